Source: an optimization exercise on an open RTL-to-GDS flow (aim: small area). Production flows keep margins and buffers that such runs may drop.
RTL that was checked went through simulation tests only; none was proved equivalent to the original.
Order is by start time. A run may have started before the one above it ended, and the first run may already hold edits.
The series may have gaps, and a smaller design here may also do less where the tests do not look.
Function not checked in runs 2 and 3: the RTL went through the layout flow alone.
No activity file was given, so power comes from the tool's default toggle rates. No driver is modelled on the clock port, so clocking that relies on it looks cheaper here than on a real chip.

--- flow/design.v ---
module CNx8 # (
	parameter DATA_W = 32,
	parameter PIPE_DEPTH = 2
)(
	input wire          			clk,
	input wire          			rst,
	input wire  [7:0]         		InputValid,
	input wire  [DATA_W*8-1:0]   	InDestVid,
	input wire  [DATA_W*8-1:0]   	InUpdate,
	output wire [DATA_W*8-1:0]   	OutUpdate,
	output wire [DATA_W*8-1:0]  	OutDestVid,
	output wire [7:0]  				OutValid
);
wire [7:0]   v [0:6];
wire [255:0] d [0:6];
wire [255:0] u [0:6];
assign v[0] = InputValid;
assign d[0] = InDestVid;
assign u[0] = InUpdate;
cnx_stage #(.DIST(1)) s0 (.clk(clk), .iv(v[0]), .id(d[0]), .iu(u[0]), .ov(v[1]), .od(d[1]), .ou(u[1]));
cnx_stage #(.DIST(2)) s1 (.clk(clk), .iv(v[1]), .id(d[1]), .iu(u[1]), .ov(v[2]), .od(d[2]), .ou(u[2]));
cnx_stage #(.DIST(1)) s2 (.clk(clk), .iv(v[2]), .id(d[2]), .iu(u[2]), .ov(v[3]), .od(d[3]), .ou(u[3]));
cnx_stage #(.DIST(4)) s3 (.clk(clk), .iv(v[3]), .id(d[3]), .iu(u[3]), .ov(v[4]), .od(d[4]), .ou(u[4]));
cnx_stage #(.DIST(2)) s4 (.clk(clk), .iv(v[4]), .id(d[4]), .iu(u[4]), .ov(v[5]), .od(d[5]), .ou(u[5]));
cnx_stage #(.DIST(1)) s5 (.clk(clk), .iv(v[5]), .id(d[5]), .iu(u[5]), .ov(v[6]), .od(d[6]), .ou(u[6]));
reg [3:0] rcnt;
always @(posedge clk) begin
	if (rst)
		rcnt <= 4'd12;
	else if (rcnt != 4'd0)
		rcnt <= rcnt - 4'd1;
end
assign OutValid   = (rcnt == 4'd0) ? v[6] : 8'h00;
assign OutDestVid = d[6];
assign OutUpdate  = u[6];
endmodule
module cnx_stage #(
	parameter DIST = 1
)(
	input  wire         clk,
	input  wire [7:0]   iv,
	input  wire [255:0] id,
	input  wire [255:0] iu,
	output reg  [7:0]   ov,
	output reg  [255:0] od,
	output reg  [255:0] ou
);
reg [7:0]   cv;
reg [255:0] cd;
reg [255:0] cu;
reg [3:0]   cm;
genvar p, k;
generate
for (p = 0; p < 4; p = p + 1) begin : pr
	localparam integer A = (DIST == 1) ? 2*p :
	                       (DIST == 2) ? ((p >> 1) * 4 + (p & 1)) :
	                       p;
	localparam integer B = A + DIST;
	wire [31:0] da = id[32*A +: 32];
	wire [31:0] db = id[32*B +: 32];
	wire [31:0] ua = iu[32*A +: 32];
	wire [31:0] ub = iu[32*B +: 32];
	wire both = iv[A] & iv[B];
	wire sw = both & (db < da);
	wire mg = both & (da == db);
	always @(posedge clk) begin
		cv[A] <= iv[A];
		cv[B] <= iv[B];
		cd[32*A +: 32] <= sw ? db : da;
		cd[32*B +: 32] <= sw ? da : db;
		cu[32*A +: 32] <= sw ? ub : ua;
		cu[32*B +: 32] <= sw ? ua : ub;
		cm[p] <= mg;
	end
	wire [31:0] xa = cu[32*A +: 32];
	wire [31:0] yb = cu[32*B +: 32] & {32{cm[p]}};
	wire [32:0] c;
	wire [31:0] s;
	assign c[0] = 1'b0;
	for (k = 0; k < 32; k = k + 1) begin : rc
		assign s[k]   = xa[k] ^ yb[k] ^ c[k];
		assign c[k+1] = (xa[k] & yb[k]) | (c[k] & (xa[k] ^ yb[k]));
	end
	always @(posedge clk) begin
		ov[A] <= cv[A];
		ov[B] <= cv[B] & ~cm[p];
		od[32*A +: 32] <= cd[32*A +: 32];
		od[32*B +: 32] <= cd[32*B +: 32];
		ou[32*A +: 32] <= s;
		ou[32*B +: 32] <= cu[32*B +: 32];
	end
end
endgenerate
endmodule
--- flow/config.mk ---
export PLATFORM = sky130hd
export DESIGN_NAME = CNx8
export DESIGN_NICKNAME = CNx8
export VERILOG_FILES = /design/flow/design.v
export SDC_FILE = /design/flow/constraint.sdc
export NUM_CORES = 4
export LEC_CHECK = 0
export CAP_MARGIN = 20
export CORE_MARGIN = 2
export CORE_UTILIZATION = 40
export SLEW_MARGIN = 20
--- flow/constraint.sdc ---
create_clock -name core_clock -period 10.0 [get_ports {clk}]
set_input_delay 2.0000 -clock core_clock [delete_from_list [all_inputs] [get_ports {clk}]]
set_output_delay 2.0000 -clock core_clock [all_outputs]
set_load 0.01 [all_outputs]
--- flow/run.sh ---
#!/bin/bash
# synth_recipe.tcl (not shown) runs the flow's synth.tcl, then flattens the netlist and writes it again
# the make line also repeats each setting of config.mk as NAME=value (left out here)
make -C /OpenROAD-flow-scripts/flow DESIGN_CONFIG=/design/flow/config.mk WORK_HOME=/design/flow/orfs CLKGATE_MAP_FILE= SYNTH_SCRIPT=/design/flow/synth_recipe.tcl finish
==> reports/results.txt, run 1 <==
status = complete, but fails checks
violated checks = negative setup slack
# DRC = 0
worst slack, placed = -1.68 ns
Tot Pwr = 71,400 µW
Finished Layout Cells = 23,200
final WL = 563,000 µm
clock tree buffer depth = 4
ranking of synthesized cells by area = dfxtp_1 (61%), mux2_2 (12%), fa_1 (7.0%)
CP top delay family = adder cells
worst vdd ir = 0.000185 V
Ports = 1,042
clock-pin slew on the worst setup and hold paths = 0.06 ns
Yosys cell types = 42
Tot GR Track Use = 21.0%
Main synth FF type = dfxtp_1
storage element area = 126,000 µm²
Synth Warn # = 4
switching power = 19,400 µW
Layout area overhead = 20.2%
Tmin final = 11.62 ns
CP Class = flop to flop
Clk pwr share = 34.5%
delay of the slowest cell on the worst path = 0.47 ns
initial drt markers = 6,707
# Max-Cap Violations = 0
WP buf/inv = 2
vias per cell = 4.54
CTS tree = yes
critical-path maximum fanout = 5
Clock Skew = 0.0533 ns
Synth Instances = 14,200
period utilization = 116%
Antenna Nets Post-Route = 0
vias in the first global route = 106,000
NumNets Final = 17,700
FILL cells = 44,300
post-synth top area share = 60.8%
Comb pwr share = 15.8%
Max Freq = 86.0 MHz
Initial Utilization = 40.2%
P_leak = 0.105 µW
1st-pass router iterations = 7
# port buffers = 1,041
RSZ-0062 raised after global routing = true
Hold Fails Final Rpt = 0
initial antenna violation count = 234
final slew viol count = 0
sequential share of power = 49.6%
Worst setup EP type = flop
multi-input logic area = 76,600 µm²
clock root buffer = clkbuf_16
pin count of the biggest net entering global routing = 127
Startpoint Class = flop
total gr overflow = 0
Max-slew headroom = 26.5%
Placed Cells = 21,900
mapped cell area = 206,000 µm²
layout cells sized above 1 = 31.2%
CP max-delay cell = fa_2
Sw Ratio = 27.1%
post-synthesis net count = 16,300
Synth async-reset ratio = 0%
Worst-Skew Late Latency = 1.09 ns
Tightest Pin Transition = 1.10 ns
global-route wire length before repair = 779,000 µm
design area = 248,000 µm²
total core area = 514,000 µm²
placed standard-cell area = 226,000 µm²
H-tree depth = 6
Critical Path RT = 10.95 ns
synthesis-stage register bit count = 6,268
min-delay worst type = flop to flop
EDFF count, synth = 0
die footprint = 522,000 µm²
syn_area_per_cell = 14.5 µm²
DR vias = 105,000
Power Dens Cells = 288 nW/µm²
Pint = 52,000 µW
Most Frequent Cell on Critical Path = fa_2
# clock sinks = 6,268
crit path DAT = 12.58 ns
DIE HEIGHT = 722 µm
cell taking the most area after synthesis = dfxtp_1
HPWL after detailed placement = 459,000 µm
cts bufs inserted = 628
final setup vio count = 122
DR WL/cell = 24.3 µm
post-synthesis sequential area ratio = 60.8%
final worst slack = -1.62 ns
die width = 722 µm
row cnt = 263
Placer Congestion = 0.905
-- through the flow --
step	TNS [ns]	utilization, %	hold WS [ns]
2_1_floorplan	-77.74	-	0.310
3_3_place_gp	-108.63	44.0	0.310
3_5_place_dp	-115.79	44.0	0.312
4_1_cts	-116.71	48.3	0.309
5_1_grt	-140.97	48.3	0.316
6_report	-114.40	48.3	0.312
-- layout by cell type (no fill, tap or decap), types with 140 or more instances in the layout --
| cell type | count |
|---|---|
| dfxtp_1 | 6227 |
| mux2_2 | 2132 |
| clkdlybuf4s50_1 | 1041 |
| inv_1 | 842 |
| mux2_4 | 800 |
| ha_1 | 770 |
| fa_2 | 720 |
| and2_1 | 704 |
| clkbuf_16 | 640 |
| a21oi_1 | 259 |
| nand2_1 | 233 |
| buf_4 | 178 |
| nand4_1 | 156 |
| mux2_1 | 140 |
-- synth_stat cells (57+ instances only) --
cell type	n
a21o_1	68
o21ai_0	77
nand4_1	156
dfxtp_1	6268
mux2_4	800
nand2_1	233
ha_1	794
inv_1	890
clkbuf_1	88
mux2_1	140
nand3_1	119
buf_2	197
a21oi_1	273
and2_1	728
nor2_1	57
mux2_2	2132
buf_12	88
fa_1	720
-- cells by family (layout without fill, tap and decap cells) --
logic type               count (synthesis)  in the layout  synth area share, %
flip-flops                            6268           6268                 60.8
multiplexers                          3072           3072                 18.2
XOR/XNOR                                50             50                0.212
AND/OR/NAND/NOR                       1459           1459                 3.99
other                                    0             92                    0
buffers and inverters                 1299           3261                 3.28
adder cells (fa/ha/maj)               1514           1514                 11.8
AO/OA/AOI/OAI                          553            553                 1.73
-- power groups by stage --
| stage | logic, µW | registers [µW] | clock network, µW |
|---|---|---|---|
| detailed placement | 11300 | 35900 | 0 |
| CTS | 11400 | 35400 | 25100 |
| global placement | 11200 | 35800 | 0 |
| finish | 11300 | 35400 | 24600 |
| floorplan | 5980 | 34000 | 0 |
| global route | 12200 | 35900 | 26100 |
-- per-layer routing --
metal  GRT usage (%)  vias to the layer above  routed length (µm)  share of wire [%]
met5               0                        -                 535              0.095
met4            6.15                       86               17200                3.1
met3            4.49                      828               36300                6.5
met2            28.9                     2696              220000                 39
met1            32.5                    50900              289000                 51
li1                -                    50500                   -                  -
-- final timing paths --
path / startpoint / to / slack (ns) / depth (start not counted)
setup / recovery: s5.cm[3] / s5.ou[223] / -1.62 / 36
hold reg to reg: s2.cu[100] / s2.ou[100] / 0.31 / 0
setup reg to reg: s5.cm[3] / s5.ou[223] / -1.62 / 36
hold / removal: s2.cu[100] / s2.ou[100] / 0.31 / 0
-- layout make-up --
type                       count  share of cell area [%]
sequential                  6268                    50.6
multi-input combinational   6648                    30.8
clock buffer                 870                    7.31
timing repair buffer        1227                    4.79
tap                         6890                    3.47
clock inverter               274                    1.57
inverter                     890                    1.35
antenna                       92                  0.0927
-- timing repair --
item / in CTS / in global routing
cloned: 0 / 0
setup buffers: 9 / 1
resized for setup: 40 / 16
pin swaps: 1 / 3
setup endpoints to repair: 128 / 144
hold buffers: 0 / 0
==> run 2: changes to the inputs <==
--- a/flow/design.v
+++ b/flow/design.v
@@ -18,5 +18,5 @@
 assign d[0] = InDestVid;
 assign u[0] = InUpdate;
-cnx_stage #(.DIST(1)) s0 (.clk(clk), .iv(v[0]), .id(d[0]), .iu(u[0]), .ov(v[1]), .od(d[1]), .ou(u[1]));
+cnx_stage #(.DIST(1), .LO(14), .UNSW(1)) s0 (.clk(clk), .iv(v[0]), .id(d[0]), .iu(u[0]), .ov(v[1]), .od(d[1]), .ou(u[1]));
 cnx_stage #(.DIST(2)) s1 (.clk(clk), .iv(v[1]), .id(d[1]), .iu(u[1]), .ov(v[2]), .od(d[2]), .ou(u[2]));
 cnx_stage #(.DIST(1)) s2 (.clk(clk), .iv(v[2]), .id(d[2]), .iu(u[2]), .ov(v[3]), .od(d[3]), .ou(u[3]));
@@ -36,5 +36,7 @@
 endmodule
 module cnx_stage #(
-	parameter DIST = 1
+	parameter DIST = 1,
+	parameter LO = 15,
+	parameter UNSW = 0
 )(
 	input  wire         clk,
@@ -64,4 +66,16 @@
 	wire sw = both & (db < da);
 	wire mg = both & (da == db);
+	wire [LO-1:0] xs = sw ? ub[LO-1:0] : ua[LO-1:0];
+	wire [LO-1:0] xl = UNSW ? ua[LO-1:0] : xs;
+	wire [LO-1:0] yl = UNSW ? ub[LO-1:0] : ub[LO-1:0] & {LO{mg}};
+	wire [LO:0]   cl;
+	wire [LO-1:0] al;
+	assign cl[0] = 1'b0;
+	for (k = 0; k < LO; k = k + 1) begin : rl
+		assign al[k]   = xl[k] ^ yl[k] ^ cl[k];
+		assign cl[k+1] = (xl[k] & yl[k]) | (cl[k] & (xl[k] ^ yl[k]));
+	end
+	wire [LO-1:0] sl = (UNSW && !mg) ? xs : al;
+	wire          co = UNSW ? (mg & cl[LO]) : cl[LO];
 	always @(posedge clk) begin
 		cv[A] <= iv[A];
@@ -69,14 +83,16 @@
 		cd[32*A +: 32] <= sw ? db : da;
 		cd[32*B +: 32] <= sw ? da : db;
-		cu[32*A +: 32] <= sw ? ub : ua;
+		cu[32*A +: 32] <= {sw ? ub[31:LO] : ua[31:LO], sl};
 		cu[32*B +: 32] <= sw ? ua : ub;
 		cm[p] <= mg;
 	end
-	wire [31:0] xa = cu[32*A +: 32];
-	wire [31:0] yb = cu[32*B +: 32] & {32{cm[p]}};
-	wire [32:0] c;
-	wire [31:0] s;
-	assign c[0] = 1'b0;
-	for (k = 0; k < 32; k = k + 1) begin : rc
+	reg cc;
+	always @(posedge clk) cc <= co;
+	wire [31-LO:0] xa = cu[32*A+LO +: 32-LO];
+	wire [31-LO:0] yb = cu[32*B+LO +: 32-LO] & {(32-LO){cm[p]}};
+	wire [32-LO:0] c;
+	wire [31-LO:0] s;
+	assign c[0] = cc;
+	for (k = 0; k < 32-LO; k = k + 1) begin : rc
 		assign s[k]   = xa[k] ^ yb[k] ^ c[k];
 		assign c[k+1] = (xa[k] & yb[k]) | (c[k] & (xa[k] ^ yb[k]));
@@ -87,5 +103,5 @@
 		od[32*A +: 32] <= cd[32*A +: 32];
 		od[32*B +: 32] <= cd[32*B +: 32];
-		ou[32*A +: 32] <= s;
+		ou[32*A +: 32] <= {s, cu[32*A +: LO]};
 		ou[32*B +: 32] <= cu[32*B +: 32];
 	end
--- a/flow/config.mk
+++ b/flow/config.mk
@@ -8,4 +8,6 @@
 export CAP_MARGIN = 20
 export CORE_MARGIN = 2
-export CORE_UTILIZATION = 40
+export CORE_UTILIZATION = 60
+export CTS_BUF_LIST = sky130_fd_sc_hd__clkbuf_4 sky130_fd_sc_hd__clkbuf_8
+export PLACE_DENSITY = 0.72
 export SLEW_MARGIN = 20
==> reports/results.txt, run 2 <==
FILL cells = 24,300 (-45%)
RR Endpoint = s2.cu[14]
status = no timing/DRC/antenna violations
most common cell in the netlist = dfxtp_1
H-tree depth = 6 (unchanged)
1st-pass router iterations = 6 (-1)
Max Freq = 113 MHz (+31%)
die width = 594 µm (-18%)
Critical Path RT = 11.18 ns (+0.23 ns)
clock-pin slew on the worst setup and hold paths = 0.06 ns (about the same)
switching power = 19,200 µW (-0.66%)
initial drt markers = 9,952 (+48%)
global-route wire length before repair = 762,000 µm (-2.2%)
multi-input logic area = 76,400 µm² (-0.18%)
Worst-Skew Late Latency = 1.29 ns (+0.20 ns)
synthesis-stage register bit count = 6,292 (+0.38%)
FF-to-FF Start = s1.od[7]
RSZ-0062 raised after global routing = false
final setup vio count = 0 (-100%)
critical-path maximum fanout = 63 (+58)
Comb pwr share = 17.2% (+1.4 points)
Clk pwr share = 31.5% (-3.0 points)
total core area = 346,000 µm² (-33%)
Synth Warn # = 5 (+1)
DR vias = 120,000 (+14%)
reg2reg path depth = 27 (-25%)
clock root buffer = clkbuf_8
delay of the slowest cell on the worst path = 0.66 ns (+0.19 ns)
CP Class = flop to flop
# clock sinks = 6,292 (+0.38%)
Max-slew headroom = 27.8% (+1.3 points)
design area = 243,000 µm² (-2.0%)
Tightest Pin Transition = 1.08 ns (-0.0173 ns)
CTS tree = yes
Placer Congestion = 0.930 (+2.8%)
Initial Utilization = 60.3% (+20 points)
cell taking the most area after synthesis = dfxtp_1
postcts setup bufs = 0 (-9)
most frequent cells in the layout = dfxtp_1 (6,292), mux2_1 (2,504), clkbuf_8 (1,158)
Power Dens Cells = 279 nW/µm² (-2.9%)
period utilization = 88.4% (-28 points)
final slew viol count = 0 (unchanged)
HPWL after detailed placement = 419,000 µm (-8.7%)
# DRC = 0 (unchanged)
# Max-Cap Violations = 0 (unchanged)
DIE HEIGHT = 594 µm (-18%)
Tot GR Track Use = 29.4% (+8.4 points)
clock tree buffer depth = 4 (unchanged)
Placed Cells = 21,000 (-4.3%)
# port buffers = 1,041 (unchanged)
storage element area = 126,000 µm² (+0.33%)
NumNets Final = 19,300 (+9.3%)
Tmin final = 8.84 ns (-2.78 ns)
CP max-delay cell = buf_4
DR WL/cell = 23.3 µm (-4.2%)
Antenna Nets Post-Route = 0 (unchanged)
vias in the first global route = 116,000 (+9.4%)
cts bufs inserted = 910 (+45%)
final WL = 528,000 µm (-6.2%)
Most Frequent Cell on Critical Path = fa_1
Main synth FF type = dfxtp_1
Clock Skew = 0.0718 ns (+0.0185 ns)
Worst setup startpoint = s1.od[7]
Synth Area in Simple Gates = 5.22% (+1.2 points)
main combinational cell family by area after synthesis = multiplexers
vias per cell = 5.29 (+17%)
most common cell after layout, fill and taps aside = dfxtp_1
Setup crit end = s2.cu[14]
Startpoint Class = flop
Yosys cell types = 53 (+26%)
post-synth top area share = 60.4% (-0.40 points)
Worst setup EP type = flop
pin count of the biggest net entering global routing = 130 (+2.4%)
row cnt = 216 (-18%)
Pint = 48,700 µW (-6.4%)
total gr overflow = 0 (unchanged)
mux share of post-synthesis cell area = 14.3% (-3.9 points)
placed standard-cell area = 223,000 µm² (-1.1%)
Layout area overhead = 16.6%
worst reg2reg setup slack = 1.16 ns (+2.78 ns)
Synth Instances = 15,800 (+11%)
initial antenna violation count = 203 (-13%)
layout cells sized above 1 = 10.5% (-21 points)
commonest cells in the netlist = dfxtp_1 (6,292), mux2_1 (2,504), nand2_1 (1,042)
post-synthesis net count = 17,900 (+10%)
total negative slack = 0 ns (+114.40 ns)
post-cts resize count = 0 (-100%)
Sw Ratio = 28.3% (+1.2 points)
post-synthesis sequential area ratio = 60.4% (-0.40 points)
sequential share of power = 51.3% (+1.7 points)
mapped cell area = 209,000 µm² (+1.0%)
Synth Area in XOR/XNOR = 0.210% (-0.0022 points)
ranking of synthesized cells by area = dfxtp_1 (60%), mux2_1 (14%), fa_1 (6.9%)
crit path DAT = 10.02 ns (-2.56 ns)
EDFF count, synth = 0 (unchanged)
Synth async-reset ratio = 0% (unchanged)
Finished Layout Cells = 22,700 (-2.1%)
Ports = 1,042 (unchanged)
Hold Fails Final Rpt = 0 (unchanged)
die footprint = 352,000 µm² (-32%)
Compound-Gate Fraction of Synth Area = 5.01% (+3.3 points)
syn_area_per_cell = 13.2 µm² (-9.4%)
WP depth = 27 (-25%)
P_leak = 0.105 µW (+0.14%)
CP top delay family = adder cells
worst vdd ir = 0.000172 V (-6.8%)
Synth Area in Adders = 11.7% (-0.12 points)
WP buf/inv = 6 (+4)
min-delay worst type = flop to flop
Hold-fix buffers, CTS = 0 (unchanged)
==> run 2: cell count changes after synthesis, moves of 138 or more <==
| cell | delta |
|---|---|
| mux2_2 | -2132 |
| mux2_4 | -710 |
| o211ai_1 | +781 |
| nand2_1 | +809 |
| inv_1 | +138 |
| mux2_1 | +2364 |
| clkbuf_1 | +205 |
==> run 2: final cells by class <==
cell class / count / share of cell area, %
Antenna cell: 78 / 0.0802
Multi-Input combinational cell: 7915 / 31.4
Timing Repair Buffer: 1156 / 4.64
Sequential cell: 6292 / 51.8
Clock buffer: 1441 / 7.42
Clock inverter: 194 / 0.737
Inverter: 1028 / 1.59
Tap cell: 4578 / 2.35
==> run 2: per-layer routing <==
metal	track usage (%)	wire [µm]	up-vias
met5	0	209	-
met4	8.03	12600	34
met3	5.72	45900	701
met2	37.9	196000	4826
met1	48.9	274000	57800
li1	-	-	56500
==> run 2: cell families after synthesis <==
| family | Yosys count |
|---|---|
| simple gates | 2214 |
| fa+ha+maj | 1514 |
| buf+inv | 1642 |
| compound gates | 1509 |
| xor+xnor | 50 |
| mux | 2628 |
| flops | 6292 |
==> run 2: worst min path at each step <==
stage	from	end	slack (ns)	cells past startpoint
after global routing	s4.cu[103]	s4.ou[103]	0.30	0
after floorplan	s0.cd[0]	s0.od[0]	0.31	0
after global placement	s1.cu[196]	s1.ou[196]	0.31	0
after detailed placement	s0.cd[107]	s0.od[107]	0.31	0
final	s1.cd[209]	s1.od[209]	0.30	0
after CTS	s2.cd[212]	s2.od[212]	0.29	0
==> run 2: stage by stage <==
step | util, % | total power [µW] | hold WS [ns] | worst slack, ns
after detailed placement | 64.5 | 46700 | 0.312 | 1.04
after global routing | 70.2 | 70700 | 0.303 | 0.736
after global placement | 64.5 | 46300 | 0.310 | 1.09
after floorplan | - | 39700 | 0.310 | 1.88
after CTS | 70.2 | 68000 | 0.288 | 1.03
final | 70.3 | 67900 | 0.296 | 1.16
==> run 2: power by group through the flow <==
stage	Sequential [µW]	Clock (µW)	Combinational, µW
floorplan	34000	0	5680
global placement	35000	0	11300
detailed placement	35200	0	11400
CTS	34700	21700	11600
global route	35300	22800	12500
finish	34800	21400	11700
==> run 3: changes to the inputs <==
--- a/flow/config.mk
+++ b/flow/config.mk
@@ -9,5 +9,4 @@
 export CORE_MARGIN = 2
 export CORE_UTILIZATION = 60
-export CTS_BUF_LIST = sky130_fd_sc_hd__clkbuf_4 sky130_fd_sc_hd__clkbuf_8
 export PLACE_DENSITY = 0.72
 export SLEW_MARGIN = 20
==> reports/results.txt, run 3 <==
status = complete, but fails checks
violated checks = antenna violations
Startpoint Class = flop
commonest cells in the netlist = dfxtp_1 (6,292), mux2_1 (2,504), nand2_1 (1,042)
Most Frequent Cell on Critical Path = fa_1
hold path endpoint = s2.ou[160]
post-synthesis sequential area ratio = 60.4% (unchanged)
clock root buffer = clkbuf_16
NumNets Final = 19,000 (-1.6%)
WP buf/inv = 6 (unchanged)
total negative slack = 0 ns (unchanged)
H-tree depth = 6 (unchanged)
Tot GR Track Use = 29.5% (+0.068 points)
vias per cell = 5.38 (+1.7%)
Layout area overhead = 16.9%
reg2reg path depth = 27 (unchanged)
Clock Skew = 0.0372 ns (-0.0345 ns)
hold slack = 0.302 ns (+0.00540 ns)
initial drt markers = 10,600 (+6.4%)
DR vias = 119,000 (-0.85%)
layout cells sized above 1 = 6.99% (-3.5 points)
Pint = 50,300 µW (+3.3%)
DR WL/cell = 24.0 µm (+3.0%)
# DRC = 0 (unchanged)
Placed Cells = 21,000 (unchanged)
CP top delay family = adder cells
most common cell in the netlist = dfxtp_1
Max Freq = 112 MHz (-0.98%)
RR Endpoint = s2.cu[14]
most frequent cells in the layout = dfxtp_1 (6,292), mux2_1 (2,504), nand2_1 (1,042)
total gr overflow = 0 (unchanged)
Synth async-reset ratio = 0% (unchanged)
Worst-Skew Late Latency = 1.04 ns (-0.25 ns)
P_leak = 0.104 µW (-0.55%)
Worst setup EP type = flop
Synth Warn # = 5 (unchanged)
clock tree buffer depth = 4 (unchanged)
RSZ-0062 raised after global routing = false
cts bufs inserted = 597 (-34%)
worst slack, placed = 1.04 ns (unchanged)
Sw Ratio = 27.8% (-0.54 points)
Placer Congestion = 0.930 (unchanged)
DIE HEIGHT = 594 µm (unchanged)
CP Class = flop to flop
hold path cells = 0 (unchanged)
Yosys cell types = 53 (unchanged)
vias in the first global route = 114,000 (-1.6%)
cell taking the most area after synthesis = dfxtp_1
worst reg2reg setup slack = 1.07 ns (-0.09 ns)
final WL = 530,000 µm (+0.39%)
critical-path maximum fanout = 63 (unchanged)
Power Dens Cells = 286 nW/µm² (+2.3%)
final worst slack = 1.07 ns (-0.0872 ns)
syn_area_per_cell = 13.2 µm² (unchanged)
# clock sinks = 6,292 (unchanged)
Hold Fails Final Rpt = 0 (unchanged)
CTS tree = yes
sequential share of power = 50.0% (-1.3 points)
total core area = 346,000 µm² (unchanged)
post-cts resize count = 0 (unchanged)
placed standard-cell area = 223,000 µm² (unchanged)
Comb pwr share = 16.8% (-0.4 points)
die width = 594 µm (unchanged)
FILL cells = 23,900 (-1.7%)
global-route wire length before repair = 763,000 µm (+0.11%)
row cnt = 216 (unchanged)
initial antenna violation count = 204 (+0.49%)
ranking of synthesized cells by area = dfxtp_1 (60%), mux2_1 (14%), fa_1 (6.9%)
delay of the slowest cell on the worst path = 0.68 ns (+0.02 ns)
clock-pin slew on the worst setup and hold paths = 0.06 ns (about the same)
post-synthesis net count = 17,900 (unchanged)
Synth Instances = 15,800 (unchanged)
most common cell after layout, fill and taps aside = dfxtp_1
FF-to-FF Start = s1.od[7]
final setup vio count = 0 (unchanged)
period utilization = 89.3% (+0.87 points)
Hold Startpoint = s2.cu[160]
Initial Utilization = 60.3% (unchanged)
die footprint = 352,000 µm² (unchanged)
EDFF count, synth = 0 (unchanged)
# port buffers = 1,041 (unchanged)
Ports = 1,042 (unchanged)
design area = 244,000 µm² (+0.23%)
Max-slew headroom = 25.5% (-2.3 points)
CP max-delay cell = buf_4
worst vdd ir = 0.000180 V (+4.4%)
Tightest Pin Transition = 1.11 ns (+0.0268 ns)
min-delay worst type = flop to flop
Hold-fix buffers, CTS = 0 (unchanged)
Finished Layout Cells = 22,100 (-2.6%)
Worst setup startpoint = s1.od[7]
1st-pass router iterations = 8 (+2)
Tmin final = 8.93 ns (+0.0872 ns)
crit path DAT = 9.90 ns (-0.12 ns)
final slew viol count = 0 (unchanged)
Main synth FF type = dfxtp_1
mapped cell area = 209,000 µm² (unchanged)
# Max-Cap Violations = 0 (unchanged)
Antenna Nets Post-Route = 1 (+1)
Critical Path RT = 10.97 ns (-0.21 ns)
synthesis-stage register bit count = 6,292 (unchanged)
postcts setup bufs = 0 (unchanged)
HPWL after detailed placement = 419,000 µm (unchanged)
post-synth top area share = 60.4% (unchanged)
pin count of the biggest net entering global routing = 130 (unchanged)
switching power = 19,400 µW (+0.62%)
Clk pwr share = 33.2% (+1.7 points)
## run 3: cell types whose count changed in the layout (fill, tap and decap cells not counted), moves of 7 or more
| cell | before | now |
|---|---|---|
| clkbuf_4 | 283 | 0 |
| clkbuf_8 | 1158 | 119 |
| clkbuf_1 | 0 | 103 |
| clkbuf_16 | 0 | 618 |
| diode_2 | 78 | 65 |
| bufinv_16 | 25 | 57 |
| clkinv_4 | 1 | 11 |
| clkinv_8 | 2 | 9 |
| clkinv_2 | 118 | 87 |
| inv_6 | 19 | 29 |
| clkinvlp_4 | 23 | 33 |
## run 3: area by class of cell
type	instances	area, µm²	area share, %
Sequential cell	6292	126000	51.6
Multi-Input combinational cell	7915	76400	31.3
Clock buffer	840	17500	7.17
Timing Repair Buffer	1156	11300	4.63
Tap cell	4578	5730	2.35
Inverter	1028	3860	1.58
Clock inverter	229	2950	1.21
Antenna cell	65	163	0.0667
## run 3: logic make-up after synthesis
group                      synth area share [%]
muxes                                      14.3
AOI/OAI and AO/OA                          5.01
buffers and inverters                      3.19
xor gates and xnor gates                  0.210
adders and majority gates                  11.7
and+or+nand+nor                            5.22
DFF                                        60.4
## run 3: power by group through the flow
stage          Combinational (µW)  Clock, µW  Sequential [µW]
3_5_place_dp                11400          0            35200
5_1_grt                     12600      24400            35300
2_1_floorplan                5680          0            34000
6_report                    11700      23100            34800
3_3_place_gp                11300          0            35000
4_1_cts                     11600      23400            34700
## run 3: how the worst max path moves through the flow
stage	cells past startpoint	slack [ns]	end
after global placement	27	1.09	s1.cu[174]
after detailed placement	27	1.04	s1.cu[174]
after CTS	27	1.00	s1.cu[174]
after global routing	27	0.72	s1.cu[174]
final	27	1.07	s2.cu[14]
after floorplan	18	1.88	s0.cu[13]
## run 3: stage by stage
step                      total power, µW  util [%]
after floorplan                     39700         -
after global placement              46300      64.5
after detailed placement            46700      64.5
after CTS                           69700      70.4
after global routing                72300      70.4
final                               69700      70.4
## run 3: layer usage
metal	up-vias	track usage, %	routed length (µm)
met5	-	0	133
met2	4781	38.3	198000
met3	696	5.17	43700
li1	55700	-	-
met1	57600	49.2	276000
met4	24	7.66	12700
## run 3: worst register-to-register path: stages (launching register included)
cell and delay, ns:
dfxtp_1 0.34, inv_1 0.05, ha_1 0.32, a21oi_1 0.12
o21ai_0 0.14, a21oi_1 0.30, o221ai_1 0.38, a211oi_4 0.48
buf_4 0.68, mux2_1 0.42, fa_1 0.45, fa_1 0.40
fa_1 0.39, fa_1 0.41, fa_1 0.40, fa_1 0.40
fa_1 0.41, fa_1 0.39, fa_1 0.40, fa_1 0.42
fa_1 0.38, inv_1 0.08, fa_1 0.16, inv_1 0.05
fa_1 0.36, inv_1 0.08, fa_1 0.40, inv_1 0.06
==> run 4: changes to the inputs <==
--- a/flow/design.v
+++ b/flow/design.v
@@ -64,6 +64,12 @@
 	wire [31:0] ub = iu[32*B +: 32];
 	wire both = iv[A] & iv[B];
-	wire sw = both & (db < da);
-	wire mg = both & (da == db);
+	wire [31:0] dt = da ^ db;
+	wire [32:0] lc;
+	assign lc[0] = 1'b0;
+	for (k = 0; k < 32; k = k + 1) begin : cmp
+		assign lc[k+1] = dt[k] ? da[k] : lc[k];
+	end
+	wire sw = both & lc[32];
+	wire mg = both & ~|dt;
 	wire [LO-1:0] xs = sw ? ub[LO-1:0] : ua[LO-1:0];
 	wire [LO-1:0] xl = UNSW ? ua[LO-1:0] : xs;
==> flow/flow/run.sh (new file) <==
#!/bin/bash
set -euo pipefail
bash standard.sh \
  "BUFFER_PORTS_ARGS=-buffer_cell sky130_fd_sc_hd__buf_1" \
  "CTS_ARGS=-sink_clustering_enable -repair_clock_nets -dont_use_dummy_load -buf_list sky130_fd_sc_hd__clkbuf_16 -sink_clustering_size 32 -sink_clustering_max_diameter 80" \
  finish > flow_make.log 2>&1
==> flow/standard.sh (new file) <==
#!/bin/bash
# synth_recipe.tcl (not shown) runs the flow's synth.tcl, then flattens the netlist and writes it again
# the make line also repeats each setting of config.mk as NAME=value (left out here)
make -C /OpenROAD-flow-scripts/flow DESIGN_CONFIG=/design/flow/config.mk WORK_HOME=/design/flow/orfs CLKGATE_MAP_FILE= SYNTH_SCRIPT=/design/flow/synth_recipe.tcl "${@:-finish}"
--- a/flow/config.mk
+++ b/flow/config.mk
@@ -8,5 +8,5 @@
 export CAP_MARGIN = 20
 export CORE_MARGIN = 2
-export CORE_UTILIZATION = 60
-export PLACE_DENSITY = 0.72
+export CORE_UTILIZATION = 55
+export PLACE_DENSITY = 0.65
 export SLEW_MARGIN = 20
removed: flow/run.sh
==> reports/results.txt, run 4 <==
status = no timing/DRC/antenna violations
clock root buffer = clkbuf_16
placed standard-cell area = 211,000 µm² (-5.6%)
crit path DAT = 10.42 ns (+0.52 ns)
Tot GR Track Use = 30.1% (+0.67 points)
Layout area overhead = 7.57%
final WL = 575,000 µm (+8.4%)
clock-pin slew on the worst setup and hold paths = 0.11 ns (+0.05 ns)
FILL cells = 29,500 (+23%)
Max Freq = 105 MHz (-6.6%)
CTS tree = yes
FF-to-FF Start = s1.od[59]
Finished Layout Cells = 21,100 (-4.6%)
most common cell after layout, fill and taps aside = dfxtp_1
Main synth FF type = dfxtp_1
P_leak = 0.0903 µW (-13%)
Antenna Nets Post-Route = 0 (-1)
DIE HEIGHT = 610 µm (+2.7%)
die width = 610 µm (+2.7%)
RSZ-0062 raised after global routing = false
hold path cells = 0 (unchanged)
initial drt markers = 11,300 (+6.6%)
worst reg2reg setup slack = 0.43 ns (-0.63 ns)
row cnt = 222 (+2.8%)
min-delay worst type = flop to flop
Placer Congestion = 1.04 (+12%)
period utilization = 95.7% (+6.3 points)
most common cell in the netlist = dfxtp_1
Synth async-reset ratio = 0% (unchanged)
Initial Utilization = 55.2% (-5.1 points)
Tightest Pin Transition = 1.11 ns (+0.00296 ns)
Worst-Skew Late Latency = 0.99 ns (-0.05 ns)
total negative slack = 0 ns (unchanged)
hold path endpoint = s3.od[43]
Startpoint Class = flop
# port buffers = 1,041 (unchanged)
post-cts resize count = 0 (unchanged)
# DRC = 0 (unchanged)
total gr overflow = 0 (unchanged)
synthesis-stage register bit count = 6,292 (unchanged)
final setup vio count = 0 (unchanged)
Hold-fix buffers, CTS = 0 (unchanged)
global-route wire length before repair = 797,000 µm (+4.4%)
Clock Skew = 0.119 ns (+0.0819 ns)
Synth Warn # = 5 (unchanged)
NumNets Final = 17,500 (-8.1%)
Worst setup EP type = flop
CP Class = flop to flop
worst vdd ir = 0.000181 V (+0.89%)
RR Endpoint = s2.cu[14]
total core area = 365,000 µm² (+5.5%)
pin count of the biggest net entering global routing = 101 (-22%)
commonest cells in the netlist = dfxtp_1 (6,292), mux2_2 (2,240), inv_1 (1,183)
Ports = 1,042 (unchanged)
EDFF count, synth = 0 (unchanged)
Max-slew headroom = 25.2% (-0.30 points)
Placed Cells = 20,800 (-0.97%)
post-synth top area share = 62.5% (+2.1 points)
die footprint = 371,000 µm² (+5.4%)
syn_area_per_cell = 13.2 µm² (+0.24%)
Tot Pwr = 56,400 µW (-19%)
Hold Startpoint = s3.cd[43]
DR vias = 113,000 (-4.8%)
vias in the first global route = 108,000 (-5.4%)
mapped cell area = 202,000 µm² (-3.3%)
Critical Path RT = 10.85 ns (-0.12 ns)
1st-pass router iterations = 6 (-2)
hold slack = 0.256 ns (-0.0452 ns)
HPWL after detailed placement = 471,000 µm (+13%)
ranking of synthesized cells by area = dfxtp_1 (62%), mux2_2 (13%), fa_1 (7.1%)
DR WL/cell = 27.3 µm (+14%)
cell taking the most area after synthesis = dfxtp_1
post-synthesis sequential area ratio = 62.5% (+2.1 points)
H-tree depth = 4 (-2)
cts bufs inserted = 233 (-61%)
critical-path maximum fanout = 5 (-92%)
layout cells sized above 1 = 16.9% (+9.9 points)
clock tree buffer depth = 4 (unchanged)
# clock sinks = 6,292 (unchanged)
reg2reg path depth = 27 (unchanged)
post-synthesis net count = 16,600 (-7.3%)
Synth Instances = 15,300 (-3.6%)
Hold Fails Final Rpt = 0 (unchanged)
# Max-Cap Violations = 0 (unchanged)
design area = 217,000 µm² (-11%)
postcts setup bufs = 0 (unchanged)
vias per cell = 5.37 (-0.18%)
Tmin final = 9.57 ns (+0.634 ns)
Yosys cell types = 79 (+49%)
initial antenna violation count = 235 (+15%)
most frequent cells in the layout = dfxtp_1 (6,292), mux2_2 (2,240), inv_1 (1,183)
Power Dens Cells = 260 nW/µm² (-9.0%)
final slew viol count = 0 (unchanged)
-- run 4: changes by cell type in the layout (fill, tap and decap cells not counted), moves of 167 or more --
cell and change:
buf_1 +1041, clkbuf_16 -385, clkdlybuf4s50_1 -1041, ha_1 -744, mux2_1 -2491, mux2_2 +2240
mux2i_1 +507, nand2_1 -678, nand2b_1 +183, nand3_1 +178, nor2b_1 +167, o211ai_1 -727
o22ai_1 +332
-- run 4: how the worst max path moves through the flow --
stage | endpoint | depth (start not counted) | start
floorplan | s1.cu[142] | 29 | s0.od[206]
global placement | s2.cu[14] | 27 | s1.od[59]
detailed placement | s2.cu[14] | 27 | s1.od[59]
CTS | s2.cu[14] | 27 | s1.od[59]
global route | s2.cu[14] | 27 | s1.od[59]
finish | s2.cu[14] | 27 | s1.od[59]
-- run 4: area by class of cell --
type                    instances  area, µm²  share of cell area, %
flip-flops and latches       6292     126000                   58.1
multi-input cells            7308      69600                   32.1
well taps                    4816       6030                   2.78
clock buffers                 233       5830                   2.69
repair buffers               1166       4860                   2.24
inverters                    1183       4440                   2.05
diodes                         86        215                 0.0992
-- run 4: layer usage --
metal	track usage (%)	share of wire, %	vias up
li1	-	-	52900
met1	48.9	51	55200
met2	40.6	38	4203
met3	4.26	7.1	758
met4	9.75	3.7	40
met5	0	0.048	-
-- run 4: power by group --
group	switching [µW]	total, µW	leakage (µW)	internal (µW)
registers	3930	35200	0.0531	31300
logic	5620	9800	0.0344	4180
clock network	7180	11400	0.00287	4190
total	16700	56400	0.0903	39700
-- run 4: stage by stage --
stage	utilization, %	setup WS [ns]
2_1_floorplan	-	1.10
3_3_place_gp	57.7	0.603
3_5_place_dp	57.7	0.551
4_1_cts	59.3	0.464
5_1_grt	59.4	0.123
6_report	59.4	0.435
-- run 4: cell families after synthesis --
logic type,count (synthesis),synth area share (%)
AO/OA/AOI/OAI,1314,4.46
AND/OR/NAND/NOR,2280,6.35
XOR/XNOR,90,0.391
buffers and inverters,1683,3.26
adder cells (fa/ha/maj),810,7.66
flip-flops,6292,62.5
multiplexers,2814,15.4
-- run 4: worst max-delay path, stage by stage, from the launching register on --
cell,delay (ns)
dfxtp_1,0.34
inv_1,0.10
o22ai_1,0.09
a211oi_1,0.78
nand3_1,0.20
a31oi_1,0.41
o21ai_0,0.24
a21oi_4,0.35
mux2_2,0.38
ha_1,0.21
fa_1,0.45
fa_1,0.47
fa_1,0.47
fa_1,0.46
fa_1,0.47
fa_1,0.47
fa_1,0.46
fa_1,0.48
fa_1,0.46
fa_1,0.47
fa_1,0.42
inv_1,0.08
fa_1,0.16
inv_1,0.05
fa_1,0.41
inv_1,0.08
fa_1,0.39
inv_1,0.06
==> run 5: changes to the inputs <==
==> flow/run.sh (new file) <==
#!/bin/bash
# synth_recipe.tcl (not shown) runs the flow's synth.tcl, then flattens the netlist and writes it again
# the make line also repeats each setting of config.mk as NAME=value (left out here)
make -C /OpenROAD-flow-scripts/flow DESIGN_CONFIG=/design/flow/config.mk WORK_HOME=/design/flow/orfs CLKGATE_MAP_FILE= SYNTH_SCRIPT=/design/flow/synth_recipe.tcl finish
--- a/flow/config.mk
+++ b/flow/config.mk
@@ -9,4 +9,7 @@
 export CORE_MARGIN = 2
 export CORE_UTILIZATION = 55
+export CTS_BUF_LIST = sky130_fd_sc_hd__clkbuf_16
+export CTS_CLUSTER_DIAMETER = 80
+export CTS_CLUSTER_SIZE = 32
 export PLACE_DENSITY = 0.65
 export SLEW_MARGIN = 20
removed: flow/flow/run.sh
removed: flow/standard.sh
==> reports/results.txt, run 5 <==
status = no timing/DRC/antenna violations
Clk pwr share = 20.9% (+0.7 points)
RSZ-0062 raised after global routing = false
most common cell in the netlist = dfxtp_1
total core area = 365,000 µm² (unchanged)
sequential share of power = 60.2% (-2.2 points)
final WL = 573,000 µm (-0.46%)
Max Freq = 106 MHz (+1.4%)
Initial Utilization = 55.2% (unchanged)
Max-slew headroom = 25.6% (+0.37 points)
Placer Congestion = 1.03 (-0.68%)
post-synthesis sequential area ratio = 62.5% (unchanged)
Synth Warn # = 5 (unchanged)
DR vias = 113,000 (-0.17%)
Hold Fails Final Rpt = 0 (unchanged)
Sw Ratio = 29.2% (-0.41 points)
clock-pin slew on the worst setup and hold paths = 0.11 ns (about the same)
NumNets Final = 17,500 (+0.011%)
initial antenna violation count = 203 (-14%)
commonest cells in the netlist = dfxtp_1 (6,292), mux2_2 (2,240), inv_1 (1,183)
# Max-Cap Violations = 0 (unchanged)
final slew viol count = 0 (unchanged)
Final Core Density = 61.5% (+2.1 points)
CTS tree = yes
Antenna Nets Post-Route = 0 (unchanged)
met2 wire len = 222,000 µm (+0.27%)
min-delay worst type = flop to flop
Hold-fix buffers, CTS = 0 (unchanged)
# port buffers = 1,041 (unchanged)
Worst-Skew Late Latency = 1.01 ns (+0.02 ns)
synthesis-stage register bit count = 6,292 (unchanged)
CP top delay family = adder cells
most frequent cells in the layout = dfxtp_1 (6,292), mux2_2 (2,240), inv_1 (1,192)
Power Dens Cells = 260 nW/µm² (+0.14%)
switching power = 17,100 µW (+2.2%)
initial drt markers = 11,700 (+3.7%)
mapped cell area = 202,000 µm² (unchanged)
postcts setup bufs = 0 (unchanged)
Worst setup EP type = flop
Comb pwr share = 18.9% (+1.5 points)
Ports = 1,042 (unchanged)
M1 wire length = 292,000 µm (+0.19%)
crit path DAT = 10.37 ns (-0.05 ns)
Startpoint Class = flop
uppermost layer routed = met5
# DRC = 0 (unchanged)
Yosys cell types = 79 (unchanged)
vias per cell = 5.34 (-0.54%)
critical-path maximum fanout = 72 (+67)
ranking of synthesized cells by area = dfxtp_1 (62%), mux2_2 (13%), fa_1 (7.1%)
Critical Path RT = 10.93 ns (+0.08 ns)
Clock Skew = 0.0517 ns (-0.0675 ns)
Main synth FF type = dfxtp_1
CP max-delay cell = buf_4
final setup vio count = 0 (unchanged)
1st-pass router iterations = 7 (+1)
Pint = 41,300 µW (+4.3%)
WL met3 = 38,300 µm (-5.9%)
period utilization = 94.4% (-1.3 points)
Tmin final = 9.44 ns (-0.130 ns)
Most Frequent Cell on Critical Path = fa_1
cell taking the most area after synthesis = dfxtp_1
delay of the slowest cell on the worst path = 0.81 ns (+0.03 ns)
row cnt = 222 (unchanged)
post-synthesis net count = 16,600 (unchanged)
total gr overflow = 0 (unchanged)
Tightest Pin Transition = 1.09 ns (-0.0249 ns)
P_leak = 0.0937 µW (+3.7%)
clock root buffer = clkbuf_16
post-cts resize count = 0 (unchanged)
die footprint = 371,000 µm² (unchanged)
vias in the first global route = 107,000 (-0.25%)
post-synth top area share = 62.5% (unchanged)
Layout area overhead = 11.3%
EDFF count, synth = 0 (unchanged)
die width = 610 µm (unchanged)
DIE HEIGHT = 610 µm (unchanged)
layout cells sized above 1 = 17.2% (+0.33 points)
DR WL/cell = 27.1 µm (-0.83%)
H-tree depth = 4 (unchanged)
syn_area_per_cell = 13.2 µm² (unchanged)
cts bufs inserted = 234 (+0.43%)
# clock sinks = 6,292 (unchanged)
WP buf/inv = 7 (+2)
global-route wire length before repair = 795,000 µm (-0.17%)
worst vdd ir = 0.000177 V (-2.2%)
CP Class = flop to flop
total negative slack = 0 ns (unchanged)
Tot GR Track Use = 30.0% (-0.11 points)
Synth Instances = 15,300 (unchanged)
Synth async-reset ratio = 0% (unchanged)
clock tree buffer depth = 4 (unchanged)
HPWL after detailed placement = 469,000 µm (-0.50%)
most common cell after layout, fill and taps aside = dfxtp_1
pin count of the biggest net entering global routing = 134 (+33%)
## run 5: metrics by stage
| stage | hold WS [ns] | setup WS (ns) | area (µm²) | power (µW) | cells |
|---|---|---|---|---|---|
| finish | 0.308 | 0.564 | 225000 | 58400 | 21200 |
| global route | 0.315 | 0.0715 | 224000 | 60600 | 21100 |
| CTS | 0.309 | 0.563 | 224000 | 58400 | 21100 |
| detailed placement | 0.312 | 0.589 | 217000 | 46500 | 20800 |
| global placement | 0.310 | 0.614 | 217000 | 46400 | 20800 |
| floorplan | 0.310 | 1.10 | 202000 | 39500 | 15300 |
## run 5: path summary, 6_finish.rpt
kind | end | start | depth (start not counted) | slack, ns
setup reg to reg | s2.cu[142] | s1.od[178] | 25 | 0.56
setup / recovery | s2.cu[142] | s1.od[178] | 25 | 0.56
hold reg to reg | s0.od[1] | s0.cd[1] | 0 | 0.31
hold / removal | s0.od[1] | s0.cd[1] | 0 | 0.31
## run 5: layout make-up
type / instances / area [µm²]
fillers: 28500 / 141000
flip-flops and latches: 6292 / 126000
multi-input cells: 7308 / 69600
repair buffers: 1167 / 11400
well taps: 4816 / 6030
clock buffers: 239 / 5980
inverters: 1183 / 4440
clock inverters: 77 / 951
diodes: 80 / 200
## run 5: per-layer routing
metal  track usage [%]  vias to the layer above
li1                  -                    53000
met1              49.0                    55000
met2              40.8                     4234
met3              3.60                      748
met4              9.32                       22
met5                 0                        -
## run 5: kinds of logic (layout without fill, tap and decap cells)
| family | count (synthesis) | count (layout) | share of synthesized area (%) |
|---|---|---|---|
| buf+inv | 1683 | 2666 | 3.26 |
| xor+xnor | 90 | 90 | 0.391 |
| simple gates | 2280 | 2280 | 6.35 |
| other cells | 0 | 80 | 0 |
| fa+ha+maj | 810 | 810 | 7.66 |
| compound gates | 1314 | 1314 | 4.46 |
| flops | 6292 | 6292 | 62.5 |
| mux | 2814 | 2814 | 15.4 |
## run 5: power groups by stage
stage	clock (µW)	combinational [µW]	sequential, µW
after floorplan	0	5500	34000
after global placement	0	10900	35500
after detailed placement	0	10800	35700
after CTS	12400	10900	35100
after global routing	13200	11700	35700
final	12200	11000	35200
==> run 6: changes to the inputs <==
--- a/flow/design.v
+++ b/flow/design.v
@@ -37,5 +37,5 @@
 module cnx_stage #(
 	parameter DIST = 1,
-	parameter LO = 15,
+	parameter LO = 13,
 	parameter UNSW = 0
 )(
==> flow/flow/run.sh (new file) <==
#!/bin/bash
set -euo pipefail
bash standard.sh \
  "BUFFER_PORTS_ARGS=-buffer_cell sky130_fd_sc_hd__buf_1" \
  "CTS_ARGS=-sink_clustering_enable -repair_clock_nets -dont_use_dummy_load -buf_list sky130_fd_sc_hd__clkbuf_16 -sink_clustering_size 32 -sink_clustering_max_diameter 80" \
  finish > flow_make.log 2>&1
==> flow/standard.sh (new file) <==
#!/bin/bash
# synth_recipe.tcl (not shown) runs the flow's synth.tcl, then flattens the netlist and writes it again
# the make line also repeats each setting of config.mk as NAME=value (left out here)
make -C /OpenROAD-flow-scripts/flow DESIGN_CONFIG=/design/flow/config.mk WORK_HOME=/design/flow/orfs CLKGATE_MAP_FILE= SYNTH_SCRIPT=/design/flow/synth_recipe.tcl "${@:-finish}"
--- a/flow/config.mk
+++ b/flow/config.mk
@@ -9,7 +9,4 @@
 export CORE_MARGIN = 2
 export CORE_UTILIZATION = 55
-export CTS_BUF_LIST = sky130_fd_sc_hd__clkbuf_16
-export CTS_CLUSTER_DIAMETER = 80
-export CTS_CLUSTER_SIZE = 32
 export PLACE_DENSITY = 0.65
 export SLEW_MARGIN = 20
removed: flow/run.sh
==> reports/results.txt, run 6 <==
worst vdd ir = 0.000156 V (-12%)
HPWL after detailed placement = 458,000 µm (-2.4%)
post-synthesis net count = 16,100 (-3.1%)
met1 Usage GRT = 47.8% (-1.2 points)
die width = 606 µm (-0.65%)
die footprint = 367,000 µm² (-1.3%)
# port buffers = 1,041 (unchanged)
Final Core Density = 59.5% (-2.0 points)
final setup vio count = 0 (unchanged)
total gr overflow = 0 (unchanged)
Hold Fails Final Rpt = 0 (unchanged)
post-synthesis sequential area ratio = 63.3% (+0.83 points)
mapped cell area = 199,000 µm² (-1.3%)
Synth Area in Simple Gates = 5.29% (-1.1 points)
Power Dens Cells = 256 nW/µm² (-1.6%)
commonest cells in the netlist = dfxtp_1 (6,292), mux2_2 (2,297), inv_1 (1,193)
CP Class = flop to flop
Synth Instances = 14,800 (-3.3%)
worst slack, placed = 1.17 ns (+0.581 ns)
synthesis-stage register bit count = 6,292 (unchanged)
# Max-Cap Violations = 0 (unchanged)
Tightest Pin Transition = 1.13 ns (+0.0399 ns)
main combinational cell family by area after synthesis = multiplexers
final worst slack = 1.24 ns (+0.677 ns)
Initial Utilization = 55.3% (+0.11 points)
DR WL/cell = 27.0 µm (-0.28%)
reg2reg path depth = 23 (-8.0%)
critical-path maximum fanout = 12 (-83%)
Worst-Skew Late Latency = 1.01 ns (about the same)
Tot GR Track Use = 29.5% (-0.51 points)
total negative slack = 0 ns (unchanged)
Layout area overhead = 7.54%
Compound-Gate Fraction of Synth Area = 3.92% (-0.54 points)
period utilization = 87.6% (-6.8 points)
vias in the first global route = 102,000 (-5.4%)
Startpoint Class = flop
Hold-fix buffers, CTS = 0 (unchanged)
cts bufs inserted = 233 (-0.43%)
Tot Pwr = 54,800 µW (-6.2%)
pin count of the biggest net entering global routing = 150 (+12%)
Max Freq = 114 MHz (+7.7%)
Yosys cell types = 91 (+15%)
Critical Path RT = 10.91 ns (-0.02 ns)
final slew viol count = 0 (unchanged)
most common cell in the netlist = dfxtp_1
clock root buffer = clkbuf_16
mux share of post-synthesis cell area = 16.0% (+0.55 points)
most frequent cells in the layout = dfxtp_1 (6,292), mux2_2 (2,297), inv_1 (1,193)
post-cts resize count = 0 (unchanged)
initial antenna violation count = 194 (-4.4%)
Max-slew headroom = 22.8% (-2.7 points)
DR vias = 108,000 (-4.7%)
status = no timing/DRC/antenna violations
P_leak = 0.0882 µW (-5.8%)
RSZ-0062 raised after global routing = false
crit path DAT = 9.66 ns (-0.71 ns)
vias per cell = 5.23 (-2.0%)
NumNets Final = 17,000 (-2.6%)
Ports = 1,042 (unchanged)
layout cells sized above 1 = 17.3% (+0.098 points)
total core area = 360,000 µm² (-1.5%)
Synth Warn # = 5 (unchanged)
cell taking the most area after synthesis = dfxtp_1
most common cell after layout, fill and taps aside = dfxtp_1
row cnt = 220 (-0.90%)
clock-pin slew on the worst setup and hold paths = 0.11 ns (about the same)
Tmin final = 8.76 ns (-0.677 ns)
Worst setup EP type = flop
Synth async-reset ratio = 0% (unchanged)
GRT met3 Usage = 3.66% (+0.057 points)
# clock sinks = 6,292 (unchanged)
post-synth top area share = 63.3% (+0.83 points)
hold path cells = 0 (unchanged)
gr busiest metal = met1
met2 usage in global routing = 40.8% (about the same)
CTS tree = yes
clock tree buffer depth = 4 (unchanged)
# DRC = 0 (unchanged)
Clock Skew = 0.101 ns (+0.0496 ns)
Main synth FF type = dfxtp_1
Finished Layout Cells = 20,600 (-2.8%)
Antenna Nets Post-Route = 0 (unchanged)
Synth Area in XOR/XNOR = 0.409% (+0.018 points)
Synth Area in Adders = 7.85% (+0.20 points)
DIE HEIGHT = 606 µm (-0.65%)
EDFF count, synth = 0 (unchanged)
min-delay worst type = flop to flop
syn_area_per_cell = 13.5 µm² (+2.1%)
1st-pass router iterations = 9 (+2)
Placer Congestion = 1.01 (-2.4%)
H-tree depth = 4 (unchanged)
ranking of synthesized cells by area = dfxtp_1 (63%), mux2_2 (13%), fa_1 (7.2%)
global-route wire length before repair = 761,000 µm (-4.3%)
initial drt markers = 10,500 (-10%)
postcts setup bufs = 0 (unchanged)
final WL = 555,000 µm (-3.0%)
Placed Cells = 20,300 (-2.4%)
## run 6: cell count changes after synthesis, moves of 64 or more
cell,delta
nand4_1,-85
nand2_1,+64
and3_1,-81
nand3_1,-227
a221oi_1,-113
clkbuf_1,-119
## run 6: critical path, cell delays in order (launching register included)
cell,delay [ns]
dfxtp_1,0.41
buf_4,0.21
nand2_1,0.10
fa_1,0.19
inv_1,0.06
fa_1,0.42
fa_1,0.47
fa_1,0.44
fa_1,0.42
fa_1,0.43
fa_1,0.43
fa_1,0.43
fa_1,0.43
fa_1,0.43
fa_1,0.43
fa_1,0.50
fa_1,0.46
fa_1,0.43
fa_1,0.43
fa_1,0.44
fa_1,0.43
fa_1,0.41
xor2_1,0.16
xnor2_1,0.12
## run 6: final timing paths
path | start | end | slack, ns
setup / recovery | s4.cm[3] | s4.ou[191] | 1.24
hold / removal | s2.cd[29] | s2.od[29] | 0.26
setup reg to reg | s4.cm[3] | s4.ou[191] | 1.24
hold reg to reg | s2.cd[29] | s2.od[29] | 0.26
## run 6: cell type report
class	count	area, µm²
antenna	78	195
clock buffer	233	5830
fill	28800	146000
inverter	1193	4480
multi-input combinational	6874	66900
sequential	6292	126000
tap	4773	5970
timing repair buffer	1137	4650
## run 6: metrics by stage
stage	hold slack [ns]	cell area (µm²)
detailed placement	0.312	208000
global route	0.259	214000
global placement	0.310	208000
CTS	0.240	214000
finish	0.262	214000
floorplan	0.310	199000
## run 6: cell families after synthesis
logic type / count (synthesis)
flip-flops: 6292
adder cells (fa/ha/maj): 829
AO/OA/AOI/OAI: 1183
XOR/XNOR: 93
multiplexers: 2879
AND/OR/NAND/NOR: 1890
buffers and inverters: 1606
## run 6: power by group
part / internal (µW) / switching, µW
Sequential: 30800 / 3780
Combinational: 3830 / 5090
Clock: 4190 / 7150
## run 6: routing by layer
layer | routed length [µm] | vias to the layer above
li1 | - | 50700
met1 | 284000 | 52700
met2 | 219000 | 3576
met3 | 34800 | 638
met4 | 17300 | 32
met5 | 199 | -
==> run 7: changes to the inputs <==
==> flow/flow/run.sh (replaced) <==
#!/bin/bash
set -euo pipefail
bash standard.sh \
  "BUFFER_PORTS_ARGS=-buffer_cell sky130_fd_sc_hd__buf_1" \
  "CTS_ARGS=-sink_clustering_enable -repair_clock_nets -dont_use_dummy_load -buf_list sky130_fd_sc_hd__clkbuf_16 -sink_clustering_size 30 -sink_clustering_max_diameter 70" \
  finish > flow_make.log 2>&1
--- a/flow/config.mk
+++ b/flow/config.mk
@@ -8,5 +8,5 @@
 export CAP_MARGIN = 20
 export CORE_MARGIN = 2
-export CORE_UTILIZATION = 55
-export PLACE_DENSITY = 0.65
+export CORE_UTILIZATION = 65
+export PLACE_DENSITY = 0.75
 export SLEW_MARGIN = 20
==> reports/results.txt, run 7 <==
Worst setup EP type = flop
cell taking the most area after synthesis = dfxtp_1
HPWL after detailed placement = 452,000 µm (-1.3%)
status = no timing/DRC/antenna violations
Tightest Pin Transition = 1.23 ns (+0.105 ns)
die width = 557 µm (-8.0%)
postcts setup bufs = 0 (unchanged)
hold path cells = 0 (unchanged)
Initial Utilization = 65.2% (+9.9 points)
DR WL/cell = 27.8 µm (+2.9%)
critical-path maximum fanout = 12 (unchanged)
total negative slack = 0 ns (unchanged)
# port buffers = 1,041 (unchanged)
final WL = 553,000 µm (-0.33%)
pin count of the biggest net entering global routing = 117 (-22%)
most common cell in the netlist = dfxtp_1
most frequent cells in the layout = dfxtp_1 (6,292), mux2_2 (2,297), inv_1 (1,193)
clock root buffer = clkbuf_16
worst vdd ir = 0.000148 V (-4.7%)
DR vias = 111,000 (+2.7%)
# clock sinks = 6,292 (unchanged)
total gr overflow = 0 (unchanged)
post-cts resize count = 0 (unchanged)
Ports = 1,042 (unchanged)
Antenna Nets Post-Route = 0 (unchanged)
global-route wire length before repair = 764,000 µm (+0.43%)
initial drt markers = 12,000 (+14%)
Hold Fails Final Rpt = 0 (unchanged)
Final Core Density = 70.1% (+11 points)
period utilization = 87.6% (about the same)
EDFF count, synth = 0 (unchanged)
Tot GR Track Use = 34.8% (+5.3 points)
RSZ-0062 raised after global routing = false
vias in the first global route = 105,000 (+3.6%)
ranking of synthesized cells by area = dfxtp_1 (63%), mux2_2 (13%), fa_1 (7.2%)
hold slack = 0.286 ns (+0.0243 ns)
Layout area overhead = 7.49% (about the same)
clock-pin slew on the worst setup and hold paths = 0.11 ns (about the same)
Synth async-reset ratio = 0% (unchanged)
Yosys cell types = 91 (unchanged)
layout cells sized above 1 = 17.5% (+0.17 points)
H-tree depth = 5 (+1)
post-synthesis net count = 16,100 (unchanged)
CTS tree = yes
Main synth FF type = dfxtp_1
# Max-Cap Violations = 0 (unchanged)
final setup vio count = 0 (unchanged)
P_leak = 0.0886 µW (+0.44%)
CP Class = flop to flop
1st-pass router iterations = 7 (-2)
Critical Path RT = 10.84 ns (-0.07 ns)
Hold-fix buffers, CTS = 0 (unchanged)
Finished Layout Cells = 19,900 (-3.1%)
initial antenna violation count = 155 (-20%)
reg2reg path depth = 23 (unchanged)
Placer Congestion = 1.03 (+2.7%)
post-synthesis sequential area ratio = 63.3% (unchanged)
Synth Instances = 14,800 (unchanged)
Max Freq = 114 MHz (about the same)
Tot Pwr = 55,500 µW (+1.3%)
row cnt = 203 (-7.7%)
FILL cells = 21,400 (-26%)
min-delay worst type = flop to flop
die footprint = 311,000 µm² (-15%)
Worst-Skew Late Latency = 0.94 ns (-0.07 ns)
clock tree buffer depth = 4 (unchanged)
syn_area_per_cell = 13.5 µm² (unchanged)
Max-slew headroom = 17.2% (-5.6 points)
post-synth top area share = 63.3% (unchanged)
Power Dens Cells = 259 nW/µm² (+1.3%)
commonest cells in the netlist = dfxtp_1 (6,292), mux2_2 (2,297), inv_1 (1,193)
synthesis-stage register bit count = 6,292 (unchanged)
Startpoint Class = flop
Placed Cells = 19,600 (-3.3%)
mapped cell area = 199,000 µm² (unchanged)
Synth Warn # = 5 (unchanged)
final slew viol count = 0 (unchanged)
most common cell after layout, fill and taps aside = dfxtp_1
DIE HEIGHT = 557 µm (-8.0%)
crit path DAT = 9.61 ns (-0.05 ns)
vias per cell = 5.54 (+6.0%)
cts bufs inserted = 263 (+13%)
NumNets Final = 17,100 (+0.21%)
total core area = 305,000 µm² (-15%)
Clock Skew = 0.0851 ns (-0.0162 ns)
# DRC = 0 (unchanged)
Tmin final = 8.76 ns (+0.00599 ns)
run 7: report_power, final:
group | internal (µW) | switching (µW)
Combinational | 3850 | 5130
Sequential | 30800 | 3820
Clock | 4760 | 7170
run 7: final cells by class:
| type | count | area, µm² | area share (%) |
|---|---|---|---|
| Sequential cell | 6292 | 126000 | 58.9 |
| Multi-Input combinational cell | 6874 | 66900 | 31.3 |
| Clock buffer | 263 | 6580 | 3.08 |
| Tap cell | 4100 | 5130 | 2.40 |
| Timing Repair Buffer | 1142 | 4680 | 2.19 |
| Inverter | 1193 | 4480 | 2.09 |
| Antenna cell | 74 | 185 | 0.0866 |
run 7: layer usage:
metal	global-route usage [%]	vias to the layer above	part of all wire [%]
met3	5.89	693	8.8
met5	0	-	0.030
li1	-	50800	-
met2	47.8	4724	40
met4	11.3	26	3.6
met1	55.3	54300	48
run 7: per-stage QoR:
step                      setup WS (ns)  instance area, µm²
after floorplan                    1.76              199000
after global placement             1.29              207000
after detailed placement           1.19              207000
after CTS                          1.16              214000
after global routing              0.852              214000
final                              1.24              214000
run 7: logic make-up after synthesis:
logic type / Yosys count / share of synthesized area, %
AOI/OAI and AO/OA: 1183 / 3.92
xor gates and xnor gates: 93 / 0.409
adders and majority gates: 829 / 7.85
buffers and inverters: 1606 / 3.27
DFF: 6292 / 63.3
muxes: 2879 / 16.0
and+or+nand+nor: 1890 / 5.29
run 7: worst paths after layout:
path	start	endpoint	slack (ns)
max	s3.cm[3]	s3.ou[127]	1.24
min	s3.cd[163]	s3.od[163]	0.29
max reg2reg	s3.cm[3]	s3.ou[127]	1.24
min reg2reg	s3.cd[163]	s3.od[163]	0.29
run 7: critical path, stage by stage (launching register included):
cell and delay (ns):
dfxtp_1 0.41, buf_4 0.21, nand2_1 0.09, fa_1 0.18
inv_1 0.05, fa_1 0.43, fa_1 0.48, fa_1 0.44
fa_1 0.43, fa_1 0.43, fa_1 0.43, fa_1 0.44
fa_1 0.43, fa_1 0.45, fa_1 0.46, fa_1 0.44
fa_1 0.42, fa_1 0.43, fa_1 0.42, fa_1 0.44
fa_1 0.43, fa_1 0.41, xor2_1 0.18, xnor2_1 0.17
==> run 8: changes to the inputs <==
--- a/flow/design.v
+++ b/flow/design.v
@@ -51,4 +51,5 @@
 reg [255:0] cd;
 reg [255:0] cu;
+reg [3:0]   cs;
 reg [3:0]   cm;
 genvar p, k;
@@ -72,7 +73,6 @@
 	wire sw = both & lc[32];
 	wire mg = both & ~|dt;
-	wire [LO-1:0] xs = sw ? ub[LO-1:0] : ua[LO-1:0];
-	wire [LO-1:0] xl = UNSW ? ua[LO-1:0] : xs;
-	wire [LO-1:0] yl = UNSW ? ub[LO-1:0] : ub[LO-1:0] & {LO{mg}};
+	wire [LO-1:0] xl = UNSW ? ua[LO-1:0] : ua[LO-1:0] & {LO{~sw}};
+	wire [LO-1:0] yl = UNSW ? ub[LO-1:0] : ub[LO-1:0] & {LO{sw | mg}};
 	wire [LO:0]   cl;
 	wire [LO-1:0] al;
@@ -82,6 +82,7 @@
 		assign cl[k+1] = (xl[k] & yl[k]) | (cl[k] & (xl[k] ^ yl[k]));
 	end
-	wire [LO-1:0] sl = (UNSW && !mg) ? xs : al;
+	wire [LO-1:0] sl = (UNSW && !mg) ? (sw ? ub[LO-1:0] : ua[LO-1:0]) : al;
 	wire          co = UNSW ? (mg & cl[LO]) : cl[LO];
+	reg cc;
 	always @(posedge clk) begin
 		cv[A] <= iv[A];
@@ -89,12 +90,14 @@
 		cd[32*A +: 32] <= sw ? db : da;
 		cd[32*B +: 32] <= sw ? da : db;
-		cu[32*A +: 32] <= {sw ? ub[31:LO] : ua[31:LO], sl};
-		cu[32*B +: 32] <= sw ? ua : ub;
+		cu[32*A +: 32] <= {ua[31:LO], sl};
+		cu[32*B +: 32] <= {ub[31:LO], sw ? ua[LO-1:0] : ub[LO-1:0]};
+		cs[p] <= sw;
 		cm[p] <= mg;
+		cc <= co;
 	end
-	reg cc;
-	always @(posedge clk) cc <= co;
-	wire [31-LO:0] xa = cu[32*A+LO +: 32-LO];
-	wire [31-LO:0] yb = cu[32*B+LO +: 32-LO] & {(32-LO){cm[p]}};
+	wire [31-LO:0] ha = cu[32*A+LO +: 32-LO];
+	wire [31-LO:0] hb = cu[32*B+LO +: 32-LO];
+	wire [31-LO:0] xa = ha & {(32-LO){~cs[p]}};
+	wire [31-LO:0] yb = hb & {(32-LO){cs[p] | cm[p]}};
 	wire [32-LO:0] c;
 	wire [31-LO:0] s;
@@ -110,5 +113,5 @@
 		od[32*B +: 32] <= cd[32*B +: 32];
 		ou[32*A +: 32] <= {s, cu[32*A +: LO]};
-		ou[32*B +: 32] <= cu[32*B +: 32];
+		ou[32*B +: 32] <= {cs[p] ? ha : hb, cu[32*B +: LO]};
 	end
 end
==> flow/flow/run.sh (replaced) <==
#!/bin/bash
# The standard layout (standard.sh) with three changes:
#  - synthesis maps the logic with flow/abc_speed.script (ABC's &nf with delay
#    relaxation and extra area-recovery rounds) instead of ORFS's speed script;
#    everything else in synthesis, including the registers, is unchanged;
#  - ports are buffered with buf_1;
#  - CTS uses larger sink clusters of clkbuf_16 and no dummy loads.
# make's output goes to flow_make.log; ORFS keeps each step's log under orfs/logs/.
set -euo pipefail
W=$PWD
rm -rf "$W/scripts_abc"
cp -r "$FLOW_HOME/scripts" "$W/scripts_abc"
cp "$W/flow/abc_speed.script" "$W/scripts_abc/abc_speed.script"
bash standard.sh \
  "SCRIPTS_DIR=$W/scripts_abc" \
  "BUFFER_PORTS_ARGS=-buffer_cell sky130_fd_sc_hd__buf_1" \
  "CTS_ARGS=-sink_clustering_enable -repair_clock_nets -dont_use_dummy_load -buf_list sky130_fd_sc_hd__clkbuf_16 -sink_clustering_size 30 -sink_clustering_max_diameter 70" \
  finish > flow_make.log 2>&1
==> flow/flow/abc_speed.script (new file) <==
&get -n
&st
&dch
&nf -R 1000
&st
&syn2
&if -g -K 6
&synch2
&nf -R 1000
&st
&dch -f
&nf -R 1000 -F 4 -A 4
&put
buffer -c
topo
stime -c
dnsize -c
==> reports/results.txt, run 8 <==
Tot GR Track Use = 36.3% (+1.5 points)
synthesis-stage register bit count = 6,316 (+0.38%)
# clock sinks = 6,316 (+0.38%)
DIE HEIGHT = 546 µm (-2.0%)
ranking of synthesized cells by area = dfxtp_1 (66%), fa_1 (7.5%), mux2_2 (4.0%)
worst vdd ir = 0.000282 V (+90%)
DR WL/cell = 26.5 µm (-4.6%)
Worst-Skew Late Latency = 0.95 ns (about the same)
post-cts resize count = 0 (unchanged)
CP top delay family = adder cells
syn_area_per_cell = 11.8 µm² (-13%)
vias in the first global route = 107,000 (+1.3%)
Initial Utilization = 65.5% (+0.29 points)
final setup vio count = 0 (unchanged)
Synth Warn # = 5 (unchanged)
Hold-fix buffers, CTS = 0 (unchanged)
Layout area overhead = 7.75%
die footprint = 298,000 µm² (-4.0%)
post-synthesis net count = 17,500 (+8.9%)
Startpoint Class = flop
row cnt = 198 (-2.5%)
final slew viol count = 0 (unchanged)
FILL cells = 20,500 (-4.0%)
clock tree buffer depth = 4 (unchanged)
1st-pass router iterations = 12 (+5)
Critical Path RT = 10.82 ns (-0.02 ns)
initial drt markers = 15,800 (+32%)
min-delay worst type = flop to flop
WP buf/inv = 1 (-1)
most common cell in the netlist = dfxtp_1
vias per cell = 5.55 (+0.13%)
CP Class = flop to flop
total negative slack = 0 ns (unchanged)
clock root buffer = clkbuf_16
Tightest Pin Transition = 1.17 ns (-0.0616 ns)
Hold Fails Final Rpt = 0 (unchanged)
# DRC = 0 (unchanged)
initial antenna violation count = 183 (+18%)
commonest cells in the netlist = dfxtp_1 (6,316), nor2b_1 (1,186), inv_1 (1,174)
Tot Pwr = 63,800 µW (+15%)
layout cells sized above 1 = 6.64% (-11 points)
clock-pin slew on the worst setup and hold paths = 0.10 ns (about the same)
Most Frequent Cell on Critical Path = fa_1
most frequent cells in the layout = dfxtp_1 (6,310), nor2b_1 (1,186), inv_1 (1,174)
Max-slew headroom = 21.5% (+4.2 points)
Ports = 1,042 (unchanged)
Worst setup EP type = flop
Clock Skew = 0.104 ns (+0.0186 ns)
Max Freq = 109 MHz (-4.5%)
cell taking the most area after synthesis = dfxtp_1
CTS tree = yes
status = no timing/DRC/antenna violations
die width = 546 µm (-2.0%)
RSZ-0062 raised after global routing = false
most common cell after layout, fill and taps aside = dfxtp_1
post-synthesis sequential area ratio = 66.2% (+2.9 points)
DR vias = 117,000 (+5.6%)
HPWL after detailed placement = 458,000 µm (+1.3%)
delay of the slowest cell on the worst path = 0.49 ns (about the same)
# port buffers = 1,041 (unchanged)
Yosys cell types = 69 (-24%)
cts bufs inserted = 267 (+1.5%)
pin count of the biggest net entering global routing = 125 (+6.8%)
CP max-delay cell = fa_1
Synth Instances = 16,200 (+9.7%)
Main synth FF type = dfxtp_1
total gr overflow = 0 (unchanged)
global-route wire length before repair = 768,000 µm (+0.53%)
final WL = 557,000 µm (+0.64%)
Placer Congestion = 1.06 (+2.3%)
total core area = 292,000 µm² (-4.5%)
NumNets Final = 18,400 (+7.7%)
EDFF count, synth = 0 (unchanged)
postcts setup bufs = 0 (unchanged)
critical-path maximum fanout = 37 (+25)
Synth async-reset ratio = 0% (unchanged)
# Max-Cap Violations = 0 (unchanged)
mapped cell area = 191,000 µm² (-4.1%)
sequence of cells on the critical path = buf_4 -> nor2b_1 -> fa_1 -> fa_1 -> fa_1 -> fa_1 -> fa_1 -> fa_1 -> fa_1 -> fa_1 -> fa_1 -> fa_1 -> fa_1 -> fa_1 -> fa_1 -> fa_1 -> fa_1 -> fa_1 -> fa_1 -> xnor2_1 -> xnor2_1
Antenna Nets Post-Route = 0 (unchanged)
Power Dens Cells = 310 nW/µm² (+19%)
period utilization = 91.8% (+4.1 points)
Tmin final = 9.18 ns (+0.414 ns)
post-synth top area share = 66.2% (+2.9 points)
P_leak = 0.0875 µW (-1.3%)
H-tree depth = 5 (unchanged)
crit path DAT = 9.99 ns (+0.38 ns)
==> run 8: path summary, 6_finish.rpt <==
check	from	end	slack, ns	cells after the start
max	s0.cs[0]	s0.ou[31]	0.82	21
min	s4.cd[49]	s4.od[49]	0.25	0
max reg2reg	s0.cs[0]	s0.ou[31]	0.82	21
min reg2reg	s4.cd[49]	s4.od[49]	0.25	0
==> run 8: cells by family after synthesis <==
| logic type | Yosys count | synth area share [%] |
|---|---|---|
| AO/OA/AOI/OAI | 2651 | 7.94 |
| buffers and inverters | 1733 | 3.41 |
| XOR/XNOR | 56 | 0.257 |
| flip-flops | 6316 | 66.2 |
| AND/OR/NAND/NOR | 3958 | 10.1 |
| multiplexers | 717 | 4.20 |
| adder cells (fa/ha/maj) | 776 | 7.91 |
==> run 8: power by group <==
part | leakage, µW | switching [µW] | internal, µW
registers | 0.0532 | 4900 | 33200
clock network | 0.00329 | 7180 | 4830
logic | 0.0309 | 8850 | 4840
==> run 8: through the flow <==
step | hold WS [ns] | worst slack, ns | instance area, µm² | utilization [%] | std cells
finish | 0.249 | 0.822 | 206000 | 70.6 | 21000
global route | 0.243 | 0.488 | 206000 | 70.5 | 21000
CTS | 0.250 | 0.802 | 206000 | 70.5 | 21000
detailed placement | 0.312 | 0.837 | 199000 | 68.2 | 20700
global placement | 0.310 | 0.943 | 199000 | 68.2 | 20700
floorplan | 0.310 | 0.972 | 191000 | - | 16200
==> run 8: metal layers <==
layer / part of all wire (%) / wire length [µm] / up-vias / track usage [%]
met3: 10 / 55600 / 796 / 5.74
met5: 0.048 / 268 / - / 0
li1: - / - / 53800 / -
met2: 41 / 229000 / 6076 / 51.5
met1: 45 / 251000 / 56100 / 56.4
met4: 3.8 / 21100 / 34 / 12.7
==> run 8: cell type report <==
cell class	instances	area [µm²]	area share, %
Multi-Input combinational cell	8158	58300	28.4
Antenna cell	52	130	0.0633
Inverter	1178	4420	2.15
Timing Repair Buffer	1165	4840	2.35
Clock buffer	267	6680	3.25
Sequential cell	6316	126000	61.5
Tap cell	3900	4880	2.37
==> run 9: changes to the inputs <==
==> flow/design.v (replaced) <==
module CNx8 # (
	parameter DATA_W = 32,
	parameter PIPE_DEPTH = 2
)(
	input wire          			clk,
	input wire          			rst,
	input wire  [7:0]         		InputValid,
	input wire  [DATA_W*8-1:0]   	InDestVid,
	input wire  [DATA_W*8-1:0]   	InUpdate,
	output wire [DATA_W*8-1:0]   	OutUpdate,
	output wire [DATA_W*8-1:0]  	OutDestVid,
	output wire [7:0]  				OutValid
);
wire [7:0]   v [0:6];
wire [255:0] d [0:6];
wire [255:0] u [0:6];
assign v[0] = InputValid;
assign d[0] = InDestVid;
assign u[0] = InUpdate;
cnx_stage #(.DIST(1), .INV(0), .LO(14), .UNSW(1)) s0 (.clk(clk), .iv(v[0]), .id(d[0]), .iu(u[0]), .ov(v[1]), .od(d[1]), .ou(u[1]));
cnx_stage #(.DIST(2), .INV(1)) s1 (.clk(clk), .iv(v[1]), .id(d[1]), .iu(u[1]), .ov(v[2]), .od(d[2]), .ou(u[2]));
cnx_stage #(.DIST(1), .INV(0)) s2 (.clk(clk), .iv(v[2]), .id(d[2]), .iu(u[2]), .ov(v[3]), .od(d[3]), .ou(u[3]));
cnx_stage #(.DIST(4), .INV(1)) s3 (.clk(clk), .iv(v[3]), .id(d[3]), .iu(u[3]), .ov(v[4]), .od(d[4]), .ou(u[4]));
cnx_stage #(.DIST(2), .INV(0)) s4 (.clk(clk), .iv(v[4]), .id(d[4]), .iu(u[4]), .ov(v[5]), .od(d[5]), .ou(u[5]));
cnx_stage #(.DIST(1), .INV(1)) s5 (.clk(clk), .iv(v[5]), .id(d[5]), .iu(u[5]), .ov(v[6]), .od(d[6]), .ou(u[6]));
reg [3:0] rcnt;
always @(posedge clk) begin
	if (rst)
		rcnt <= 4'd12;
	else if (rcnt != 4'd0)
		rcnt <= rcnt - 4'd1;
end
assign OutValid   = (rcnt == 4'd0) ? v[6] : 8'h00;
assign OutDestVid = d[6];
assign OutUpdate  = u[6];
endmodule
module cnx_stage #(
	parameter DIST = 1,
	parameter INV = 0,
	parameter LO = 13,
	parameter UNSW = 0
)(
	input  wire         clk,
	input  wire [7:0]   iv,
	input  wire [255:0] id,
	input  wire [255:0] iu,
	output reg  [7:0]   ov,
	output reg  [255:0] od,
	output reg  [255:0] ou
);
localparam HI = 32 - LO;
reg [7:0]   cv;
reg [255:0] cd;
reg [255:0] cu;
reg [3:0]   cs;
reg [3:0]   cm;
genvar p, k;
generate
for (p = 0; p < 4; p = p + 1) begin : pr
	localparam integer A = (DIST == 1) ? 2*p :
	                       (DIST == 2) ? ((p >> 1) * 4 + (p & 1)) :
	                       p;
	localparam integer B = A + DIST;
	wire [31:0] ra = id[32*A +: 32];
	wire [31:0] rb = id[32*B +: 32];
	wire [31:0] qa = iu[32*A +: 32];
	wire [31:0] qb = iu[32*B +: 32];
	wire both = iv[A] & iv[B];
	wire [31:0] dt = ra ^ rb;
	wire [32:0] lc;
	assign lc[0] = 1'b0;
	for (k = 0; k < 32; k = k + 1) begin : cmp
		assign lc[k+1] = dt[k] ? (INV ? rb[k] : ra[k]) : lc[k];
	end
	wire sw = both & lc[32];
	wire mg = both & ~|dt;
	wire [LO-1:0] xl, yl, al;
	wire [LO:0]   cl;
	if (UNSW) begin : unsw
		assign xl = qa[LO-1:0];
		assign yl = qb[LO-1:0];
		assign cl[0] = 1'b0;
	end else if (INV) begin : tadd
		assign xl = ~(qa[LO-1:0] | {LO{sw}});
		assign yl = ~(qb[LO-1:0] | {LO{~(sw | mg)}});
		assign cl[0] = 1'b0;
	end else begin : nadd
		assign xl = ~(qa[LO-1:0] & {LO{~sw}});
		assign yl = ~(qb[LO-1:0] & {LO{sw | mg}});
		assign cl[0] = 1'b1;
	end
	assign al[0] = UNSW ? xl[0] ^ yl[0] : ~(~xl[0] ^ ~yl[0]) ^ INV;
	assign cl[1] = UNSW ? xl[0] & yl[0] : INV ? xl[0] & yl[0] : ~(~xl[0] & ~yl[0]);
	for (k = 1; k < LO; k = k + 1) begin : rl
		assign al[k]   = xl[k] ^ yl[k] ^ cl[k];
		assign cl[k+1] = (xl[k] & yl[k]) | (cl[k] & (xl[k] ^ yl[k]));
	end
	wire [LO-1:0] sl = UNSW ? ~(mg ? al : (sw ? qb[LO-1:0] : qa[LO-1:0])) : al;
	wire          co = UNSW ? ~(mg & cl[LO]) : cl[LO];
	reg cc;
	always @(posedge clk) begin
		cv[A] <= iv[A];
		cv[B] <= iv[B];
		cd[32*A +: 32] <= ~(sw ? rb : ra);
		cd[32*B +: 32] <= ~(sw ? ra : rb);
		cu[32*A +: 32] <= {qa[31:LO], sl};
		cu[32*B +: 32] <= {qb[31:LO], ~(sw ? qa[LO-1:0] : qb[LO-1:0])};
		cs[p] <= sw;
		cm[p] <= mg;
		cc <= co;
	end
	wire [HI-1:0] ha = cu[32*A+LO +: HI];
	wire [HI-1:0] hb = cu[32*B+LO +: HI];
	wire [HI-1:0] xa = INV ? ~(ha | {HI{cs[p]}}) : ~(ha & {HI{~cs[p]}});
	wire [HI-1:0] yb = INV ? ~(hb | {HI{~(cs[p] | cm[p])}}) : ~(hb & {HI{cs[p] | cm[p]}});
	wire [HI:0] c;
	wire [HI-1:0] s;
	assign c[0] = cc;
	for (k = 0; k < HI; k = k + 1) begin : rc
		assign s[k]   = xa[k] ^ yb[k] ^ c[k];
		assign c[k+1] = (xa[k] & yb[k]) | (c[k] & (xa[k] ^ yb[k]));
	end
	always @(posedge clk) begin
		ov[A] <= cv[A];
		ov[B] <= cv[B] & ~cm[p];
		od[32*A +: 32] <= cd[32*A +: 32];
		od[32*B +: 32] <= cd[32*B +: 32];
		ou[32*A +: 32] <= {s, cu[32*A +: LO]};
		ou[32*B +: 32] <= {~(cs[p] ? ha : hb), cu[32*B +: LO]};
	end
end
endgenerate
endmodule
--- a/flow/config.mk
+++ b/flow/config.mk
@@ -6,7 +6,7 @@
 export NUM_CORES = 4
 export LEC_CHECK = 0
-export CAP_MARGIN = 20
+export CAP_MARGIN = 30
 export CORE_MARGIN = 2
 export CORE_UTILIZATION = 65
 export PLACE_DENSITY = 0.75
-export SLEW_MARGIN = 20
+export SLEW_MARGIN = 30
==> reports/results.txt, run 9 <==
met2 usage in global routing = 47.5% (-4.0 points)
Startpoint Class = flop
final setup vio count = 0 (unchanged)
RSZ-0062 raised after global routing = false
met1 Usage GRT = 56.0% (-0.32 points)
clock-pin slew on the worst setup and hold paths = 0.11 ns (about the same)
Main synth FF type = dfxtp_1
synthesis-stage register bit count = 6,316 (unchanged)
Pint = 41,900 µW (-2.2%)
Worst-Skew Late Latency = 0.95 ns (about the same)
1st-pass router iterations = 8 (-4)
Tot Pwr = 61,400 µW (-3.8%)
# clock sinks = 6,316 (unchanged)
pin count of the biggest net entering global routing = 127 (+1.6%)
WP buf/inv = 1 (unchanged)
reg2reg path depth = 23 (+9.5%)
CP max-delay cell = dfxtp_1
# port buffers = 1,041 (unchanged)
Placer Congestion = 1.01 (-4.1%)
worst vdd ir = 0.000261 V (-7.4%)
cell taking the most area after synthesis = dfxtp_1
Tot GR Track Use = 34.6% (-1.7 points)
mapped cell area = 189,000 µm² (-1.0%)
CTS tree = yes
total core area = 289,000 µm² (-1.0%)
Placed Cells = 19,500 (-5.8%)
FF-to-FF Start = s4.cs[3]
most common cell in the netlist = dfxtp_1
syn_area_per_cell = 12.7 µm² (+7.4%)
Most Frequent Cell on Critical Path = fa_1
CP top delay family = adder cells
initial drt markers = 13,300 (-16%)
Max-slew headroom = 32.0% (+11 points)
Initial Utilization = 65.5% (about the same)
Synth Instances = 14,900 (-7.8%)
die footprint = 295,000 µm² (-1.0%)
# DRC = 0 (unchanged)
GRT met3 Usage = 5.46% (-0.27 points)
crit path DAT = 9.56 ns (-0.43 ns)
Layout area overhead = 7.97%
H-tree depth = 5 (unchanged)
sequence of cells on the critical path = or2_2 -> and2_1 -> fa_1 -> inv_1 -> fa_1 -> fa_1 -> fa_1 -> fa_1 -> fa_1 -> fa_1 -> fa_1 -> fa_1 -> fa_1 -> fa_1 -> fa_1 -> fa_1 -> fa_1 -> fa_1 -> fa_1 -> fa_1 -> fa_1 -> xnor2_1 -> xnor2_1
most common cell after layout, fill and taps aside = dfxtp_1
DR WL/cell = 26.5 µm (about the same)
switching power = 19,500 µW (-7.0%)
Final Core Density = 70.7% (+0.13 points)
Comb pwr share = 19.0% (-2.5 points)
gr busiest metal = met1
total negative slack = 0 ns (unchanged)
ranking of synthesized cells by area = dfxtp_1 (67%), mux2i_1 (9.3%), fa_1 (7.6%)
final slew viol count = 0 (unchanged)
clock tree buffer depth = 4 (unchanged)
Critical Path RT = 10.87 ns (+0.05 ns)
CP Class = flop to flop
min-delay worst type = flop to flop
vias in the first global route = 100,000 (-6.1%)
commonest cells in the netlist = dfxtp_1 (6,316), mux2i_1 (1,749), nor2_1 (1,348)
post-synth top area share = 66.9% (+0.69 points)
Synth Warn # = 7 (+2)
period utilization = 86.9% (-4.9 points)
Ports = 1,042 (unchanged)
EDFF count, synth = 0 (unchanged)
layout cells sized above 1 = 3.34% (-3.3 points)
Tightest Pin Transition = 1.01 ns (-0.159 ns)
DIE HEIGHT = 543 µm (-0.52%)
NumNets Final = 17,200 (-6.5%)
Max Freq = 115 MHz (+5.6%)
P_leak = 0.0861 µW (-1.5%)
cts bufs inserted = 269 (+0.75%)
Antenna Nets Post-Route = 0 (unchanged)
global-route wire length before repair = 722,000 µm (-6.0%)
Clk pwr share = 19.6% (+0.8 points)
postcts setup bufs = 0 (unchanged)
Synth async-reset ratio = 0% (unchanged)
hold path cells = 0 (unchanged)
RR Endpoint = s4.ou[191]
status = no timing/DRC/antenna violations
Sw Ratio = 31.7% (-1.1 points)
Worst setup EP type = flop
# Max-Cap Violations = 0 (unchanged)
most frequent cells in the layout = dfxtp_1 (6,303), mux2i_1 (1,749), nor2_1 (1,344)
DR vias = 109,000 (-6.5%)
HPWL after detailed placement = 431,000 µm (-5.8%)
total gr overflow = 0 (unchanged)
post-cts resize count = 0 (unchanged)
worst reg2reg setup slack = 1.31 ns (+0.49 ns)
Hold Fails Final Rpt = 0 (unchanged)
Yosys cell types = 72 (+4.3%)
clock root buffer = clkbuf_16
delay of the slowest cell on the worst path = 0.70 ns (+0.21 ns)
Finished Layout Cells = 19,800 (-5.8%)
row cnt = 197 (-0.51%)
vias per cell = 5.51 (-0.74%)
Tmin final = 8.69 ns (-0.486 ns)
final WL = 524,000 µm (-5.9%)
Hold-fix buffers, CTS = 0 (unchanged)
die width = 543 µm (-0.52%)
post-synthesis sequential area ratio = 66.9% (+0.69 points)
sequential share of power = 61.4% (+1.7 points)
Clock Skew = 0.0979 ns (-0.00580 ns)
Hold Startpoint = s3.cd[142]
initial antenna violation count = 126 (-31%)
Power Dens Cells = 301 nW/µm² (-3.0%)
hold path endpoint = s3.od[142]
post-synthesis net count = 16,200 (-7.3%)
critical-path maximum fanout = 19 (-49%)
-- run 9: cell count changes after synthesis, moves of 182 or more --
| cell | change |
|---|---|
| a21oi_1 | -549 |
| mux2_2 | -664 |
| mux2i_1 | +1708 |
| nand2_1 | -608 |
| nand2b_1 | +182 |
| nor2_1 | +184 |
| nor2b_1 | -1045 |
| o21ai_0 | -478 |
-- run 9: power groups by stage --
stage                     registers (µW)  logic (µW)  clock network (µW)
after detailed placement           38000       11400                   0
final                              37700       11700               12000
after global routing               38100       12500               12900
after global placement             37800       11300                   0
after floorplan                    35900        6240                   0
after CTS                          37400       11500               12100
-- run 9: layout make-up --
class	instances	area (µm²)
Antenna cell	43	108
Timing Repair Buffer	1151	4780
Inverter	1244	4670
Multi-Input combinational cell	6917	56400
Clock buffer	269	6730
Sequential cell	6316	126000
Fill cell	20300	84600
Tap cell	3880	4850
-- run 9: worst register-to-register path, delay by kind of cell (launching register included) --
| kind | cells | cell delay [ns] |
|---|---|---|
| and+or+nand+nor | 2 | 0.69 |
| buffers and inverters | 1 | 0.05 |
| adders and majority gates | 18 | 6.89 |
| xor gates and xnor gates | 2 | 0.32 |
| DFF | 1 | 0.70 |
-- run 9: through the flow --
step                      hold WS (ns)  area, µm²  setup WS [ns]
after floorplan                  0.310     189000           1.56
after global placement           0.310     197000           1.40
after detailed placement         0.312     197000           1.35
after CTS                        0.242     204000           1.33
after global routing             0.241     204000          0.930
final                            0.245     204000           1.31
-- run 9: logic make-up after synthesis --
logic type	Yosys count	synth area share (%)
AOI/OAI and AO/OA	1698	5.78
xor gates and xnor gates	54	0.250
adders and majority gates	774	7.98
muxes	1761	9.34
buffers and inverters	1702	3.41
DFF	6316	66.9
and+or+nand+nor	2630	6.33
-- run 9: worst max-delay path by stage --
stage / startpoint / endpoint / cells after the start
5_1_grt: s4.cs[3] / s4.ou[191] / 23
3_3_place_gp: InUpdate[128] / s0.cu[141] / 19
3_5_place_dp: s4.cs[3] / s4.ou[191] / 23
2_1_floorplan: s3.cs[3] / s3.ou[127] / 23
6_report: s4.cs[3] / s4.ou[191] / 23
4_1_cts: s4.cs[3] / s4.ou[191] / 23
-- run 9: routing by layer --
| metal | part of all wire [%] | vias up |
|---|---|---|
| met5 | 0.034 | - |
| met4 | 3.1 | 24 |
| met3 | 9.4 | 683 |
| met2 | 40 | 5426 |
| met1 | 48 | 52700 |
| li1 | - | 50400 |

static timing again, ports no longer ideal:
How much do the figures lean on ideal ports? The routed layouts below were timed once more, with nothing changed but the port constraints.
Step 1 assumes that a clkbuf_16 drives the clock port and a buf_2 every other input.
Step 2 times the ports against the registers' clock, not the clock port: input delays grow and output delays shrink by t, the midpoint of the rising clock arrivals with the driver on.
a / b / c = ideal / step 1 / step 2; a / b = the first two.
| run | t (ns) | setup slack, ns | worst data-port slew with drivers (ns) | pins driven straight from the clock port |
|---|---|---|---|---|
| run 1 | 1.177 | -1.624 / -1.624 / -1.624 | 0.26 | 1 |
| run 2 | 1.361 | 1.156 / 1.156 / 1.070 | 0.18 | 1 |
| run 3 | 1.126 | 1.069 / 1.069 / 1.064 | 0.17 | 1 |
| run 4 | 1.054 | 0.435 / 0.435 / 0.435 | 0.27 | 1 |
| run 5 | 1.099 | 0.564 / 0.564 / 0.564 | 0.26 | 1 |
| run 6 | 1.073 | 1.242 / 1.242 / 1.242 | 0.28 | 1 |
| run 7 | 1.008 | 1.236 / 1.236 / 1.236 | 0.26 | 1 |
| run 8 | 1.015 | 0.822 / 0.822 / 0.822 | 0.20 | 1 |
| run 9 | 1.006 | 1.308 / 1.308 / 1.308 | 0.20 | 1 |
The setup slack of run 2, which loses most, moves by 0.000 ns with the drivers and by -0.086 ns with both steps.
